Background: an optimization exercise with open tools, aiming at small area and few clock cycles. Do not read the settings as production practice.
Function was checked by simulation only, so behaviour that the tests miss may differ from the original.
Order is by start time. A run may have started before the one above it ended, and the first run may already hold edits.
Some runs may be left out. An edit can pass the tests and still lose a function that they never use.
No activity file was given, so power comes from the tool's default toggle rates.

$ cat flow/run.sh
#!/bin/bash
# synth_recipe.tcl (not shown) runs the flow's synth.tcl, then flattens the netlist and writes it again
# the make line also repeats each setting of config.mk as NAME=value (left out here)
make -C /OpenROAD-flow-scripts/flow DESIGN_CONFIG=/design/flow/config.mk WORK_HOME=/design/flow/orfs CLKGATE_MAP_FILE= SYNTH_SCRIPT=/design/flow/synth_recipe.tcl finish
$ cat flow/config.mk
export PLATFORM = sky130hd
export DESIGN_NAME = cache
export DESIGN_NICKNAME = cache
export VERILOG_FILES = /design/flow/design.v
export SDC_FILE = /design/flow/constraint.sdc
export NUM_CORES = 4
export LEC_CHECK = 0
export CAP_MARGIN = 20
export CORE_MARGIN = 2
export CORE_UTILIZATION = 40
export PLACE_DENSITY = 0.6
export SETUP_SLACK_MARGIN = 0.2
export SLEW_MARGIN = 20
$ cat flow/constraint.sdc
create_clock -name core_clock -period 10.0 [get_ports {i_clk}]
set_input_delay 2.0000 -clock core_clock [delete_from_list [all_inputs] [get_ports {i_clk}]]
set_output_delay 2.0000 -clock core_clock [all_outputs]
set_load 0.01 [all_outputs]
$ cat flow/design.v
`default_nettype none
module cache (
    input  wire        i_clk,
    input  wire        i_rst,
    input  wire        i_mem_ready,
    output wire [31:0] o_mem_addr,
    output wire        o_mem_ren,
    output wire        o_mem_wen,
    output wire [31:0] o_mem_wdata,
    input  wire [31:0] i_mem_rdata,
    input  wire        i_mem_valid,
    output wire        o_busy,
    input  wire [31:0] i_req_addr,
    input  wire        i_req_ren,
    input  wire        i_req_wen,
    input  wire [ 3:0] i_req_mask,
    input  wire [31:0] i_req_wdata,
    output wire [31:0] o_res_rdata
);
  localparam O = 4;   
  localparam S = 3;   
  localparam DEPTH = 2 ** S;   
  localparam W = 2;   
  localparam T = 32 - O - S;   
  localparam D = 2 ** O / 4;   
  reg busy1;
  assign o_busy = busy1;
  reg [   31:0] datas0[DEPTH - 1:0][D - 1:0];   
  reg [   31:0] datas1[DEPTH - 1:0][D - 1:0];   
  reg [T - 1:0] tags0 [DEPTH - 1:0];   
  reg [T - 1:0] tags1 [DEPTH - 1:0];   
  reg [    1:0] valid [DEPTH - 1:0];   
  reg           lru   [DEPTH - 1:0];   
  wire [T - 1:0] req_tag = i_req_addr[31:O+S];   
  wire [S - 1:0] req_index = i_req_addr[O+S-1:O];   
  wire [1:0] req_wrdOffset = i_req_addr[3:2];   
  wire hit;
  wire Line0_hit = valid[req_index][0] && (tags0[req_index] == req_tag);
  wire Line1_hit = valid[req_index][1] && (tags1[req_index] == req_tag);
  assign hit = Line0_hit || Line1_hit;
  reg cache_Rhit;
  reg ready2write;
  localparam IDLE     = 3'b000;
  localparam MEMREAD  = 3'b001;
  localparam MEMWRITE = 3'b010;
  localparam OUT_DATA = 3'b011;
  reg [2:0] state;
  reg [2:0] next_state;
  always @(posedge i_clk) begin
    if (i_rst) begin
      state <= IDLE;
    end else begin
      state <= next_state;
    end
  end
  reg i_req_wen_ff;
  reg i_req_ren_ff;
  always @(posedge i_clk) begin
    if (i_rst) begin
      i_req_wen_ff <= 1'b0;
      i_req_ren_ff <= 1'b0;
    end else begin
      if (state == IDLE) begin
        i_req_wen_ff <= i_req_wen;
        i_req_ren_ff <= i_req_ren;
      end
    end
  end
  reg [2:0] mem_add_read;
  reg [1:0] block_offset;
  wire [31:0] o_req_addr_offset = {i_req_addr[31:O], mem_add_read[1:0], 2'b00};
  wire [31:0] Data2Write;
  assign o_mem_addr = (state == MEMREAD) ? o_req_addr_offset : {i_req_addr[31:2], 2'b00};
  assign o_mem_ren  = (state == MEMREAD) && ~mem_add_read[2];
  integer i, x;
  always @(posedge i_clk) begin
    if (i_rst) begin
      for (i = 0; i < DEPTH; i = i + 1) begin
        valid[i] <= 2'd0;
        tags0[i] <= {T{1'b0}};
        tags1[i] <= {T{1'b0}};
        lru[i]   <= 1'd0;
        for (x = 0; x < D; x = x + 1) begin
          datas0[i][x] <= 32'b0;
          datas1[i][x] <= 32'b0;
        end
      end
      mem_add_read <= 3'b0;
      block_offset <= 2'b0;
    end else begin
      if (state != MEMREAD) begin
        mem_add_read <= 3'b0;
        block_offset <= 2'b0;
      end else begin
        if (o_mem_ren && i_mem_ready) begin
          mem_add_read <= mem_add_read + 3'd1;
        end
        if (i_mem_valid) begin
          block_offset <= block_offset + 2'd1;
          if (~valid[req_index][0]) begin
            datas0[req_index][block_offset] <= i_mem_rdata;
            tags0[req_index] <= req_tag;
            if (block_offset == 2'd3) begin
              valid[req_index][0] <= 1'b1;
              lru[req_index] <= 1'b1;   
            end
          end else if (~valid[req_index][1]) begin
            datas1[req_index][block_offset] <= i_mem_rdata;
            tags1[req_index] <= req_tag;
            if (block_offset == 2'd3) begin
              valid[req_index][1] <= 1'b1;
              lru[req_index] <= 1'b0;   
            end
          end else begin
            if (lru[req_index] == 1'b0) begin
              datas0[req_index][block_offset] <= i_mem_rdata;
              tags0[req_index] <= req_tag;
              if (block_offset == 2'd3) begin
                lru[req_index] <= 1'b1;   
              end
            end else begin
              datas1[req_index][block_offset] <= i_mem_rdata;
              tags1[req_index] <= req_tag;
              if (block_offset == 2'd3) begin
                lru[req_index] <= 1'b0;   
              end
            end
          end
        end
      end
      if (ready2write) begin
        if (Line0_hit) begin
          datas0[req_index][req_wrdOffset] <= Data2Write;
          lru[req_index] <= 1'b1;   
        end
        if (Line1_hit) begin
          datas1[req_index][req_wrdOffset] <= Data2Write;
          lru[req_index] <= 1'b0;   
        end
      end
    end
  end
  wire [31:0] cache_word =
    Line0_hit ? datas0[req_index][req_wrdOffset] :
    Line1_hit ? datas1[req_index][req_wrdOffset] :
    32'h0;
  wire [31:0] mask32 =
    (i_req_mask == 4'b1111) ? 32'hFFFFFFFF :
    (i_req_mask == 4'b0011) ? 32'h0000FFFF :
    (i_req_mask == 4'b1100) ? 32'hFFFF0000 :
    (i_req_mask == 4'b0001) ? 32'h000000FF :
    (i_req_mask == 4'b0010) ? 32'h0000FF00 :
    (i_req_mask == 4'b0100) ? 32'h00FF0000 :
    (i_req_mask == 4'b1000) ? 32'hFF000000 :
                              32'h00000000;
  wire [31:0] Cache_masked_output_val = cache_word & mask32;
  assign o_res_rdata = (cache_Rhit) ? Cache_masked_output_val : 32'b0;
  assign Data2Write = (cache_word & ~mask32) | (i_req_wdata & mask32);
  assign o_mem_wen   = ready2write;
  assign o_mem_wdata = Data2Write;
  always @(*) begin
    next_state = state;
    busy1 = 1'b0;
    cache_Rhit = 1'b0;
    ready2write = 1'b0;
    case (state)
      IDLE: begin
        cache_Rhit = 1'b1;
        if ((i_req_wen || i_req_ren) && ~hit) begin   
          next_state = MEMREAD;
          busy1 = 1'b1;
          cache_Rhit = 1'b0;
        end
        if (hit && i_req_wen) begin   
          cache_Rhit = 1'b0;
          if (i_mem_ready) begin
            ready2write = 1'b1;
          end else begin
            next_state = MEMWRITE;
            busy1 = 1'b1;
          end
        end
      end
      MEMREAD: begin
        busy1 = 1'b1;   
        if (block_offset == 2'd3 && i_mem_valid) begin   
          if (i_req_ren_ff) begin
            next_state = OUT_DATA;
          end else begin
            next_state = MEMWRITE;
          end
        end
      end
      OUT_DATA: begin
        cache_Rhit = 1'b1;
        next_state = IDLE;
      end
      MEMWRITE: begin
        busy1 = 1'b1;
        if (i_mem_ready) begin
          ready2write = 1'b1;
          busy1 = 1'b0;   
          next_state = IDLE;
        end
      end
      default: begin
        next_state = IDLE;
      end
    endcase
  end
endmodule
`default_nettype wire
==> results of run 1 <==
==> kinds of logic (layout without fill, tap and decap cells) <==
family,count (synthesis),count (layout),synth area share
buffers and inverters,1167,1147,0.0392
muxes,916,916,0.115
xor gates and xnor gates,29,29,0.00216
and+or+nand+nor,2398,2398,0.0923
adders and majority gates,2,2,0.000212
AOI/OAI and AO/OA,1825,1825,0.121
DFF,2481,2481,0.630
other,1,19,0.0000318
==> critical path, stage by stage <==
cell,delay [ns]
buf_4,0.34
nor2b_2,0.71
a221oi_1,0.18
o21ai_0,0.44
xor2_1,0.16
or3_1,0.43
or4_1,0.61
nor3_4,0.60
buf_4,0.42
buf_4,0.20
a21oi_1,0.06
nor3_1,0.82
buf_4,0.24
clkdlybuf4s50_1,0.52
==> power breakdown <==
group	internal (mW)	switching (mW)	leakage, nW	total [mW]
registers	11.7	0.0875	25.5	11.8
logic	0.597	1.47	14.3	2.07
clock network	5.62	4.39	4.21	10.0
total	18.0	5.94	44.1	23.9
==> through the flow <==
step,instance area [um2],total power [mW]
floorplan,118000,13.1
global placement,125000,14.0
detailed placement,125000,14.0
CTS,134000,23.9
global route,134000,24.4
finish,134000,23.9
==> worst paths after layout <==
kind / end / slack, ns / startpoint / cells past startpoint
worst max-delay path: o_res_rdata[28] / 0.23 / i_req_addr[5] / 14
worst min-delay path: valid[6][1] / 0.48 / valid[6][1] / 2
worst max register to register: datas1[3][22] / 4.79 / tags1[6][2] / 11
worst min register to register: valid[6][1] / 0.48 / valid[6][1] / 2
==> state kept, by name, summed over array words and instances, names as in the netlist <==
| register | flops |
|---|---|
| datas0 | 1024 |
| datas1 | 1024 |
| tags0 | 200 |
| tags1 | 200 |
| valid | 16 |
| lru | 8 |
| mem_add_read | 3 |
| state | 3 |
| block_offset | 2 |
| i_req_ren_ff | 1 |
==> synth_stat cells (42+ instances only) <==
library cell     n
mux2_2         255
edfxtp_1      2456
o32ai_1        931
a22o_1          42
nand3_1        137
mux2i_1        331
and2_1         326
a21oi_1        148
clkbuf_1       960
a22oi_1        104
o21ai_0         84
buf_1           77
nand2b_1        42
o22ai_1        141
nor2b_1         46
nand2_1        318
nor2_1        1224
buf_2           58
nor3_1         139
mux4_2         329
a211oi_1        63
or3_1           47
o31ai_1         96
==> cell type report <==
type	count	area share
Multi-Input combinational cell	5173	0.301
Inverter	30	0.000840
Timing Repair Buffer	626	0.0426
Clock inverter	140	0.0102
Sequential cell	2481	0.554
Antenna cell	16	0.000299
Clock buffer	351	0.0546
Tap cell	3919	0.0366
==> per-layer routing <==
metal	vias up	wire, um	GRT usage
met4	10	31900	0.182
met5	-	72	0
li1	34300	-	-
met2	6753	201000	0.445
met1	43200	157000	0.370
met3	1405	58900	0.0770
==> summary.md, run 1 <==
| Metric | Value |
|---|---|
| Placed insts | ~12,000 |
| Sink Count | ~2,500 |
| Gp weighted congestion | 0.905 |
| Worst setup SP type | input port |
| RSZ-0062 raised after global routing | false |
| Final core utilization | 0.457 |
| CP arrival | approximately 7.8 ns |
| Hold Violations, Final | 0 |
| CP endpoint kind | output pin |
| Routed WL per cell | 35.3 um |
| Syn Inst Count | 8,819 |
| Leakage | 44.1 nW |
| Synth warn | 1 |
| GRT Residual Overflow | 0 |
| Most common cell after layout, fill and taps aside | edfxtp_1 |
| Post-Route WL | between 400,000 and 500,000 um |
| Top post-synthesis cells by area | edfxtp_1 63%, o32ai_1 6.9%, mux4_2 6.3% |
| Main synth FF type | edfxtp_1 |
| Post-CTS Repair Setup Buffers | 0 |
| Final Cycle Share | 0.977 |
| Multi-input logic area | ~40,000 um2 |
| Core area | about 290,000 um2 |
| Worst hold slack | ~0.48 ns |
| Peak supply drop | 130 uV |
| Share of post-route cells with drive strength above 1 | 0.191 |
| Area share of the largest cell type after synthesis | 0.626 |
| DRT Pass-1 Iters | 7 |
| Clock transition at path regs | 0.06 ns |
| Worst slack, placed | roughly 0.34 ns |
| Final setup fails | 0 |
| Outcome | complete, no violations |
| Min-delay worst type | flip-flop to flip-flop |
| Setup TNS | 0 ns |
| Fmax | about 0.1 GHz |
| Number of synthesized register bits | 2,481 |
| Clk root buf | clkbuf_16 |
| Post-synth EDFFs | approximately 2,500 |
| Full die area | between 200,000 and 300,000 um2 |
| Vias in the first global route | about 84,000 |
| Crit Path Category | input port to output pin |
| Register area | 74,300 um2 |
| Netlist cell types | 73 |
| Pwr per Cell Area | 178 nW/um2 |
| Most frequent cells in the layout | 2,456 x edfxtp_1, 1,180 x nor2_1, 931 x o32ai_1, 392 x buf_4, 331 x mux2i_1 |
| Initial Utilization | 0.401 |
| Port Buf Inserts | 200 |
| First-pass GRT wire length | approximately 630,000 um |
| Max Slew Vio Count | 0 |
| Resized cells post-CTS | 0 |
| Cell area after synthesis | 118,000 um2 |
| Avg Inst Size Synth | around 13 um2 |
| Detail Placement HPWL | about 270,000 um |
| Area growth syn-to-layout | 13.7% |
| Vias per cell | 6.73 |
| Crit path max fanout | 21 |
| Initial antenna violation count | 23 |
| Row count | approximately 200 |
| Critical Path RT | about 8 ns |
| Chip width | approximately 550 um |
| Clk Latency, worst-skew pair | approximately 0.95 ns |
| Pin count of the biggest net entering global routing | 154 |
| Layout Cells excl Fill | roughly 13,000 |
| GRT Util Overall | 0.292 |
| H-tree depth | 5 |
| Cts hold-fix bufs | 0 |
| Seq/Total Area, Yosys | 0.630 |
| # IOs | just over 200 |
| Post-synthesis async set-or-reset flop share | 0 |
| Worst clock skew | approximately 0.10 ns |
| Slew HR | 0.0976 |
| Setup ws final | between 0.2 and 0.25 ns |
| Vias | between 80,000 and 90,000 |
| Die Y | around 550 um |
| Final #Nets | 8,699 |
| ANT nets after route | 0 |
| 1st-iter DRT viols | roughly 14,000 |
| FILL cells | about 26,000 |
| Cts bufs inserted | around 280 |
| Min Tclk post-route | between 9 and 10 ns |
| Max-Cap Viols | 0 |
| Clk buf depth | 4 |
| CTS tree | done |
| Slew @ Worst Pin | ~1.4 ns |
| Cell taking the most area after synthesis | edfxtp_1 |
| DRC errors left | 0 |
Testbench counts, summed over its fixed seeds: cycles 61,603.
==> inputs of run 2 (changes only) <==
==> flow/design.v (replaced) <==
`default_nettype none
module cache (
    input  wire        i_clk,
    input  wire        i_rst,
    input  wire        i_mem_ready,
    output wire [31:0] o_mem_addr,
    output wire        o_mem_ren,
    output wire        o_mem_wen,
    output wire [31:0] o_mem_wdata,
    input  wire [31:0] i_mem_rdata,
    input  wire        i_mem_valid,
    output wire        o_busy,
    input  wire [31:0] i_req_addr,
    input  wire        i_req_ren,
    input  wire        i_req_wen,
    input  wire [ 3:0] i_req_mask,
    input  wire [31:0] i_req_wdata,
    output wire [31:0] o_res_rdata
);
  localparam S = 3;
  localparam DEPTH = 8;
  localparam T = 25;
  reg [31:0] datas0[0:DEPTH*4-1];
  reg [31:0] datas1[0:DEPTH*4-1];
  reg [T-1:0] tags0[0:DEPTH-1];
  reg [T-1:0] tags1[0:DEPTH-1];
  reg [DEPTH-1:0] valid0;
  reg [DEPTH-1:0] valid1;
  reg [DEPTH-1:0] lru;   
  wire [T-1:0] req_tag = i_req_addr[31:7];
  wire [S-1:0] req_set = i_req_addr[6:4];
  wire [1:0] req_word = i_req_addr[3:2];
  wire hit0 = valid0[req_set] && (tags0[req_set] == req_tag);
  wire hit1 = valid1[req_set] && (tags1[req_set] == req_tag);
  wire hit = hit0 || hit1;
  reg st_fill;   
  reg st_wait;   
  reg wr_r;   
  reg wdone;   
  reg [2:0] ic;   
  reg [2:0] rc;   
  wire idle = ~st_fill & ~st_wait;
  wire req = i_req_ren | i_req_wen;
  wire miss_start = idle & req & ~hit;
  wire whit = idle & i_req_wen & hit;
  wire resp = st_fill & i_mem_valid;
  wire resp_first = resp & (rc[1:0] == 2'd0) & ~rc[2];
  wire resp_last = resp & (rc[1:0] == 2'd3);
  wire rc_done = rc[2] | resp_last;
  assign o_mem_ren = miss_start | (st_fill & ~ic[2]);
  wire rd_acc = o_mem_ren & i_mem_ready;
  wire [1:0] rd_word = req_word + (ic[1:0] & {2{st_fill}});
  assign o_mem_addr = {i_req_addr[31:4], rd_word, 2'b00};
  wire [4:0] widx = {req_set, req_word};
  wire [31:0] cache_word = hit1 ? datas1[widx] : datas0[widx];
  wire [31:0] mask32 = {{8{i_req_mask[3]}}, {8{i_req_mask[2]}}, {8{i_req_mask[1]}}, {8{i_req_mask[0]}}};
  wire merge = ~resp | (wr_r & resp_first);
  wire [31:0] base = resp ? i_mem_rdata : cache_word;
  wire [31:0] din = merge ? ((base & ~mask32) | (i_req_wdata & mask32)) : base;
  wire fill_w = st_fill & wr_r & ~wdone & ic[2] & merge & ((rc != 3'd0) ^ resp);
  assign o_mem_wen = whit | st_wait | fill_w;
  assign o_mem_wdata = din;
  wire w_acc = o_mem_wen & i_mem_ready;
  wire fill_done = st_fill & rc_done & (~wr_r | wdone | w_acc);
  assign o_busy = idle ? (miss_start | (whit & ~i_mem_ready)) :
                  st_wait ? ~i_mem_ready : ~fill_done;
  assign o_res_rdata = cache_word;
  wire fway = ~valid0[req_set] ? 1'b0 : ~valid1[req_set] ? 1'b1 : lru[req_set];
  wire uway = hit ? hit1 : fway;
  wire arr_we = whit | resp;
  wire arr_way = hit1;
  wire [1:0] arr_word = resp ? (req_word + rc[1:0]) : req_word;
  wire [4:0] aidx = {req_set, arr_word};
  always @(posedge i_clk) begin
    if (arr_we) begin
      if (arr_way) datas1[aidx] <= din;
      else datas0[aidx] <= din;
    end
    if (miss_start) begin
      if (fway) tags1[req_set] <= req_tag;
      else tags0[req_set] <= req_tag;
    end
    if (miss_start | whit) lru[req_set] <= ~uway;
  end
  always @(posedge i_clk) begin
    if (i_rst) begin
      valid0 <= {DEPTH{1'b0}};
      valid1 <= {DEPTH{1'b0}};
    end else if (miss_start) begin
      if (fway) valid1[req_set] <= 1'b1;
      else valid0[req_set] <= 1'b1;
    end
  end
  always @(posedge i_clk) begin
    if (i_rst) begin
      st_fill <= 1'b0;
      st_wait <= 1'b0;
    end else begin
      if (miss_start) st_fill <= 1'b1;
      else if (fill_done) st_fill <= 1'b0;
      if (whit & ~i_mem_ready) st_wait <= 1'b1;
      else if (st_wait & i_mem_ready) st_wait <= 1'b0;
    end
  end
  always @(posedge i_clk) begin
    if (miss_start) begin
      wr_r <= i_req_wen;
      wdone <= 1'b0;
      ic <= {2'b00, i_mem_ready};
      rc <= 3'd0;
    end else begin
      if (rd_acc) ic <= ic + 3'd1;
      if (resp) rc <= rc + 3'd1;
      if (w_acc) wdone <= 1'b1;
    end
  end
endmodule
`default_nettype wire
==> summary.md, run 2 <==
| Metric | Value |
|---|---|
| Core area | approximately 240,000 um2 |
| Internal power | between 15 and 20 mW |
| Peak supply drop | slightly below 200 uV |
| Main synth FF type | edfxtp_1 |
| DRT Pass-1 Iters | 6 |
| Post-route cell area | around 110,000 um2 |
| Slew HR | 0.151 |
| Worst setup SP type | input port |
| Post-synthesis async set-or-reset flop share | 0 |
| Full die area | ~250,000 um2 |
| Min Tclk post-route | roughly 9.3 ns |
| Post-CTS Repair Setup Buffers | 0 |
| Sink Count | 2,482 |
| Row count | 180 |
| Most frequent cells in the layout | 2,458 x edfxtp_1, 580 x mux4_2, 240 x buf_4, 233 x clkbuf_16, 210 x mux2i_1 |
| Clk buf depth | 3 |
| Crit. path cell count | 12 |
| Cts bufs inserted | roughly 230 |
| Die Y | ~500 um |
| Netlist cell types | 75 |
| Initial antenna violation count | 18 |
| Post-Route WL | between 200,000 and 300,000 um |
| Routed wl met3 | approximately 19,000 um |
| H-tree depth | 4 |
| Most common cell after layout, fill and taps aside | edfxtp_1 |
| CP endpoint kind | output pin |
| DRC errors left | 0 |
| Clock transition at path regs | approximately 0.060 ns |
| Crit path max fanout | 32 |
| Port Buf Inserts | 200 |
| WL met2 | 131,000 um |
| ANT nets after route | 0 |
| Resized cells post-CTS | 0 |
| Vias per cell | 5.85 |
| Initial Utilization | 0.402 |
| Worst clock skew | 0.0292 ns |
| Crit Path Category | input port to output pin |
| Clk root buf | clkbuf_16 |
| Worst hold slack | 0.468 ns |
| Cell taking the most area after synthesis | edfxtp_1 |
| Area growth syn-to-layout | 15.7% |
| Post-synth EDFFs | around 2,500 |
| Reg2Reg Depth | 11 |
| Area of placed instances | approximately 100,000 um2 |
| Switch Pwr | approximately 5.0 mW |
| WL met1 | 107,000 um |
| Max-Cap Viols | 0 |
| Worst setup path endpoint | o_mem_wdata[18] |
| CP max stage delay | 0.79 ns |
| Critical Path RT | 8.00 ns |
| Worst Setup SP | i_req_addr[6] |
| GRT Util Overall | 0.217 |
| Vias in the first global route | just under 50,000 |
| Top sig layer | met4 |
| Pwr per Cell Area | 197 nW/um2 |
| Synth warn | 1 |
| Cell area after synthesis | between 90,000 and 100,000 um2 |
| Clk Latency, worst-skew pair | ~0.86 ns |
| Pin count of the biggest net entering global routing | 90 |
| Gp weighted congestion | 0.864 |
| Worst path buffer plus inverter count | 4 |
| Setup ws final | just under 0.7 ns |
| RSZ-0062 raised after global routing | false |
| Reg2reg end | datas0[20][0] |
| Flop pwr share | 0.534 |
| Area share of the largest cell type after synthesis | 0.765 |
| 1st-iter DRT viols | 5,370 |
| Sw frac | 0.229 |
| Share of post-route cells with drive strength above 1 | 0.262 |
| Setup TNS | 0 ns |
| Seq/Total Area, Yosys | 0.770 |
| Top post-synthesis cells by area | edfxtp_1 76%, mux4_2 14%, mux2i_1 2.2% |
| CP arrival | about 7.3 ns |
| # IOs | ~210 |
| Worst slack, placed | between 0.7 and 0.8 ns |
| Cell chain of the critical path | clkdlybuf4s50_1 -> buf_4 -> nor2b_2 -> a22oi_1 -> a21oi_1 -> o22ai_1 -> or4_1 -> nor4_4 -> buf_12 -> mux2i_1 -> o21ai_4 -> clkdlybuf4s50_1 |
| Fmax | 0.107 GHz |
| Reg2reg setup slack | between 4 and 5 ns |
| Synth top cells by count | 2,458 x edfxtp_1, 580 x mux4_2, 210 x mux2i_1, 133 x clkbuf_1, 105 x a22oi_1 |
| Biggest regs | datas0 x1024, datas1 x1024 |
| Worst flop-to-flop path startpoint | tags1[7][13] |
| Min-delay worst type | flip-flop to flip-flop |
| Chip width | slightly below 500 um |
| Comb power frac | 0.080 |
| Final setup fails | 0 |
| Number of synthesized register bits | approximately 2,500 |
| Slowest CP cell | nor2b_2 |
| Top-count cell post-synth | edfxtp_1 |
| Hold Violations, Final | 0 |
| Outcome | complete, no violations |
| Final core utilization | 0.465 |
| Max Slew Vio Count | 0 |
| CTS tree | done |
| Slew @ Worst Pin | around 1.3 ns |
| Vias | approximately 48,000 |
| Cts hold-fix bufs | 0 |
| Clock Power Share | 0.386 |
| CP delay by family, top | simple AND/OR/NAND/NOR gates |
| Final #Nets | between 4,000 and 5,000 |
| Syn Inst Count | between 4,000 and 5,000 |
| Final Cycle Share | 0.931 |
| First-pass GRT wire length | between 300,000 and 400,000 um |
| Routed WL per cell | about 32 um |
| Avg Inst Size Synth | roughly 22 um2 |
| Most used cell, CP | clkdlybuf4s50_1 |
| GRT Residual Overflow | 0 |
| Leakage | 35.1 nW |
| Detail Placement HPWL | between 150,000 and 200,000 um |
[run 2: cell count changes after synthesis, moves of 227 or more]
cell | previous run | this run
nor2_1 | 1224 | 55
o32ai_1 | 931 | 0
clkbuf_1 | 960 | 133
and2_1 | 326 | 8
mux4_2 | 329 | 580
mux2_2 | 255 | 25
nand2_1 | 318 | 91
[run 2: tightest hold or removal path, cell delays in order, from the launching register on]
cell	delay, ns
dfxtp_1	0.33
nand2b_1	0.06
o41ai_1	0.05
[run 2: metrics by stage]
stage | power (mW) | std cells
after global placement | 13.7 | 7784
after CTS | 22.2 | 8213
final | 22.0 | 8229
after floorplan | 12.9 | 4414
after detailed placement | 13.8 | 7785
after global routing | 22.7 | 8218
[run 2: power by group through the flow]
stage | Clock [mW] | Combinational [mW] | Sequential [mW]
3_5_place_dp | 0 | 1.79 | 12.0
6_report | 8.50 | 1.77 | 11.8
3_3_place_gp | 0 | 1.76 | 12.0
2_1_floorplan | 0 | 0.834 | 12.0
5_1_grt | 9.04 | 1.86 | 11.8
4_1_cts | 8.64 | 1.80 | 11.8
[run 2: metal layers]
metal  vias to the layer above  GRT usage
met5                         -          0
met4                         0     0.0794
met3                       359     0.0377
met2                      1923      0.357
met1                     26200      0.291
li1                      19600          -
[run 2: logic make-up (layout without fill, tap and decap cells)]
group | after synthesis | in the layout | share of synthesized area
AO/OA/AOI/OAI | 375 | 375 | 0.0289
XOR/XNOR | 41 | 41 | 0.00372
adder cells (fa/ha/maj) | 9 | 9 | 0.00117
buffers and inverters | 313 | 928 | 0.0148
flip-flops | 2482 | 2482 | 0.770
multiplexers | 815 | 815 | 0.160
other | 1 | 17 | 0.0000389
AND/OR/NAND/NOR | 377 | 377 | 0.0214
[run 2: how the worst min path moves through the flow]
| stage | start | endpoint | slack [ns] | depth (start not counted) |
|---|---|---|---|---|
| after floorplan | valid1[6] | valid1[6] | 0.42 | 2 |
| after global placement | valid1[0] | valid1[0] | 0.44 | 2 |
| after detailed placement | valid1[6] | valid1[6] | 0.44 | 2 |
| after CTS | valid1[7] | valid1[7] | 0.46 | 2 |
| after global routing | valid1[7] | valid1[7] | 0.47 | 2 |
| final | valid0[7] | valid0[7] | 0.47 | 2 |
[run 2: layout make-up]
class,instances,area [um2]
fillers,19800,129000
flip-flops and latches,2482,74300
multi-input cells,1619,21800
clock buffers,289,6070
repair buffers,458,4180
well taps,3185,3990
clock inverters,139,1160
inverters,42,165
diodes,15,37.5
Testbench counts for the RTL of run 2, summed over its fixed seeds: cycles 55,009.
==> inputs of run 3 (changes only) <==
--- a/flow/design.v
+++ b/flow/design.v
@@ -22,6 +22,8 @@
   localparam T = 25;
-  reg [31:0] datas0[0:DEPTH*4-1];
-  reg [31:0] datas1[0:DEPTH*4-1];
-  reg [T-1:0] tags0[0:DEPTH-1];
-  reg [T-1:0] tags1[0:DEPTH-1];
+  reg [31:0] dx0[0:15];
+  reg [31:0] dy0[0:15];
+  reg [31:0] dx1[0:15];
+  reg [31:0] dy1[0:15];
+  reg [T-1:0] tx[0:DEPTH-1];
+  reg [T-1:0] ty[0:DEPTH-1];
   reg [DEPTH-1:0] valid0;
@@ -29,2 +31,3 @@
   reg [DEPTH-1:0] lru;   
+  reg ph;
   wire [T-1:0] req_tag = i_req_addr[31:7];
@@ -32,4 +35,26 @@
   wire [1:0] req_word = i_req_addr[3:2];
-  wire hit0 = valid0[req_set] && (tags0[req_set] == req_tag);
-  wire hit1 = valid1[req_set] && (tags1[req_set] == req_tag);
+  wire [DEPTH-1:0] set_dec = 8'd1 << req_set;
+  wire [15:0] pair_dec = 16'd1 << {req_set, req_word[1]};
+  wire rd_y = req_word[0] ^ ph;   
+  reg [T-1:0] tagx_r, tagy_r;
+  reg [31:0] word0_r, word1_r;
+  integer k;
+  always @(*) begin
+    tagx_r = {T{1'b0}};
+    tagy_r = {T{1'b0}};
+    for (k = 0; k < DEPTH; k = k + 1) begin
+      tagx_r = tagx_r | (tx[k] & {T{set_dec[k]}});
+      tagy_r = tagy_r | (ty[k] & {T{set_dec[k]}});
+    end
+    word0_r = 32'd0;
+    word1_r = 32'd0;
+    for (k = 0; k < 16; k = k + 1) begin
+      word0_r = word0_r | (dx0[k] & {32{pair_dec[k] & ~rd_y}}) | (dy0[k] & {32{pair_dec[k] & rd_y}});
+      word1_r = word1_r | (dx1[k] & {32{pair_dec[k] & ~rd_y}}) | (dy1[k] & {32{pair_dec[k] & rd_y}});
+    end
+  end
+  wire eqx = (tagx_r == req_tag);
+  wire eqy = (tagy_r == req_tag);
+  wire hit0 = valid0[req_set] && (ph ? eqy : eqx);
+  wire hit1 = valid1[req_set] && (ph ? eqx : eqy);
   wire hit = hit0 || hit1;
@@ -37,4 +62,7 @@
   reg st_wait;   
+  reg awp;   
   reg wr_r;   
   reg wdone;   
+  reg fw_r;   
+  reg tag_pend;   
   reg [2:0] ic;   
@@ -46,3 +74,3 @@
   wire resp = st_fill & i_mem_valid;
-  wire resp_first = resp & (rc[1:0] == 2'd0) & ~rc[2];
+  wire resp_first = resp & (rc == 3'd0);
   wire resp_last = resp & (rc[1:0] == 2'd3);
@@ -53,4 +81,10 @@
   assign o_mem_addr = {i_req_addr[31:4], rd_word, 2'b00};
-  wire [4:0] widx = {req_set, req_word};
-  wire [31:0] cache_word = hit1 ? datas1[widx] : datas0[widx];
+  reg wb_valid;
+  reg wb_way;
+  reg [S-1:0] wb_set;
+  reg [1:0] wb_word;
+  reg [31:0] wb_data;
+  wire acc_way = st_fill ? fw_r : hit1;
+  wire fwd = wb_valid & (wb_way == acc_way) & (wb_set == req_set) & (wb_word == req_word);
+  wire [31:0] cache_word = fwd ? wb_data : acc_way ? word1_r : word0_r;
   wire [31:0] mask32 = {{8{i_req_mask[3]}}, {8{i_req_mask[2]}}, {8{i_req_mask[1]}}, {8{i_req_mask[0]}}};
@@ -59,2 +93,9 @@
   wire [31:0] din = merge ? ((base & ~mask32) | (i_req_wdata & mask32)) : base;
+  wire [1:0] in_word = st_fill ? (req_word + rc[1:0]) : req_word;
+  wire in_now = in_word[0] ^ ph;   
+  wire aw_ok = ~(in_now & wb_valid);
+  wire aw_req = whit | (st_wait & awp);
+  wire in_we = resp | (aw_req & aw_ok);
+  wire in_direct = in_we & in_now & ~wb_valid;
+  wire in_buf = in_we & ~in_now;
   wire fill_w = st_fill & wr_r & ~wdone & ic[2] & merge & ((rc != 3'd0) ^ resp);
@@ -64,21 +105,29 @@
   wire fill_done = st_fill & rc_done & (~wr_r | wdone | w_acc);
-  assign o_busy = idle ? (miss_start | (whit & ~i_mem_ready)) :
-                  st_wait ? ~i_mem_ready : ~fill_done;
+  wire wait_done = i_mem_ready & (~awp | aw_ok);
+  assign o_busy = idle ? (miss_start | (whit & ~(i_mem_ready & aw_ok))) :
+                  st_wait ? ~wait_done : ~fill_done;
   assign o_res_rdata = cache_word;
   wire fway = ~valid0[req_set] ? 1'b0 : ~valid1[req_set] ? 1'b1 : lru[req_set];
-  wire uway = hit ? hit1 : fway;
-  wire arr_we = whit | resp;
-  wire arr_way = hit1;
-  wire [1:0] arr_word = resp ? (req_word + rc[1:0]) : req_word;
-  wire [4:0] aidx = {req_set, arr_word};
+  wire [31:0] bus = wb_valid ? wb_data : din;
+  wire b_we = wb_valid | in_direct;
+  wire b_way = wb_valid ? wb_way : acc_way;
+  wire [3:0] b_pair = wb_valid ? {wb_set, wb_word[1]} : {req_set, in_word[1]};
+  wire t_we = (miss_start & (fway != ph)) | tag_pend;
+  wire t_way = st_fill ? fw_r : fway;
   always @(posedge i_clk) begin
-    if (arr_we) begin
-      if (arr_way) datas1[aidx] <= din;
-      else datas0[aidx] <= din;
+    for (k = 0; k < 16; k = k + 1) begin
+      dy0[k] <= dx0[k];
+      dy1[k] <= dx1[k];
+      dx0[k] <= (b_we & ~b_way & (b_pair == k)) ? bus : dy0[k];
+      dx1[k] <= (b_we & b_way & (b_pair == k)) ? bus : dy1[k];
     end
-    if (miss_start) begin
-      if (fway) tags1[req_set] <= req_tag;
-      else tags0[req_set] <= req_tag;
+    for (k = 0; k < DEPTH; k = k + 1) begin
+      ty[k] <= tx[k];
+      tx[k] <= (t_we & (req_set == k)) ? req_tag : ty[k];
     end
-    if (miss_start | whit) lru[req_set] <= ~uway;
+    if (miss_start | whit) lru[req_set] <= ~(hit ? hit1 : fway);
+    wb_data <= din;
+    wb_way <= acc_way;
+    wb_set <= req_set;
+    wb_word <= in_word;
   end
@@ -95,2 +144,5 @@
     if (i_rst) begin
+      ph <= 1'b0;
+      wb_valid <= 1'b0;
+      tag_pend <= 1'b0;
       st_fill <= 1'b0;
@@ -98,6 +150,9 @@
     end else begin
+      ph <= ~ph;
+      wb_valid <= in_buf;
+      tag_pend <= miss_start & (fway == ph);
       if (miss_start) st_fill <= 1'b1;
       else if (fill_done) st_fill <= 1'b0;
-      if (whit & ~i_mem_ready) st_wait <= 1'b1;
-      else if (st_wait & i_mem_ready) st_wait <= 1'b0;
+      if (whit & ~(i_mem_ready & aw_ok)) st_wait <= 1'b1;
+      else if (st_wait & wait_done) st_wait <= 1'b0;
     end
@@ -105,2 +160,4 @@
   always @(posedge i_clk) begin
+    if (whit) awp <= ~aw_ok;
+    else if (aw_ok) awp <= 1'b0;
     if (miss_start) begin
@@ -108,2 +165,3 @@
       wdone <= 1'b0;
+      fw_r <= fway;
       ic <= {2'b00, i_mem_ready};
--- a/flow/config.mk
+++ b/flow/config.mk
@@ -7,2 +7,3 @@
 export LEC_CHECK = 0
+export ABC_AREA = 1
 export CAP_MARGIN = 20
==> summary.md, run 3 <==
| Metric | Value |
|---|---|
| Worst clock skew | approximately 0.095 ns |
| Max Slew Vio Count | 0 |
| Full die area | 225,000 um2 |
| Internal power | ~19 mW |
| Post-synthesis async set-or-reset flop share | 0 |
| Post-CTS Repair Setup Buffers | 0 |
| Hold Violations, Final | 0 |
| Gp weighted congestion | roughly 0.91 |
| ANT nets after route | 0 |
| Clk Latency, worst-skew pair | 0.97 ns |
| Compound-Gate Fraction of Synth Area | 0.0897 |
| Pwr per Cell Area | roughly 260 nW/um2 |
| Leakage | about 46 nW |
| Share of post-route cells with drive strength above 1 | 0.0726 |
| Worst hold slack | ~0.30 ns |
| Cts hold-fix bufs | 0 |
| Cell taking the most area after synthesis | dfxtp_1 |
| Slew HR | 0.194 |
| Top post-synthesis cells by area | dfxtp_1 57%, nand2_1 21%, a22o_1 4.2% |
| Post-synthesis xor/xnor area fraction | 0.000779 |
| Routed WL per cell | approximately 24 um |
| # IOs | between 200 and 250 |
| Critical Path RT | approximately 8.0 ns |
| Placed insts | about 14,000 |
| Layout Cells excl Fill | between 10,000 and 15,000 |
| Peak supply drop | between 200 and 250 uV |
| Crit Path Category | input port to output pin |
| Comb power frac | 0.129 |
| Initial antenna violation count | 2 |
| Seq/Total Area, Yosys | 0.573 |
| Setup TNS | 0 ns |
| Clock transition at path regs | 0.06 ns |
| GRT Residual Overflow | 0 |
| GRT Util Overall | 0.286 |
| Synth warn | 7 |
| RSZ-0062 raised after global routing | false |
| Vias in the first global route | approximately 73,000 |
| Most used cell, CP | nand2_1 |
| Final setup fails | 0 |
| Min Tclk post-route | 9.54 ns |
| Slew @ Worst Pin | approximately 1.2 ns |
| Vias | between 70,000 and 80,000 |
| Synth top cells by count | 4,994 x nand2_1, 2,513 x dfxtp_1, 420 x a22o_1, 399 x nor2_1, 373 x inv_1 |
| Final Cycle Share | 0.954 |
| CP max stage delay | 0.96 ns |
| Fmax | about 0.10 GHz |
| Slowest CP cell | nor4_1 |
| Most common cell after layout, fill and taps aside | nand2_1 |
| Worst setup SP type | input port |
| Detail Placement HPWL | around 200,000 um |
| Worst path buffer plus inverter count | 5 |
| Post-synth EDFFs | 12 |
| DRC errors left | 0 |
| Netlist cell types | 60 |
| Port Buf Inserts | 200 |
| Clock Power Share | 0.374 |
| Chip width | about 470 um |
| Clk buf depth | 4 |
| Number of synthesized register bits | 2,525 |
| Cts bufs inserted | roughly 280 |
| DRT Pass-1 Iters | 6 |
| Flop pwr share | 0.498 |
| Core area | 220,000 um2 |
| Top-count cell post-synth | nand2_1 |
| Switch Pwr | roughly 7.6 mW |
| CP delay by family, top | simple AND/OR/NAND/NOR gates |
| Min-delay worst type | flip-flop to flip-flop |
| Sw frac | 0.283 |
| Area growth syn-to-layout | 15.1% |
| Row count | roughly 170 |
| Largest family of logic cells by synthesized area | simple AND/OR/NAND/NOR gates |
| Pwr Total | between 20 and 30 mW |
| Crit path max fanout | 18 |
| Pin count of the biggest net entering global routing | 51 |
| CP arrival | 7.54 ns |
| Max-Cap Viols | 0 |
| Cell area after synthesis | slightly below 90,000 um2 |
| H-tree depth | 5 |
| Resized cells post-CTS | 0 |
| Avg Inst Size Synth | between 8 and 9 um2 |
| Syn Inst Count | between 10,000 and 15,000 |
| Post-Route WL | ~330,000 um |
| Sink Count | 2,525 |
| Cell chain of the critical path | clkdlybuf4s50_1 -> xnor2_4 -> inv_2 -> nand2_1 -> inv_2 -> buf_4 -> a22o_1 -> nor2_1 -> nand4_1 -> nor4_1 -> nand3_1 -> nand2_1 -> nand2_1 -> nand3_1 -> a21boi_0 -> clkdlybuf4s50_1 |
| 1st-iter DRT viols | around 8,000 |
| Clk root buf | clkbuf_16 |
| First-pass GRT wire length | between 400,000 and 500,000 um |
| Mux contribution to synthesized area | 0 |
| Area share of the largest cell type after synthesis | 0.569 |
| Most frequent cells in the layout | 4,983 x nand2_1, 2,512 x dfxtp_1, 420 x a22o_1, 385 x nor2_1, 369 x inv_1 |
| Vias per cell | approximately 5.4 |
| Initial Utilization | 0.402 |
| Die Y | between 400 and 500 um |
| Adder-Cell Fraction of Synth Area | 0.00184 |
| Post-synthesis simple-gate area fraction | 0.276 |
| Main synth FF type | dfxtp_1 |
| Outcome | complete, no violations |
| CP endpoint kind | output pin |
| CTS tree | done |
| Final #Nets | approximately 11,000 |
[run 3: power by group through the flow]
stage	combinational, mW	sequential (mW)	clock, mW
finish	3.44	13.3	9.99
global placement	3.29	13.3	0
floorplan	2.04	13.1	0
CTS	3.38	13.3	10.1
detailed placement	3.35	13.4	0
global route	3.71	13.5	10.5
[run 3: area by class of cell]
class                           count  area [um2]
Inverter                          432        1650
Fill cell                       21100      118000
Timing Repair Buffer              446        4140
Sequential cell                  2525       50700
Tap cell                         2958        3700
Clock buffer                      399        8090
Multi-Input combinational cell   7162       32700
Antenna cell                        8        20.0
Clock inverter                     67         663
[run 3: per-layer routing]
metal	track usage	share of wire
met1	0.371	0.40
met2	0.438	0.43
met3	0.0540	0.10
met4	0.178	0.071
met5	0	0
[run 3: worst paths after layout]
check	start	to	slack, ns	cells past startpoint
worst min register to register	dx1[2][14]	dy1[2][14]	0.30	0
worst max register to register	tx[0][6]	dx0[10][18]	4.22	26
worst min-delay path	dx1[2][14]	dy1[2][14]	0.30	0
worst max-delay path	i_req_addr[2]	o_mem_wdata[22]	0.46	16
[run 3: per-stage QoR]
stage	area [um2]	setup slack (ns)	utilization
2_1_floorplan	88400	2.93	-
3_3_place_gp	92900	0.558	0.423
3_5_place_dp	92900	0.572	0.423
4_1_cts	102000	0.536	0.463
5_1_grt	102000	0.206	0.463
6_report	102000	0.455	0.463
[run 3: kinds of logic (layout without fill, tap and decap cells)]
kind of cell	count (synthesis)	after routing
and+or+nand+nor	6063	6063
buffers and inverters	1092	1344
adders and majority gates	13	13
DFF	2525	2525
AOI/OAI and AO/OA	1077	1077
xor gates and xnor gates	7	7
other	1	10
Testbench counts for the RTL of run 3, summed over its fixed seeds: cycles 55,580.
==> inputs of run 4 (changes only) <==
--- a/flow/config.mk
+++ b/flow/config.mk
@@ -10,4 +10,6 @@
 export CORE_MARGIN = 2
-export CORE_UTILIZATION = 40
-export PLACE_DENSITY = 0.6
+export CORE_UTILIZATION = 60
+export CTS_BUF_LIST = sky130_fd_sc_hd__clkbuf_8
+export CTS_CLUSTER_SIZE = 30
+export PLACE_DENSITY = 0.7
 export SETUP_SLACK_MARGIN = 0.2
==> summary.md, run 4 <==
| Metric | Value |
|---|---|
| Outcome | complete, no violations |
| Hold path cells | 0 |
| Setup TNS | 0 ns |
| Row count | between 100 and 150 |
| CP arrival | about 7.5 ns |
| Post-synth EDFFs | 12 |
| Synth top cells by count | 4,994 x nand2_1, 2,513 x dfxtp_1, 420 x a22o_1, 399 x nor2_1, 373 x inv_1 |
| Final core utilization | 0.682 |
| Vias in the first global route | ~73,000 |
| Full die area | 150,000 um2 |
| Netlist cell types | 60 |
| Max Slew Vio Count | 0 |
| Post-synthesis async set-or-reset flop share | 0 |
| Vias per cell | between 5 and 6 |
| Pin count of the biggest net entering global routing | 64 |
| Synth warn | 7 |
| First-pass GRT wire length | roughly 460,000 um |
| Core area | 146,000 um2 |
| Worst setup SP type | input port |
| Share of post-route cells with drive strength above 1 | 0.0851 |
| Cts bufs inserted | 396 |
| Max-Cap Viols | 0 |
| Clock transition at path regs | roughly 0.06 ns |
| Area share of the largest cell type after synthesis | 0.569 |
| Most common cell after layout, fill and taps aside | nand2_1 |
| Post-Route WL | around 310,000 um |
| # IOs | 205 |
| Cell taking the most area after synthesis | dfxtp_1 |
| Gp weighted congestion | 0.930 |
| Area growth syn-to-layout | 12.6% |
| Worst hold start | dx0[15][11] |
| Clk buf depth | 4 |
| CTS tree | done |
| Die Y | around 390 um |
| Reg2reg end | dx0[15][13] |
| Top post-synthesis cells by area | dfxtp_1 57%, nand2_1 21%, a22o_1 4.2% |
| Slew HR | 0.253 |
| Initial antenna violation count | 9 |
| Met3 Usage GRT | 0.103 |
| Seq/Total Area, Yosys | 0.573 |
| Vias | between 70,000 and 80,000 |
| Slew @ Worst Pin | ~1.1 ns |
| Clk Latency, worst-skew pair | around 1.1 ns |
| Worst clock skew | 0.0857 ns |
| Reg2Reg Depth | 18 |
| Cts hold-fix bufs | 0 |
| Clk root buf | clkbuf_8 |
| Fmax | around 0.11 GHz |
| Hold Violations, Final | 0 |
| Cell area after synthesis | between 80,000 and 90,000 um2 |
| Crit path max fanout | 31 |
| GRT Util Overall | 0.406 |
| M2 GR Usage | 0.595 |
| Hold Path Sink | dy0[15][11] |
| Avg Inst Size Synth | ~8 um2 |
| Initial Utilization | 0.606 |
| Critical Path RT | 8.00 ns |
| Most Crowded Layer GR | met2 |
| Top-count cell post-synth | nand2_1 |
| Pwr per Cell Area | between 200 and 300 nW/um2 |
| GR Util met1 | 0.538 |
| DRT Pass-1 Iters | 8 |
| Leakage | ~46 nW |
| Syn Inst Count | between 10,000 and 15,000 |
| GRT Residual Overflow | 0 |
| Chip width | approximately 390 um |
| RSZ-0062 raised after global routing | false |
| Sink Count | ~2,500 |
| ANT nets after route | 0 |
| Main synth FF type | dfxtp_1 |
| Min Tclk post-route | between 9 and 10 ns |
| Port Buf Inserts | 200 |
| Reg2reg setup slack | 4.21 ns |
| Routed WL per cell | approximately 24 um |
| Final Cycle Share | 0.950 |
| Final #Nets | 11,100 |
| H-tree depth | 5 |
| DRC errors left | 0 |
| Most frequent cells in the layout | 4,983 x nand2_1, 2,512 x dfxtp_1, 502 x clkbuf_8, 498 x inv_1, 420 x a22o_1 |
| Worst Setup SP | i_req_addr[5] |
| 1st-iter DRT viols | roughly 8,700 |
| Crit Path Category | input port to output pin |
| Peak supply drop | 153 uV |
| Min-delay worst type | flip-flop to flip-flop |
| CP endpoint kind | output pin |
| Final setup fails | 0 |
| Number of synthesized register bits | 2,525 |
| Worst flop-to-flop path startpoint | ph |
| Detail Placement HPWL | between 150,000 and 200,000 um |
| Post-CTS Repair Setup Buffers | 0 |
-- run 4: cell counts after synthesis --
Identical to the previous run, type by type.
-- run 4: kinds of logic after synthesis --
logic type | synth area share
compound gates | 0.0897
xor+xnor | 0.000779
fa+ha+maj | 0.00184
buf+inv | 0.0583
flops | 0.573
other cells | 0.0000424
simple gates | 0.276
-- run 4: layer usage --
layer | wire [um] | vias to the layer above | share of wire
met5 | 40 | - | 0.00013
met2 | 131000 | 4772 | 0.42
li1 | - | 34900 | -
met1 | 123000 | 36200 | 0.39
met3 | 39900 | 954 | 0.13
met4 | 20500 | 6 | 0.065
-- run 4: cell type report --
cell class                      count  area, um2
Fill cell                       11900      46400
Antenna cell                        8       20.0
Multi-Input combinational cell   7162      32700
Sequential cell                  2525      50700
Timing Repair Buffer              458       4300
Inverter                          432       1640
Clock inverter                    177        816
Tap cell                         1917       2400
Clock buffer                      502       6910
-- run 4: power breakdown --
group,internal (mW),leakage (nW),switching (mW)
clock,4.55,4.50,4.01
combinational,1.08,21.3,2.35
sequential,12.2,20.7,1.09
-- run 4: worst max path at each step --
stage | slack, ns | endpoint
2_1_floorplan | 2.93 | o_mem_wdata[1]
3_3_place_gp | 0.34 | o_mem_wdata[11]
3_5_place_dp | 0.34 | o_mem_wdata[9]
4_1_cts | 0.30 | o_mem_wdata[9]
5_1_grt | 0.29 | o_mem_wdata[0]
6_report | 0.50 | o_mem_wdata[6]
-- run 4: per-stage QoR --
step / instances / total power [mW] / hold WS, ns / setup slack, ns / area [um2]
final: 13200 / 25.3 / 0.300 / 0.502 / 99500
after global routing: 13200 / 26.2 / 0.314 / 0.292 / 99500
after CTS: 13200 / 25.2 / 0.294 / 0.298 / 99400
after detailed placement: 12500 / 16.7 / 0.336 / 0.336 / 91700
after global placement: 12500 / 16.6 / 0.332 / 0.342 / 91700
after floorplan: 10800 / 15.2 / 0.327 / 2.93 / 88400
-- run 4: timing repair --
item                       4_1_cts  5_1_grt
setup endpoints to repair        0       63
gates resized for setup          0        7
hold endpoints to repair         0        0
-- run 4: worst max-delay path, cell delays in order --
cell,delay [ns]
clkdlybuf4s50_1,0.51
buf_4,0.19
ha_1,0.37
buf_4,0.28
inv_2,0.06
nor2_4,0.26
buf_12,0.26
nand2_1,0.08
nand2_1,0.07
nor2_1,0.06
nand3_1,0.08
nand2_1,0.05
nor2_1,0.10
nand2_1,0.11
nor2_2,0.30
nand3_2,0.24
nand2_1,0.15
nand3_2,0.12
nand2_4,0.14
nand3b_4,0.26
buf_4,0.31
nand3_2,0.10
buf_4,0.29
nand2_1,0.18
nand3_1,0.12
a21boi_0,0.15
clkdlybuf4s50_1,0.60
==> inputs of run 5 (changes only) <==
--- a/flow/design.v
+++ b/flow/design.v
@@ -56,3 +56,3 @@
   wire eqx = (tagx_r == req_tag);
-  wire eqy = (tagy_r == req_tag);
+  wire eqy = (tagy_r == ~req_tag);
   wire hit0 = valid0[req_set] && (ph ? eqy : eqx);
@@ -66,3 +66,3 @@
   reg fw_r;   
-  reg tag_pend;   
+  reg [1:0] tag_st;   
   reg [2:0] ic;   
@@ -81,10 +81,11 @@
   assign o_mem_addr = {i_req_addr[31:4], rd_word, 2'b00};
-  reg wb_valid;
-  reg wb_way;
-  reg [S-1:0] wb_set;
-  reg [1:0] wb_word;
-  reg [31:0] wb_data;
+  reg s1_valid, s1_clr, s1_way, s2_valid, s2_way;
+  reg [S-1:0] s1_set, s2_set;
+  reg [1:0] s1_word, s2_word;
+  reg [31:0] s1_data, s2_data;
   wire acc_way = st_fill ? fw_r : hit1;
-  wire fwd = wb_valid & (wb_way == acc_way) & (wb_set == req_set) & (wb_word == req_word);
-  wire [31:0] cache_word = fwd ? wb_data : acc_way ? word1_r : word0_r;
+  wire fwd1 = s1_valid & (s1_way == acc_way) & (s1_set == req_set) & (s1_word == req_word);
+  wire fwd2 = s2_valid & (s2_way == acc_way) & (s2_set == req_set) & (s2_word == req_word);
+  wire [31:0] arr_word = (acc_way ? word1_r : word0_r) ^ {32{rd_y}};
+  wire [31:0] cache_word = fwd1 ? s1_data : fwd2 ? s2_data : arr_word;
   wire [31:0] mask32 = {{8{i_req_mask[3]}}, {8{i_req_mask[2]}}, {8{i_req_mask[1]}}, {8{i_req_mask[0]}}};
@@ -94,8 +95,6 @@
   wire [1:0] in_word = st_fill ? (req_word + rc[1:0]) : req_word;
-  wire in_now = in_word[0] ^ ph;   
-  wire aw_ok = ~(in_now & wb_valid);
+  wire in_x = ~(in_word[0] ^ ph);   
+  wire aw_ok = ~(in_x & s1_valid & ~s1_clr);
   wire aw_req = whit | (st_wait & awp);
   wire in_we = resp | (aw_req & aw_ok);
-  wire in_direct = in_we & in_now & ~wb_valid;
-  wire in_buf = in_we & ~in_now;
   wire fill_w = st_fill & wr_r & ~wdone & ic[2] & merge & ((rc != 3'd0) ^ resp);
@@ -110,24 +109,37 @@
   wire fway = ~valid0[req_set] ? 1'b0 : ~valid1[req_set] ? 1'b1 : lru[req_set];
-  wire [31:0] bus = wb_valid ? wb_data : din;
-  wire b_we = wb_valid | in_direct;
-  wire b_way = wb_valid ? wb_way : acc_way;
-  wire [3:0] b_pair = wb_valid ? {wb_set, wb_word[1]} : {req_set, in_word[1]};
-  wire t_we = (miss_start & (fway != ph)) | tag_pend;
+  wire c1_we = in_we & in_x;
+  wire [4:0] c1_row = {acc_way, req_set, in_word[1]};
+  wire c2_we = s1_valid & ~s1_clr;
+  wire [4:0] c2_row = {s1_way, s1_set, s1_word[1]};
+  wire set1 = s1_valid & s1_clr;
+  wire b_we = set1 | s2_valid;
+  wire [4:0] b_row = set1 ? {s1_way, s1_set, s1_word[1]} : {s2_way, s2_set, s2_word[1]};
+  wire [31:0] bus = set1 ? s1_data : s2_data;
   wire t_way = st_fill ? fw_r : fway;
+  wire t_clr = (miss_start & (fway == ph)) | tag_st[1];
+  wire t_set = tag_st[0];
   always @(posedge i_clk) begin
-    for (k = 0; k < 16; k = k + 1) begin
-      dy0[k] <= dx0[k];
-      dy1[k] <= dx1[k];
-      dx0[k] <= (b_we & ~b_way & (b_pair == k)) ? bus : dy0[k];
-      dx1[k] <= (b_we & b_way & (b_pair == k)) ? bus : dy1[k];
+    for (k = 0; k < 32; k = k + 1) begin
+      if (k < 16) begin
+        dy0[k] <= ~(dx0[k] | {32{(c1_we & (c1_row == k)) | (c2_we & (c2_row == k))}});
+        dx0[k] <= ~(dy0[k] | ({32{b_we & (b_row == k)}} & ~bus));
+      end else begin
+        dy1[k-16] <= ~(dx1[k-16] | {32{(c1_we & (c1_row == k)) | (c2_we & (c2_row == k))}});
+        dx1[k-16] <= ~(dy1[k-16] | ({32{b_we & (b_row == k)}} & ~bus));
+      end
     end
     for (k = 0; k < DEPTH; k = k + 1) begin
-      ty[k] <= tx[k];
-      tx[k] <= (t_we & (req_set == k)) ? req_tag : ty[k];
+      ty[k] <= ~(tx[k] | {T{t_clr & (req_set == k)}});
+      tx[k] <= ~(ty[k] | ({T{t_set & (req_set == k)}} & ~req_tag));
     end
     if (miss_start | whit) lru[req_set] <= ~(hit ? hit1 : fway);
-    wb_data <= din;
-    wb_way <= acc_way;
-    wb_set <= req_set;
-    wb_word <= in_word;
+    s1_clr <= in_x;
+    s1_way <= acc_way;
+    s1_set <= req_set;
+    s1_word <= in_word;
+    s1_data <= din;
+    s2_way <= s1_way;
+    s2_set <= s1_set;
+    s2_word <= s1_word;
+    s2_data <= s1_data;
   end
@@ -145,4 +157,5 @@
       ph <= 1'b0;
-      wb_valid <= 1'b0;
-      tag_pend <= 1'b0;
+      s1_valid <= 1'b0;
+      s2_valid <= 1'b0;
+      tag_st <= 2'd0;
       st_fill <= 1'b0;
@@ -151,4 +164,5 @@
       ph <= ~ph;
-      wb_valid <= in_buf;
-      tag_pend <= miss_start & (fway == ph);
+      s1_valid <= in_we;
+      s2_valid <= s1_valid & ~s1_clr;
+      tag_st <= {miss_start & (fway != ph), t_clr};
       if (miss_start) st_fill <= 1'b1;
==> flow/config.mk (replaced) <==
export PLATFORM = sky130hd
export DESIGN_NAME = cache
export DESIGN_NICKNAME = cache
export VERILOG_FILES = /design/flow/design.v
export SDC_FILE = /design/flow/constraint.sdc
export NUM_CORES = 4
export LEC_CHECK = 0
export CAP_MARGIN = 20
export CORE_MARGIN = 2
export CORE_UTILIZATION = 40
export CTS_CLUSTER_DIAMETER = 120
export CTS_CLUSTER_SIZE = 25
export PLACE_DENSITY = 0.6
export SETUP_SLACK_MARGIN = 0.2
export SLEW_MARGIN = 20
==> summary.md, run 5 <==
| Metric | Value |
|---|---|
| Synth warn | 7 |
| Cell area after synthesis | 83,700 um2 |
| Reg2reg setup slack | around 4.3 ns |
| Vias per cell | between 6 and 7 |
| Most used cell, CP | clkdlybuf4s50_1 |
| Clk Latency, worst-skew pair | 0.84 ns |
| Min-delay worst type | flip-flop to flip-flop |
| Fmax | 0.103 GHz |
| Top-count cell post-synth | dfxtp_1 |
| Met3 Usage GRT | 0.0710 |
| Final #Nets | approximately 8,500 |
| Vias | 70,500 |
| Worst Setup SP | i_req_addr[4] |
| DRT Pass-1 Iters | 10 |
| Placed insts | between 10,000 and 15,000 |
| Final setup fails | 0 |
| Area of placed instances | between 80,000 and 90,000 um2 |
| H-tree depth | 3 |
| Worst setup SP type | input port |
| Detail Placement HPWL | about 190,000 um |
| Full die area | around 210,000 um2 |
| Worst flop-to-flop path startpoint | tx[4][3] |
| Sink Count | around 2,600 |
| Seq/Total Area, Yosys | 0.615 |
| 1st-iter DRT viols | around 10,000 |
| Clk root buf | clkbuf_16 |
| Reg2Reg Depth | 13 |
| Worst clock skew | about 0.057 ns |
| Post-Route WL | roughly 350,000 um |
| GR Util met1 | 0.403 |
| Top post-synthesis cells by area | dfxtp_1 61%, a22oi_1 7.8%, nor2_1 7.8% |
| Reg2reg end | dy0[14][17] |
| Hold Violations, Final | 0 |
| Min Tclk post-route | between 9 and 10 ns |
| CP arrival | around 7.7 ns |
| Number of synthesized register bits | 2,566 |
| Chip width | ~460 um |
| Most Crowded Layer GR | met2 |
| DRC errors left | 0 |
| Outcome | complete, no violations |
| Initial Utilization | 0.403 |
| RSZ-0062 raised after global routing | false |
| Clk buf depth | 3 |
| Slowest CP cell | clkdlybuf4s50_1 |
| CTS tree | done |
| Worst setup path endpoint | o_mem_wdata[4] |
| Setup ws final | around 0.26 ns |
| Cts hold-fix bufs | 0 |
| Area share of the largest cell type after synthesis | 0.611 |
| Pin count of the biggest net entering global routing | 60 |
| Post-synthesis async set-or-reset flop share | 0 |
| Most frequent cells in the layout | 2,554 x dfxtp_1, 1,705 x nor2_1, 1,062 x a21oi_1, 872 x a22oi_1, 290 x nand2_1 |
| GRT Util Overall | 0.315 |
| Vias in the first global route | 68,300 |
| M2 GR Usage | 0.487 |
| GRT Residual Overflow | 0 |
| Gp weighted congestion | a little over 0.9 |
| Hold path cells | 0 |
| First-pass GRT wire length | around 500,000 um |
| Die Y | between 400 and 500 um |
| Initial antenna violation count | 10 |
| CP max stage delay | 0.63 ns |
| FILL cells | just under 20,000 |
| Post-synth EDFFs | 12 |
| Avg Inst Size Synth | 9.85 um2 |
| Max Slew Vio Count | 0 |
| Row count | 167 |
| # IOs | a little over 200 |
| Syn Inst Count | 8,495 |
| Post-route cell area | roughly 93,000 um2 |
| ANT nets after route | 0 |
| Cts bufs inserted | between 100 and 150 |
| Core area | between 200,000 and 250,000 um2 |
| CP endpoint kind | output pin |
| Clock transition at path regs | roughly 0.10 ns |
| Synth top cells by count | 2,554 x dfxtp_1, 1,738 x nor2_1, 1,065 x a21oi_1, 872 x a22oi_1, 485 x clkbuf_1 |
| Slew HR | 0.179 |
| Max-Cap Viols | 0 |
| Final Cycle Share | 0.974 |
| Most common cell after layout, fill and taps aside | dfxtp_1 |
| Routed WL per cell | between 30 and 40 um |
| Peak supply drop | approximately 140 uV |
| Pwr per Cell Area | roughly 230 nW/um2 |
| Setup TNS | 0 ns |
| Cell chain of the critical path | clkdlybuf4s50_1 -> inv_1 -> ha_1 -> ha_4 -> a22o_1 -> a221o_1 -> o21ai_0 -> nand4_1 -> or4_1 -> nor4b_1 -> o2bb2a_2 -> mux2i_1 -> nand2_1 -> buf_4 -> nor2_4 -> buf_12 -> a211o_1 -> a31o_2 -> clkdlybuf4s50_1 |
| Crit path max fanout | 19 |
| Share of post-route cells with drive strength above 1 | 0.0743 |
| Worst slack, placed | 0.0902 ns |
| Crit Path Category | input port to output pin |
| Critical Path RT | approximately 8 ns |
| Worst hold slack | around 0.37 ns |
| Netlist cell types | between 60 and 70 |
| Slew @ Worst Pin | 1.23 ns |
| Main synth FF type | dfxtp_1 |
| Port Buf Inserts | 200 |
| Leakage | ~38 nW |
| Cell taking the most area after synthesis | dfxtp_1 |
| Layout Cells excl Fill | ~11,000 |
| Area growth syn-to-layout | 11.0% |
| Worst hold start | s1_word[0] |
-- run 5: area by class of cell --
| cell class | count | area, um2 | share of cell area |
|---|---|---|---|
| Antenna cell | 3 | 7.51 | 0.0000808 |
| Clock inverter | 9 | 115 | 0.00124 |
| Sequential cell | 2566 | 51500 | 0.554 |
| Multi-Input combinational cell | 5212 | 30300 | 0.326 |
| Timing Repair Buffer | 474 | 4460 | 0.0480 |
| Clock buffer | 121 | 2900 | 0.0312 |
| Tap cell | 2788 | 3490 | 0.0376 |
| Inverter | 26 | 103 | 0.00110 |
-- run 5: layer usage --
layer / wire, um / share of wire
met4: 24400 / 0.070
met2: 151000 / 0.43
met1: 130000 / 0.37
met3: 42300 / 0.12
met5: 23 / 0.000066
-- run 5: worst min-delay path by stage --
stage,endpoint,slack [ns]
floorplan,s2_data[0],0.34
global placement,s2_word[0],0.36
detailed placement,s2_word[0],0.36
CTS,s2_word[0],0.37
global route,s2_data[1],0.39
finish,s2_word[0],0.37
-- run 5: what timing repair did --
action,CTS,global route
gates resized for setup,8,10
endpoints found under the setup margin,22,32
buffers inserted,0,1
-- run 5: critical path, delay by kind of cell --
family | cells | cell delay [ns]
simple gates | 5 | 1.24
buf+inv | 5 | 1.85
mux | 1 | 0.33
compound gates | 6 | 1.66
fa+ha+maj | 2 | 0.58
-- run 5: cell families (layout without fill, tap and decap cells) --
logic type / count (synthesis) / after routing / share of synthesized area
xor+xnor: 83 / 83 / 0.00869
mux: 94 / 94 / 0.0123
flops: 2566 / 2566 / 0.615
fa+ha+maj: 13 / 13 / 0.00194
compound gates: 2437 / 2437 / 0.194
simple gates: 2583 / 2583 / 0.131
other cells: 1 / 5 / 0.0000448
buf+inv: 718 / 630 / 0.0366
-- run 5: power breakdown --
part,switching [mW],internal [mW]
clock,3.25,2.08
combinational,2.18,1.32
sequential,0.997,11.9
total,6.42,15.3
-- run 5: stage by stage --
| stage | power (mW) | utilization |
|---|---|---|
| floorplan | 14.8 | - |
| global placement | 16.3 | 0.432 |
| CTS | 21.6 | 0.447 |
| detailed placement | 16.5 | 0.433 |
| finish | 21.8 | 0.448 |
| global route | 22.5 | 0.448 |
Testbench counts for the RTL of run 5, summed over its fixed seeds: cycles 55,595.
==> inputs of run 6 (changes only) <==
--- a/flow/config.mk
+++ b/flow/config.mk
@@ -10,4 +10,4 @@
 export CORE_UTILIZATION = 40
-export CTS_CLUSTER_DIAMETER = 120
-export CTS_CLUSTER_SIZE = 25
+export CTS_CLUSTER_DIAMETER = 90
+export CTS_CLUSTER_SIZE = 30
 export PLACE_DENSITY = 0.6
==> summary.md, run 6 <==
| Metric | Value |
|---|---|
| Cell chain of the critical path | clkdlybuf4s50_1 -> inv_1 -> ha_1 -> ha_4 -> a22o_1 -> a221o_1 -> o21ai_0 -> nand4_1 -> or4_1 -> nor4b_1 -> o2bb2a_2 -> o21a_1 -> inv_4 -> mux2i_1 -> buf_4 -> xnor2_1 -> a221o_1 -> a31o_2 -> clkdlybuf4s50_1 |
| Clock transition at path regs | between 0.1 and 0.15 ns |
| Area of placed instances | 89,800 um2 |
| Initial antenna violation count | 9 |
| Post-Route WL | 346,000 um |
| CP max stage delay | roughly 0.62 ns |
| 1st-iter DRT viols | slightly above 10,000 |
| Post-route cell area | between 90,000 and 100,000 um2 |
| Clk Latency, worst-skew pair | just over 0.8 ns |
| Slew @ Worst Pin | between 1 and 1.5 ns |
| Area growth syn-to-layout | 11.2% |
| Top post-synthesis cells by area | dfxtp_1 61%, a22oi_1 7.8%, nor2_1 7.8% |
| Post-synthesis async set-or-reset flop share | 0 |
| DRC errors left | 0 |
| Die Y | between 400 and 500 um |
| Full die area | between 200,000 and 250,000 um2 |
| Final #Nets | 8,503 |
| Post-synth EDFFs | 12 |
| Detail Placement HPWL | between 150,000 and 200,000 um |
| Final Cycle Share | 0.976 |
| Pwr per Cell Area | 235 nW/um2 |
| GRT Util Overall | 0.314 |
| Syn Inst Count | 8,495 |
| Number of synthesized register bits | 2,566 |
| Vias per cell | around 6.3 |
| Vias in the first global route | between 60,000 and 70,000 |
| Clk root buf | clkbuf_16 |
| CP endpoint kind | output pin |
| Clk buf depth | 3 |
| Pin count of the biggest net entering global routing | 60 |
| Share of post-route cells with drive strength above 1 | 0.0767 |
| Routed WL per cell | roughly 31 um |
| FILL cells | 19,500 |
| Outcome | complete, no violations |
| Netlist cell types | between 60 and 70 |
| Synth warn | 7 |
| Most common cell after layout, fill and taps aside | dfxtp_1 |
| Min Tclk post-route | just under 10 ns |
| # IOs | 205 |
| Pwr Total | between 20 and 25 mW |
| CTS tree | done |
| Seq/Total Area, Yosys | 0.615 |
| H-tree depth | 3 |
| Top-count cell post-synth | dfxtp_1 |
| Leakage | approximately 38 nW |
| Row count | around 170 |
| Cell area after synthesis | ~84,000 um2 |
| Peak supply drop | between 150 and 200 uV |
| Most frequent cells in the layout | 2,554 x dfxtp_1, 1,705 x nor2_1, 1,062 x a21oi_1, 872 x a22oi_1, 289 x nand2_1 |
| Port Buf Inserts | 200 |
| DRT Pass-1 Iters | 9 |
| Critical Path RT | 8.00 ns |
| CP delay by family, top | compound AO/OA/AOI/OAI gates |
| Cts bufs inserted | about 100 |
| Initial Utilization | 0.403 |
| Sink Count | roughly 2,600 |
| Worst clock skew | 0.0522 ns |
| Worst setup SP type | input port |
| First-pass GRT wire length | 488,000 um |
| RSZ-0062 raised after global routing | false |
| Cts hold-fix bufs | 0 |
| Synth top cells by count | 2,554 x dfxtp_1, 1,738 x nor2_1, 1,065 x a21oi_1, 872 x a22oi_1, 485 x clkbuf_1 |
| Area share of the largest cell type after synthesis | 0.611 |
| Final setup fails | 0 |
| Crit path max fanout | 15 |
| Main synth FF type | dfxtp_1 |
| Crit Path Category | input port to output pin |
| Slowest CP cell | clkdlybuf4s50_1 |
| Max-Cap Viols | 0 |
| Avg Inst Size Synth | 9.85 um2 |
| Max Slew Vio Count | 0 |
| GRT Residual Overflow | 0 |
| CP arrival | between 7 and 8 ns |
| Hold Violations, Final | 0 |
| Worst path buffer plus inverter count | 5 |
| Vias | 70,400 |
| Cell taking the most area after synthesis | dfxtp_1 |
| Chip width | between 400 and 500 um |
| Core area | 207,000 um2 |
| ANT nets after route | 0 |
| Gp weighted congestion | 0.922 |
| Setup TNS | 0 ns |
| Worst hold slack | ~0.37 ns |
| Min-delay worst type | flip-flop to flip-flop |
| Fmax | around 0.10 GHz |
| Slew HR | 0.199 |
[run 6: cell counts after synthesis]
Identical to the previous run, type by type.
[run 6: area by class of cell]
| cell class | instances | area, um2 | share of cell area |
|---|---|---|---|
| multi-input combinational | 5212 | 30300 | 0.326 |
| inverter | 26 | 100 | 0.00108 |
| tap | 2788 | 3490 | 0.0375 |
| timing repair buffer | 474 | 4460 | 0.0479 |
| clock inverter | 32 | 417 | 0.00448 |
| sequential | 2566 | 51500 | 0.553 |
| antenna | 2 | 5.00 | 0.0000538 |
| clock buffer | 116 | 2770 | 0.0298 |
[run 6: kinds of logic (layout without fill, tap and decap cells)]
kind of cell,count (synthesis),count (layout),share of synthesized area
simple gates,2583,2583,0.131
flops,2566,2566,0.615
compound gates,2437,2437,0.194
buf+inv,718,648,0.0366
mux,94,94,0.0123
xor+xnor,83,83,0.00869
fa+ha+maj,13,13,0.00194
other cells,1,4,0.0000448
[run 6: final timing paths]
kind	startpoint	endpoint	slack, ns	cells past startpoint
setup / recovery	i_req_addr[4]	o_mem_wdata[1]	0.24	19
hold / removal	s1_word[0]	s2_word[0]	0.37	0
setup reg to reg	tx[4][3]	dy0[14][17]	4.41	13
hold reg to reg	s1_word[0]	s2_word[0]	0.37	0
[run 6: stage by stage]
step           setup slack, ns   util  instances
2_1_floorplan             1.43      -       8496
3_3_place_gp             0.164  0.432      11100
3_5_place_dp            0.0902  0.433      11100
4_1_cts                  0.202  0.448      11200
5_1_grt                  0.205  0.448      11200
6_report                 0.237  0.448      11200
[run 6: timing repair]
action,4_1_cts,5_1_grt
gates resized for setup,8,8
setup buffers,0,1
endpoints found under the hold margin,0,0
setup endpoints to repair,22,31
cloned,0,0
[run 6: power by group]
| group | internal, mW | total [mW] | switching, mW | leakage [nW] |
|---|---|---|---|---|
| Combinational | 1.32 | 3.49 | 2.17 | 14.7 |
| Clock | 2.11 | 5.43 | 3.32 | 1.56 |
| Sequential | 11.9 | 12.9 | 0.996 | 21.6 |
| Total | 15.4 | 21.8 | 6.48 | 37.8 |
[run 6: routing by layer]
metal  GRT usage  vias up  part of all wire
met5           0        -           0.00014
met4       0.178        8             0.070
met3      0.0734     1220              0.12
met2       0.488     4731              0.43
met1       0.401    34800              0.37
li1            -    29700                 -
[run 6: worst register-to-register path, stage by stage (launching register included)]
cell and delay [ns]:
dfxtp_1 0.33, a22o_1 0.22, a221o_1 0.29, a211oi_2 0.35, xnor2_1 0.11, nor4_1 0.40
nand4_1 0.37, o32ai_1 0.63, mux2i_1 0.23, o31ai_4 0.70, nand4_4 0.35, o21ai_4 0.88
buf_4 0.55, nor2_1 0.09
==> inputs of run 7 (changes only) <==
--- a/flow/config.mk
+++ b/flow/config.mk
@@ -9,6 +9,6 @@
 export CORE_MARGIN = 2
-export CORE_UTILIZATION = 40
+export CORE_UTILIZATION = 55
 export CTS_CLUSTER_DIAMETER = 90
 export CTS_CLUSTER_SIZE = 30
-export PLACE_DENSITY = 0.6
+export PLACE_DENSITY = 0.7
 export SETUP_SLACK_MARGIN = 0.2
==> summary.md, run 7 <==
| Metric | Value |
|---|---|
| Outcome | complete, no violations |
| Seq/Total Area, Yosys | 0.615 |
| Main synth FF type | dfxtp_1 |
| GRT Residual Overflow | 0 |
| Port Buf Inserts | 200 |
| Syn Inst Count | 8,495 |
| Share of post-route cells with drive strength above 1 | 0.0724 |
| CP arrival | 7.66 ns |
| Crit path max fanout | 19 |
| 1st-iter DRT viols | 11,600 |
| Hold Violations, Final | 0 |
| Cts bufs inserted | between 90 and 100 |
| Final setup fails | 0 |
| Area growth syn-to-layout | 9.86% |
| Synth warn | 7 |
| Pin count of the biggest net entering global routing | between 60 and 70 |
| Vias in the first global route | around 69,000 |
| DRT Pass-1 Iters | 9 |
| Worst clock skew | around 0.04 ns |
| Top-count cell post-synth | dfxtp_1 |
| RSZ-0062 raised after global routing | false |
| Die Y | 394 um |
| FILL cells | between 10,000 and 15,000 |
| Avg Inst Size Synth | 9.85 um2 |
| Post-synthesis async set-or-reset flop share | 0 |
| Clk root buf | clkbuf_16 |
| Cts hold-fix bufs | 0 |
| Clk Latency, worst-skew pair | approximately 0.78 ns |
| ANT nets after route | 0 |
| Vias | 71,800 |
| Top post-synthesis cells by area | dfxtp_1 61%, a22oi_1 7.8%, nor2_1 7.8% |
| Row count | between 100 and 150 |
| Initial antenna violation count | 11 |
| Vias per cell | approximately 6.9 |
| Max Slew Vio Count | 0 |
| Setup TNS | 0 ns |
| Final #Nets | 8,493 |
| Fmax | 0.104 GHz |
| Final core utilization | 0.606 |
| Netlist cell types | about 70 |
| H-tree depth | 3 |
| Worst setup SP type | input port |
| Clk buf depth | 3 |
| Detail Placement HPWL | 186,000 um |
| Leakage | roughly 38 nW |
| Min Tclk post-route | between 9 and 10 ns |
| Slew @ Worst Pin | between 1 and 1.5 ns |
| First-pass GRT wire length | approximately 470,000 um |
| Initial Utilization | 0.552 |
| Area share of the largest cell type after synthesis | 0.611 |
| Cell area after synthesis | roughly 84,000 um2 |
| Post-Route WL | 332,000 um |
| Chip width | approximately 390 um |
| Sink Count | about 2,600 |
| Crit Path Category | input port to output pin |
| Routed WL per cell | between 30 and 40 um |
| CP endpoint kind | output pin |
| Gp weighted congestion | between 0.9 and 1 |
| Max-Cap Viols | 0 |
| # IOs | roughly 210 |
| Min-delay worst type | flip-flop to flip-flop |
| CP max stage delay | ~0.59 ns |
| Cell chain of the critical path | clkdlybuf4s50_1 -> inv_1 -> ha_1 -> ha_2 -> buf_4 -> a22oi_1 -> nand2_1 -> o21ai_0 -> nand4_1 -> or4_1 -> nor4b_1 -> o2bb2a_2 -> mux2i_1 -> nand2b_2 -> nor2_4 -> buf_4 -> a221o_1 -> buf_4 -> clkdlybuf4s50_1 |
| Post-synth EDFFs | 12 |
| Full die area | roughly 160,000 um2 |
| Pwr per Cell Area | between 200 and 250 nW/um2 |
| Clock transition at path regs | ~0.11 ns |
| Peak supply drop | a little under 200 uV |
| DRC errors left | 0 |
| Final Cycle Share | 0.966 |
| Most used cell, CP | buf_4 |
| CTS tree | done |
| Critical Path RT | around 8 ns |
| Most frequent cells in the layout | 2,554 x dfxtp_1, 1,705 x nor2_1, 1,061 x a21oi_1, 872 x a22oi_1, 291 x nand2_1 |
| Most common cell after layout, fill and taps aside | dfxtp_1 |
| Cell taking the most area after synthesis | dfxtp_1 |
| Core area | 152,000 um2 |
| Number of synthesized register bits | approximately 2,600 |
| Slowest CP cell | clkdlybuf4s50_1 |
| GRT Util Overall | 0.411 |
| Synth top cells by count | 2,554 x dfxtp_1, 1,738 x nor2_1, 1,065 x a21oi_1, 872 x a22oi_1, 485 x clkbuf_1 |
| Slew HR | 0.158 |
## run 7: cell counts after synthesis
Identical to the previous run, type by type.
## run 7: layout make-up
cell class | count | area, um2 | area share
Antenna cell | 5 | 12.5 | 0.000136
Multi-Input combinational cell | 5212 | 30300 | 0.329
Tap cell | 2030 | 2540 | 0.0276
Sequential cell | 2566 | 51500 | 0.560
Clock inverter | 10 | 110 | 0.00120
Timing Repair Buffer | 471 | 4820 | 0.0524
Inverter | 26 | 98.8 | 0.00108
Clock buffer | 109 | 2590 | 0.0282
## run 7: report_power, final
part | leakage, nW | switching, mW | internal (mW) | total (mW)
logic | 14.8 | 2.05 | 1.38 | 3.43
clock network | 1.32 | 3.13 | 1.87 | 5.01
registers | 21.6 | 1.02 | 11.9 | 12.9
total | 37.7 | 6.19 | 15.2 | 21.4
## run 7: layer usage
layer,vias to the layer above,part of all wire,global-route usage
met5,-,0.00024,0
met4,12,0.077,0.242
met3,1504,0.16,0.130
met2,5908,0.41,0.598
met1,34700,0.36,0.536
li1,29600,-,-
## run 7: path summary, 6_finish.rpt
path                                    start  slack [ns]  depth (start not counted)             end
worst min-delay path               s1_word[0]        0.38                          0      s2_word[0]
worst max-delay path            i_req_addr[5]        0.34                         19  o_res_rdata[7]
worst max register to register       tx[6][6]        4.35                         13      dy0[6][31]
worst min register to register     s1_word[0]        0.38                          0      s2_word[0]
## run 7: worst max-delay path, delay by kind of cell
family	cells	cell delay (ns)
buffers and inverters	6	2.10
and+or+nand+nor	6	1.73
AOI/OAI and AO/OA	4	1.06
adders and majority gates	2	0.55
muxes	1	0.18
## run 7: metrics by stage
step           std cells  power (mW)  setup slack [ns]  hold slack, ns  area (um2)
6_report           10400        21.4             0.343           0.379       91900
5_1_grt            10400        22.0             0.221           0.390       91900
4_1_cts            10400        21.1             0.312           0.376       91600
3_5_place_dp       10300        16.3             0.106           0.361       88900
3_3_place_gp       10300        16.1             0.141           0.357       88700
2_1_floorplan       8496        14.8              1.43           0.343       83700
## run 7: timing repair
item | in CTS | in global routing
endpoints found under the setup margin | 6 | 38
pin swaps | 0 | 0
resized for setup | 2 | 5
gates cloned | 0 | 0
setup buffers | 0 | 1
endpoints found under the hold margin | 0 | 0
## run 7: kinds of logic (layout without fill, tap and decap cells)
logic type	after synthesis	after routing	share of synthesized area
AO/OA/AOI/OAI	2437	2437	0.194
other	1	7	0.0000448
flip-flops	2566	2566	0.615
AND/OR/NAND/NOR	2583	2583	0.131
adder cells (fa/ha/maj)	13	13	0.00194
multiplexers	94	94	0.0123
buffers and inverters	718	616	0.0366
XOR/XNOR	83	83	0.00869
==> inputs of run 8 (changes only) <==
==> flow/flow/run.sh (new file) <==
#!/bin/bash
# The standard layout (standard.sh: ORFS synth .. finish), except that the
# input and output ports are buffered with the smallest buffer cell instead of
# the one buffer_ports picks by default. Every port still gets its buffer.
set -euo pipefail
export BUFFER_PORTS_ARGS="-buffer_cell sky130_fd_sc_hd__buf_1"
bash standard.sh > standard.log 2>&1
==> flow/standard.sh (new file) <==
#!/bin/bash
# synth_recipe.tcl (not shown) runs the flow's synth.tcl, then flattens the netlist and writes it again
# the make line also repeats each setting of config.mk as NAME=value (left out here)
make -C /OpenROAD-flow-scripts/flow DESIGN_CONFIG=/design/flow/config.mk WORK_HOME=/design/flow/orfs CLKGATE_MAP_FILE= SYNTH_SCRIPT=/design/flow/synth_recipe.tcl "${@:-finish}"
--- a/flow/config.mk
+++ b/flow/config.mk
@@ -9,6 +9,6 @@
 export CORE_MARGIN = 2
-export CORE_UTILIZATION = 55
+export CORE_UTILIZATION = 40
 export CTS_CLUSTER_DIAMETER = 90
 export CTS_CLUSTER_SIZE = 30
-export PLACE_DENSITY = 0.7
+export PLACE_DENSITY = 0.6
 export SETUP_SLACK_MARGIN = 0.2
removed: flow/run.sh
==> summary.md, run 8 <==
| Metric | Value |
|---|---|
| Outcome | complete, no violations |
| Worst flop-to-flop path startpoint | tx[6][15] |
| Sink Count | around 2,600 |
| Pin count of the biggest net entering global routing | 65 |
| Top post-synthesis cells by area | dfxtp_1 61%, a22oi_1 7.8%, nor2_1 7.8% |
| Comb power frac | 0.152 |
| Hold path cells | 1 |
| Port Buf Inserts | 200 |
| Most frequent cells in the layout | 2,554 x dfxtp_1, 1,705 x nor2_1, 1,062 x a21oi_1, 872 x a22oi_1, 290 x nand2_1 |
| Synth warn | 7 |
| Area growth syn-to-layout | 9.58% |
| Main synth FF type | dfxtp_1 |
| Seq/Total Area, Yosys | 0.615 |
| Setup ws final | about 0.25 ns |
| Reg2reg setup slack | between 4 and 5 ns |
| Routed WL per cell | 30.8 um |
| Sw frac | 0.300 |
| Final Cycle Share | 0.975 |
| Initial antenna violation count | 8 |
| Crit Path Category | input port to output pin |
| Reg2reg end | dy1[6][9] |
| Flop pwr share | 0.597 |
| Pwr per Cell Area | about 240 nW/um2 |
| Vias | roughly 71,000 |
| Netlist cell types | 68 |
| CTS tree | done |
| Slew HR | 0.159 |
| Post-Route WL | 346,000 um |
| Worst hold slack | between 0.3 and 0.4 ns |
| Area share of the largest cell type after synthesis | 0.611 |
| # IOs | 205 |
| Worst slack, placed | ~0.48 ns |
| Peak supply drop | 147 uV |
| Final setup fails | 0 |
| Final core utilization | 0.442 |
| RSZ-0062 raised after global routing | false |
| Core area | between 200,000 and 250,000 um2 |
| Layout Cells excl Fill | 11,200 |
| Fmax | between 0.1 and 0.15 GHz |
| Hold Path Sink | dy1[11][25] |
| Reg2Reg Depth | 13 |
| Max Slew Vio Count | 0 |
| GRT Residual Overflow | 0 |
| Setup TNS | 0 ns |
| Slowest CP cell | or4_1 |
| Cts hold-fix bufs | 0 |
| Worst clock skew | 0.0636 ns |
| Min Tclk post-route | 9.75 ns |
| H-tree depth | 3 |
| Placed insts | ~11,000 |
| Max-Cap Viols | 0 |
| Gp weighted congestion | between 0.9 and 1 |
| Cell taking the most area after synthesis | dfxtp_1 |
| DRT Pass-1 Iters | 7 |
| Post-synthesis async set-or-reset flop share | 0 |
| Avg Inst Size Synth | just under 10 um2 |
| Crit. path cell count | 20 |
| DRC errors left | 0 |
| Full die area | approximately 210,000 um2 |
| Cts bufs inserted | between 100 and 150 |
| Clock Power Share | 0.251 |
| 1st-iter DRT viols | between 10,000 and 15,000 |
| Post-synth EDFFs | 12 |
| FILL cells | about 20,000 |
| ANT nets after route | 0 |
| Switch Pwr | 6.51 mW |
| CP max stage delay | between 0.5 and 0.6 ns |
| Clk root buf | clkbuf_16 |
| Synth top cells by count | 2,554 x dfxtp_1, 1,738 x nor2_1, 1,065 x a21oi_1, 872 x a22oi_1, 485 x clkbuf_1 |
| Most common cell after layout, fill and taps aside | dfxtp_1 |
| Clk Latency, worst-skew pair | between 0.8 and 0.9 ns |
| Cell chain of the critical path | buf_1 -> inv_1 -> ha_4 -> buf_4 -> a22oi_1 -> a32oi_1 -> or3_1 -> nand4_1 -> or4_1 -> nor4b_1 -> o2bb2a_1 -> o21a_1 -> buf_4 -> clkinv_2 -> buf_12 -> mux2i_1 -> xnor2_1 -> a221o_1 -> a31o_2 -> buf_1 |
| Detail Placement HPWL | 190,000 um |
| CP arrival | between 7 and 8 ns |
| GRT Util Overall | 0.314 |
| Number of synthesized register bits | 2,566 |
| Hold Violations, Final | 0 |
| CP endpoint kind | output pin |
| Worst setup SP type | input port |
| Leakage | between 30 and 40 nW |
| CP delay by family, top | compound AO/OA/AOI/OAI gates |
| Vias per cell | 6.30 |
| First-pass GRT wire length | 487,000 um |
| Clock transition at path regs | roughly 0.11 ns |
| Final #Nets | about 8,500 |
| Worst path buffer plus inverter count | 7 |
| Slew @ Worst Pin | 1.26 ns |
| Share of post-route cells with drive strength above 1 | 0.0734 |
| Syn Inst Count | between 8,000 and 9,000 |
| Crit path max fanout | 30 |
| Clk buf depth | 3 |
| Internal power | 15.2 mW |
| Vias in the first global route | 68,000 |
| Min-delay worst type | flip-flop to flip-flop |
| Initial Utilization | 0.403 |
| Row count | between 150 and 200 |
| Die Y | approximately 460 um |
| Chip width | about 460 um |
| Worst hold start | dx1[11][25] |
| Cell area after synthesis | between 80,000 and 90,000 um2 |
| Critical Path RT | 8.00 ns |
| Top-count cell post-synth | dfxtp_1 |
==> run 8: logic make-up (layout without fill, tap and decap cells) <==
kind of cell / after synthesis / in the layout / synth area share
and+or+nand+nor: 2583 / 2583 / 0.131
xor gates and xnor gates: 83 / 83 / 0.00869
DFF: 2566 / 2566 / 0.615
AOI/OAI and AO/OA: 2437 / 2437 / 0.194
adders and majority gates: 13 / 13 / 0.00194
muxes: 94 / 94 / 0.0123
other: 1 / 9 / 0.0000448
buffers and inverters: 718 / 629 / 0.0366
==> run 8: routing by layer <==
metal | share of wire | global-route usage | wire length (um)
met1 | 0.38 | 0.401 | 131000
met2 | 0.43 | 0.486 | 150000
met3 | 0.12 | 0.0670 | 40300
met4 | 0.071 | 0.188 | 24700
met5 | 0.000058 | 0 | 20
==> run 8: cell type report <==
| type | instances | area, um2 | share of cell area |
|---|---|---|---|
| sequential | 2566 | 51500 | 0.562 |
| multi-input combinational | 5212 | 30300 | 0.330 |
| tap | 2788 | 3490 | 0.0381 |
| timing repair buffer | 455 | 3130 | 0.0341 |
| clock buffer | 117 | 2710 | 0.0296 |
| clock inverter | 31 | 460 | 0.00502 |
| inverter | 26 | 98.8 | 0.00108 |
| antenna | 7 | 17.5 | 0.000191 |
==> run 8: how the worst max path moves through the flow <==
stage / start / end / slack (ns)
after floorplan: i_req_addr[5] / o_mem_wdata[20] / 1.43
after global placement: i_req_addr[4] / o_mem_wdata[21] / 0.50
after detailed placement: i_req_addr[4] / o_mem_wdata[21] / 0.48
after CTS: i_req_addr[4] / o_mem_wdata[2] / 0.48
after global routing: i_req_addr[4] / o_mem_wdata[2] / 0.27
final: i_req_addr[4] / o_mem_wdata[2] / 0.25
==> run 8: timing repair <==
action / 4_1_cts / 5_1_grt
setup buffers: 0 / 0
gates resized for setup: 0 / 1
endpoints found under the setup margin: 0 / 1
==> run 8: through the flow <==
step	power (mW)	area (um2)
6_report	21.7	91700
5_1_grt	22.4	91700
4_1_cts	21.5	91600
3_5_place_dp	16.3	88400
3_3_place_gp	16.1	88200
2_1_floorplan	14.8	83700
==> run 8: power groups by stage <==
stage / sequential (mW) / combinational [mW] / clock, mW
floorplan: 12.8 / 1.96 / 0
global placement: 13.1 / 3.07 / 0
detailed placement: 13.1 / 3.18 / 0
CTS: 12.9 / 3.19 / 5.44
global route: 13.1 / 3.49 / 5.81
finish: 12.9 / 3.30 / 5.43
==> run 8: worst register-to-register path: stages (launching register included) <==
cell,delay [ns]
dfxtp_1,0.33
a222oi_1,0.39
nand2_1,0.13
a222oi_1,0.39
xnor2_1,0.21
nor4_1,0.36
nand3_1,0.30
o32ai_1,0.39
mux2i_1,0.22
o31ai_4,0.70
nand4_4,0.33
o21ai_4,1.03
buf_4,0.42
nor2_1,0.08
==> inputs of run 9 (changes only) <==
--- a/flow/config.mk
+++ b/flow/config.mk
@@ -7,3 +7,3 @@
 export LEC_CHECK = 0
-export CAP_MARGIN = 20
+export CAP_MARGIN = 0
 export CORE_MARGIN = 2
@@ -14,2 +14,2 @@
 export SETUP_SLACK_MARGIN = 0.2
-export SLEW_MARGIN = 20
+export SLEW_MARGIN = 0
==> summary.md, run 9 <==
| Metric | Value |
|---|---|
| 1st-iter DRT viols | around 10,000 |
| Post-synth EDFFs | 12 |
| Area of placed instances | 88,200 um2 |
| Die Y | roughly 460 um |
| Post-synthesis async set-or-reset flop share | 0 |
| Fmax | between 0.1 and 0.15 GHz |
| Largest family of logic cells by synthesized area | compound AO/OA/AOI/OAI gates |
| Min-delay worst type | flip-flop to flip-flop |
| Mux contribution to synthesized area | 0.0123 |
| Clk Latency, worst-skew pair | 0.83 ns |
| Crit Path Category | input port to output pin |
| Leakage | between 30 and 40 nW |
| H-tree depth | 3 |
| ANT nets after route | 0 |
| Cell taking the most area after synthesis | dfxtp_1 |
| Critical Path RT | around 8 ns |
| Vias | 70,800 |
| Top-count cell post-synth | dfxtp_1 |
| Gp weighted congestion | around 0.93 |
| Row count | 167 |
| Syn Inst Count | roughly 8,500 |
| Adder-Cell Fraction of Synth Area | 0.00194 |
| CP arrival | around 7.6 ns |
| Placed insts | roughly 11,000 |
| Most common cell after layout, fill and taps aside | dfxtp_1 |
| Final setup fails | 0 |
| GRT Util Overall | 0.314 |
| Clk buf depth | 3 |
| Share of post-route cells with drive strength above 1 | 0.0725 |
| Cts bufs inserted | between 100 and 150 |
| Cell area after synthesis | between 80,000 and 90,000 um2 |
| Full die area | about 210,000 um2 |
| CP endpoint kind | output pin |
| RSZ-0062 raised after global routing | false |
| SO Viols | max-capacitance violations, max-slew violations |
| CP delay by family, top | compound AO/OA/AOI/OAI gates |
| Clock transition at path regs | 0.11 ns |
| DRC errors left | 0 |
| Core area | approximately 210,000 um2 |
| CP max stage delay | 0.66 ns |
| Vias per cell | 6.32 |
| First-pass GRT wire length | approximately 490,000 um |
| Compound-Gate Fraction of Synth Area | 0.194 |
| Port Buf Inserts | 200 |
| Final #Nets | between 8,000 and 9,000 |
| Final Cycle Share | 0.964 |
| Slowest CP cell | mux2i_1 |
| Layout Cells excl Fill | 11,200 |
| Avg Inst Size Synth | 9.85 um2 |
| FILL cells | between 15,000 and 20,000 |
| Routed WL per cell | just over 30 um |
| Clk root buf | clkbuf_16 |
| Chip width | ~460 um |
| Cts hold-fix bufs | 0 |
| Post-synthesis simple-gate area fraction | 0.131 |
| Top post-synthesis cells by area | dfxtp_1 61%, a22oi_1 7.8%, nor2_1 7.8% |
| Setup TNS | 0 ns |
| Peak supply drop | around 170 uV |
| Slew HR | -0.0427 |
| Max Slew Vio Count | 19 |
| Initial antenna violation count | 13 |
| Seq/Total Area, Yosys | 0.615 |
| Cell chain of the critical path | buf_1 -> inv_1 -> ha_1 -> ha_2 -> buf_4 -> a22o_1 -> a21o_1 -> o21ai_0 -> nand4_1 -> or4_1 -> nor4b_1 -> o2bb2a_1 -> o21a_1 -> buf_4 -> clkinv_2 -> buf_12 -> mux2i_1 -> xnor2_1 -> a211o_1 -> a31o_2 -> buf_1 |
| GRT Residual Overflow | 0 |
| Most frequent cells in the layout | 2,554 x dfxtp_1, 1,705 x nor2_1, 1,062 x a21oi_1, 872 x a22oi_1, 292 x nand2_1 |
| DRT Pass-1 Iters | 7 |
| Pwr per Cell Area | between 200 and 250 nW/um2 |
| Initial Utilization | 0.403 |
| Synth top cells by count | 2,554 x dfxtp_1, 1,738 x nor2_1, 1,065 x a21oi_1, 872 x a22oi_1, 485 x clkbuf_1 |
| Area growth syn-to-layout | 9.33% |
| Max-Cap Viols | 1 |
| Main synth FF type | dfxtp_1 |
| # IOs | between 200 and 250 |
| Sink Count | 2,566 |
| Outcome | failed layout checks |
| Pin count of the biggest net entering global routing | 65 |
| CTS tree | done |
| Min Tclk post-route | between 9 and 10 ns |
| Synth warn | 7 |
| Area share of the largest cell type after synthesis | 0.611 |
| Worst clock skew | between 0.05 and 0.06 ns |
| Slew @ Worst Pin | approximately 1.6 ns |
| Crit path max fanout | 25 |
| Number of synthesized register bits | ~2,600 |
| Worst slack, placed | between 0.4 and 0.5 ns |
| Post-Route WL | between 300,000 and 400,000 um |
| Post-synthesis xor/xnor area fraction | 0.00869 |
| Worst path buffer plus inverter count | 7 |
| Setup ws final | between 0.3 and 0.4 ns |
| Vias in the first global route | slightly below 70,000 |
| Worst setup SP type | input port |
| Hold Violations, Final | 0 |
| Post-route cell area | between 90,000 and 100,000 um2 |
| Detail Placement HPWL | around 190,000 um |
| Netlist cell types | 68 |
[run 9: cell counts after synthesis]
Identical to the previous run, type by type.
[run 9: logic make-up after synthesis]
logic type               count (synthesis)
multiplexers                            94
XOR/XNOR                                83
adder cells (fa/ha/maj)                 13
AND/OR/NAND/NOR                       2583
other                                    1
AO/OA/AOI/OAI                         2437
buffers and inverters                  718
flip-flops                            2566
[run 9: through the flow]
stage / total power [mW] / hold slack, ns / util
CTS: 21.5 / 0.374 / 0.441
global route: 22.4 / 0.379 / 0.441
floorplan: 14.8 / 0.343 / -
global placement: 16.1 / 0.354 / 0.425
detailed placement: 16.3 / 0.358 / 0.425
finish: 21.6 / 0.379 / 0.441
[run 9: area by class of cell]
cell class / instances / area (um2) / share of cell area
Sequential cell: 2566 / 51500 / 0.563
Inverter: 26 / 98.8 / 0.00108
Timing Repair Buffer: 448 / 2940 / 0.0321
Antenna cell: 3 / 7.51 / 0.0000821
Clock inverter: 33 / 487 / 0.00532
Multi-Input combinational cell: 5212 / 30300 / 0.331
Clock buffer: 113 / 2690 / 0.0294
Tap cell: 2788 / 3490 / 0.0381
[run 9: path summary, 6_finish.rpt]
kind	startpoint	endpoint	slack, ns	depth (start not counted)
worst max-delay path	i_req_addr[4]	o_mem_wdata[21]	0.36	21
worst min register to register	s1_word[0]	s2_word[0]	0.38	0
worst max register to register	tx[6][15]	dy0[0][6]	4.27	13
worst min-delay path	s1_word[0]	s2_word[0]	0.38	0
[run 9: where the power goes]
part	switching, mW	internal (mW)
logic	2.15	1.11
clock network	3.35	2.09
registers	1.01	11.9
total	6.51	15.1
[run 9: what timing repair did]
| item | CTS | global route |
|---|---|---|
| gates resized for setup | 0 | 2 |
| endpoints found under the setup margin | 0 | 2 |
| buffers inserted | 0 | 1 |
[run 9: metal layers]
metal / wire, um / GRT usage / share of wire
met1: 130000 / 0.402 / 0.38
met4: 25000 / 0.186 / 0.072
met3: 41500 / 0.0705 / 0.12
met2: 149000 / 0.485 / 0.43
met5: 69 / 0 / 0.00020
[run 9: worst reg2reg max path, stage by stage, from the launching register on]
cell and delay, ns:
dfxtp_1 0.33, a222oi_1 0.34, nand2_1 0.12, a222oi_1 0.40, xnor2_1 0.21, nor4_1 0.45
nand3_1 0.32, o32ai_1 0.41, mux2i_1 0.22, o31ai_4 0.71, nand4_4 0.34, o21ai_4 1.24
buf_4 0.47, nor2_1 0.07
==> inputs of run 10 (changes only) <==
--- a/flow/design.v
+++ b/flow/design.v
@@ -74,3 +74,3 @@
   wire resp = st_fill & i_mem_valid;
-  wire resp_first = resp & (rc == 3'd0);
+  wire resp_req = resp & (rc == 3'd1);   
   wire resp_last = resp & (rc[1:0] == 2'd3);
@@ -79,3 +79,3 @@
   wire rd_acc = o_mem_ren & i_mem_ready;
-  wire [1:0] rd_word = req_word + (ic[1:0] & {2{st_fill}});
+  wire [1:0] rd_word = req_word + (st_fill ? {ic[1], ~ic[0] & ~ic[2]} : {1'b0, ~hit});
   assign o_mem_addr = {i_req_addr[31:4], rd_word, 2'b00};
@@ -91,6 +91,6 @@
   wire [31:0] mask32 = {{8{i_req_mask[3]}}, {8{i_req_mask[2]}}, {8{i_req_mask[1]}}, {8{i_req_mask[0]}}};
-  wire merge = ~resp | (wr_r & resp_first);
+  wire merge = ~resp | (wr_r & resp_req);
   wire [31:0] base = resp ? i_mem_rdata : cache_word;
   wire [31:0] din = merge ? ((base & ~mask32) | (i_req_wdata & mask32)) : base;
-  wire [1:0] in_word = st_fill ? (req_word + rc[1:0]) : req_word;
+  wire [1:0] in_word = st_fill ? (req_word + {rc[1], ~rc[0]}) : req_word;
   wire in_x = ~(in_word[0] ^ ph);   
@@ -99,3 +99,4 @@
   wire in_we = resp | (aw_req & aw_ok);
-  wire fill_w = st_fill & wr_r & ~wdone & ic[2] & merge & ((rc != 3'd0) ^ resp);
+  wire fill_w = st_fill & wr_r & ~wdone & ic[2] & merge &
+                ((rc[2:1] != 2'd0) | resp_req | (&i_req_mask));
   assign o_mem_wen = whit | st_wait | fill_w;
--- a/flow/config.mk
+++ b/flow/config.mk
@@ -7,3 +7,3 @@
 export LEC_CHECK = 0
-export CAP_MARGIN = 0
+export CAP_MARGIN = 20
 export CORE_MARGIN = 2
@@ -14,2 +14,2 @@
 export SETUP_SLACK_MARGIN = 0.2
-export SLEW_MARGIN = 0
+export SLEW_MARGIN = 20
==> summary.md, run 10 <==
| Metric | Value |
|---|---|
| Pwr per Cell Area | between 200 and 250 nW/um2 |
| CP endpoint kind | output pin |
| Share of post-route cells with drive strength above 1 | 0.0788 |
| Outcome | complete, no violations |
| Netlist cell types | 72 |
| Final setup fails | 0 |
| Area growth syn-to-layout | 9.92% |
| Resized cells post-CTS | 0 |
| Routed WL per cell | between 30 and 40 um |
| FILL cells | between 15,000 and 20,000 |
| Post-synth EDFFs | 12 |
| Main synth FF type | dfxtp_1 |
| Final Cycle Share | 0.970 |
| Row count | about 170 |
| Cell taking the most area after synthesis | dfxtp_1 |
| Core area | ~210,000 um2 |
| Vias per cell | between 6 and 7 |
| Leakage | around 37 nW |
| Max Slew Vio Count | 0 |
| DRC errors left | 0 |
| Post-Route WL | ~350,000 um |
| ANT nets after route | 0 |
| Pin count of the biggest net entering global routing | between 60 and 70 |
| Most frequent cells in the layout | 2,554 x dfxtp_1, 1,650 x nor2_1, 1,069 x a21oi_1, 563 x a22oi_1, 289 x a22o_1 |
| GRT Util Overall | 0.317 |
| Die Y | ~460 um |
| Max-Cap Viols | 0 |
| Clk root buf | clkbuf_16 |
| Gp weighted congestion | 0.888 |
| Full die area | approximately 210,000 um2 |
| Top post-synthesis cells by area | dfxtp_1 61%, nor2_1 7.7%, a21oi_1 6.4% |
| Fmax | 0.103 GHz |
| Worst setup SP type | input port |
| Clock transition at path regs | 0.11 ns |
| RSZ-0062 raised after global routing | false |
| Worst slack, placed | between 0.4 and 0.5 ns |
| Clk buf depth | 3 |
| CP arrival | approximately 7.7 ns |
| Cts hold-fix bufs | 0 |
| Area of placed instances | between 80,000 and 90,000 um2 |
| Seq/Total Area, Yosys | 0.614 |
| Initial antenna violation count | 7 |
| DRT Pass-1 Iters | 7 |
| Final #Nets | ~8,500 |
| Slew HR | 0.155 |
| Avg Inst Size Synth | around 10 um2 |
| Pwr Total | 21.8 mW |
| Crit Path Category | input port to output pin |
| Hold Violations, Final | 0 |
| Post-synthesis async set-or-reset flop share | 0 |
| Syn Inst Count | 8,405 |
| Post-CTS Repair Setup Buffers | 0 |
| Synth warn | 7 |
| Crit path max fanout | 27 |
| Vias | 71,300 |
| Peak supply drop | approximately 140 uV |
| Post-route cell area | approximately 90,000 um2 |
| Min-delay worst type | flip-flop to flip-flop |
| Min Tclk post-route | 9.70 ns |
| Clk Latency, worst-skew pair | 0.82 ns |
| # IOs | 205 |
| Sink Count | 2,566 |
| GRT Residual Overflow | 0 |
| Setup TNS | 0 ns |
| H-tree depth | 3 |
| Setup ws final | 0.301 ns |
| Chip width | between 400 and 500 um |
| Worst clock skew | 0.0994 ns |
| Slew @ Worst Pin | ~1.3 ns |
| Cts bufs inserted | 100 |
| Reg2reg setup slack | approximately 4.0 ns |
| First-pass GRT wire length | between 400,000 and 500,000 um |
| Detail Placement HPWL | ~200,000 um |
| Top-count cell post-synth | dfxtp_1 |
| Number of synthesized register bits | approximately 2,600 |
| Area share of the largest cell type after synthesis | 0.610 |
| Cell area after synthesis | 83,900 um2 |
| 1st-iter DRT viols | 9,526 |
| Synth top cells by count | 2,554 x dfxtp_1, 1,710 x nor2_1, 1,069 x a21oi_1, 563 x a22oi_1, 395 x clkbuf_1 |
| Most common cell after layout, fill and taps aside | dfxtp_1 |
| Critical Path RT | ~8 ns |
| Initial Utilization | 0.401 |
| Final core utilization | 0.441 |
| Vias in the first global route | approximately 70,000 |
| CTS tree | done |
| Port Buf Inserts | 200 |
-- run 10: cell types whose count changed in the layout (fill, tap and decap cells not counted), moves of 30 or more --
cell | before | now
a221oi_1 | 116 | 283
nor2_1 | 1705 | 1650
nand4_1 | 151 | 248
nor2_4 | 33 | 65
nand2_1 | 292 | 174
a22oi_1 | 872 | 563
buf_4 | 223 | 268
nand2_2 | 3 | 38
nand3_1 | 127 | 43
o21ai_1 | 0 | 42
nor3_2 | 38 | 8
o211ai_1 | 1 | 31
a22o_1 | 118 | 289
a31o_1 | 1 | 32
-- run 10: per-stage QoR --
| step | hold WS (ns) | instances |
|---|---|---|
| final | 0.367 | 11200 |
| after global routing | 0.379 | 11200 |
| after CTS | 0.349 | 11200 |
| after detailed placement | 0.378 | 11000 |
| after global placement | 0.373 | 11000 |
| after floorplan | 0.349 | 8406 |
-- run 10: metal layers --
layer | GRT usage | vias up | wire length [um]
met4 | 0.180 | 6 | 24400
met5 | 0 | - | 41
met1 | 0.411 | 35200 | 132000
met2 | 0.484 | 5150 | 149000
met3 | 0.0713 | 1226 | 43300
li1 | - | 29700 | -
-- run 10: final timing paths --
kind / start / endpoint / depth (start not counted)
hold / removal: dy1[8][29] / dx1[8][29] / 1
hold reg to reg: dy1[8][29] / dx1[8][29] / 1
setup / recovery: i_req_addr[4] / o_mem_wdata[6] / 17
setup reg to reg: ty[4][19] / dy1[0][1] / 13
-- run 10: worst max-delay path, cell delays in order --
cell and delay, ns:
buf_1 0.28, buf_4 0.41, ha_4 0.48, and2_1 0.69
a221oi_1 0.19, and3_1 0.24, nor4_1 0.65, and4b_1 0.32
and4_1 0.29, o21a_1 0.30, nor2_4 0.20, buf_12 0.26
mux2i_1 0.48, xnor2_1 0.16, o21ai_1 0.28, a31o_1 0.22
buf_1 0.16
-- run 10: final cells by class --
class | instances | area [um2] | share of cell area
well taps | 2805 | 3510 | 0.0381
clock inverters | 28 | 445 | 0.00483
multi-input cells | 5093 | 30100 | 0.327
diodes | 5 | 12.5 | 0.000136
flip-flops and latches | 2566 | 51500 | 0.558
repair buffers | 521 | 3850 | 0.0418
inverters | 52 | 195 | 0.00212
clock buffers | 108 | 2570 | 0.0279
-- run 10: cells by family (layout without fill, tap and decap cells) --
family	count (synthesis)	after routing	share of synthesized area
xor+xnor	58	58	0.00606
simple gates	2413	2413	0.122
other cells	1	7	0.0000447
mux	136	136	0.0177
fa+ha+maj	12	12	0.00179
buf+inv	747	709	0.0409
compound gates	2472	2472	0.198
flops	2566	2566	0.614
-- run 10: power by group --
| part | switching [mW] | internal (mW) |
|---|---|---|
| Clock | 3.29 | 2.02 |
| Sequential | 1.08 | 12.0 |
| Combinational | 2.14 | 1.19 |
| Total | 6.52 | 15.2 |
Testbench counts for the RTL of run 10, summed over its fixed seeds: cycles 55,262.
==> inputs of run 11 (changes only) <==
--- a/flow/config.mk
+++ b/flow/config.mk
@@ -12,3 +12,3 @@
 export CTS_CLUSTER_SIZE = 30
-export PLACE_DENSITY = 0.6
+export PLACE_DENSITY = 0.8
 export SETUP_SLACK_MARGIN = 0.2
==> summary.md, run 11 <==
| Metric | Value |
|---|---|
| Row count | 168 |
| Cell taking the most area after synthesis | dfxtp_1 |
| Post-synth EDFFs | 12 |
| Most frequent cells in the layout | 2,554 x dfxtp_1, 1,650 x nor2_1, 1,069 x a21oi_1, 563 x a22oi_1, 289 x a22o_1 |
| Placed insts | ~11,000 |
| Most used cell, CP | buf_4 |
| First-pass GRT wire length | 480,000 um |
| DRC errors left | 0 |
| CP max stage delay | 0.72 ns |
| Avg Inst Size Synth | ~10 um2 |
| Peak supply drop | ~180 uV |
| Register area | ~50,000 um2 |
| Switch Pwr | roughly 6.5 mW |
| GRT Util Overall | 0.303 |
| Clk Latency, worst-skew pair | 0.84 ns |
| Clk buf depth | 3 |
| Chip width | 462 um |
| Detail Placement HPWL | approximately 200,000 um |
| Core area | roughly 210,000 um2 |
| Post-synthesis async set-or-reset flop share | 0 |
| Cts bufs inserted | slightly below 100 |
| Synth warn | 7 |
| 1st-iter DRT viols | roughly 14,000 |
| Main synth FF type | dfxtp_1 |
| GRT Residual Overflow | 0 |
| Sink Count | approximately 2,600 |
| Initial antenna violation count | 22 |
| Comb power frac | 0.158 |
| Slew @ Worst Pin | 1.29 ns |
| Clk root buf | clkbuf_16 |
| Netlist cell types | 72 |
| Critical Path RT | roughly 8.0 ns |
| Final setup fails | 0 |
| Min Tclk post-route | approximately 9.7 ns |
| Worst clock skew | 0.112 ns |
| Leakage | roughly 37 nW |
| Max Slew Vio Count | 0 |
| CP arrival | a little under 8 ns |
| DRT Pass-1 Iters | 10 |
| Top post-synthesis cells by area | dfxtp_1 61%, nor2_1 7.7%, a21oi_1 6.4% |
| Port Buf Inserts | 200 |
| Share of post-route cells with drive strength above 1 | 0.0751 |
| Cts hold-fix bufs | 0 |
| FILL cells | between 15,000 and 20,000 |
| Multi-input logic area | 30,100 um2 |
| CTS tree | done |
| Vias | 74,300 |
| Outcome | complete, no violations |
| Full die area | 213,000 um2 |
| Worst slack, placed | roughly 0.22 ns |
| Vias per cell | between 6 and 7 |
| Post-Route WL | roughly 340,000 um |
| Min-delay worst type | flip-flop to flip-flop |
| Crit path max fanout | 19 |
| Area growth syn-to-layout | 9.74% |
| Synth top cells by count | 2,554 x dfxtp_1, 1,710 x nor2_1, 1,069 x a21oi_1, 563 x a22oi_1, 395 x clkbuf_1 |
| Vias in the first global route | roughly 72,000 |
| Flop pwr share | 0.610 |
| Layout Cells excl Fill | roughly 11,000 |
| CP endpoint kind | output pin |
| Syn Inst Count | 8,405 |
| Crit Path Category | input port to output pin |
| Cell chain of the critical path | buf_1 -> buf_4 -> ha_2 -> inv_1 -> o21ai_1 -> nor3_1 -> nand4b_1 -> or4_1 -> nor4_1 -> buf_4 -> o21a_1 -> buf_4 -> nor2_4 -> mux2i_1 -> xnor2_1 -> o21ai_1 -> a31o_1 -> buf_1 |
| Setup ws final | between 0.2 and 0.3 ns |
| Initial Utilization | 0.401 |
| Seq/Total Area, Yosys | 0.614 |
| Slowest CP cell | mux2i_1 |
| Max-Cap Viols | 0 |
| Most common cell after layout, fill and taps aside | dfxtp_1 |
| Gp weighted congestion | ~0.97 |
| Clock transition at path regs | about 0.12 ns |
| Cell area after synthesis | roughly 84,000 um2 |
| RSZ-0062 raised after global routing | false |
| Top-count cell post-synth | dfxtp_1 |
| Routed WL per cell | between 30 and 40 um |
| Internal power | 15.1 mW |
| ANT nets after route | 0 |
| Hold Violations, Final | 0 |
| Setup TNS | 0 ns |
| Final #Nets | 8,444 |
| H-tree depth | 3 |
| Final Cycle Share | 0.974 |
| Area share of the largest cell type after synthesis | 0.610 |
| Pwr per Cell Area | 234 nW/um2 |
| Clock Power Share | 0.232 |
| Die Y | between 400 and 500 um |
| Slew HR | 0.135 |
| Sw frac | 0.300 |
| Number of synthesized register bits | roughly 2,600 |
| Worst setup SP type | input port |
| Pin count of the biggest net entering global routing | slightly below 80 |
| # IOs | 205 |
| Fmax | roughly 0.10 GHz |
==> run 11: kinds of logic after synthesis <==
logic type,after synthesis,share of synthesized area
DFF,2566,0.614
AOI/OAI and AO/OA,2472,0.198
and+or+nand+nor,2413,0.122
buffers and inverters,747,0.0409
muxes,136,0.0177
xor gates and xnor gates,58,0.00606
adders and majority gates,12,0.00179
other,1,0.0000447
==> run 11: path summary, 6_finish.rpt <==
check / startpoint / endpoint / slack [ns] / depth (start not counted)
max: i_req_addr[5] / o_mem_wdata[6] / 0.26 / 18
min: s1_word[0] / s2_word[0] / 0.37 / 0
max reg2reg: tx[0][14] / dy1[10][21] / 4.07 / 14
min reg2reg: s1_word[0] / s2_word[0] / 0.37 / 0
==> run 11: final cells by class <==
| class | instances | share of cell area |
|---|---|---|
| flip-flops and latches | 2566 | 0.559 |
| multi-input cells | 5094 | 0.327 |
| repair buffers | 515 | 0.0437 |
| well taps | 2805 | 0.0381 |
| clock buffers | 102 | 0.0270 |
| clock inverters | 10 | 0.00217 |
| inverters | 52 | 0.00212 |
| diodes | 18 | 0.000489 |
==> run 11: power groups by stage <==
| stage | Sequential, mW | Combinational, mW | Clock [mW] |
|---|---|---|---|
| final | 13.1 | 3.40 | 5.00 |
| after CTS | 13.1 | 3.16 | 4.92 |
| after global placement | 13.2 | 2.96 | 0 |
| after floorplan | 12.9 | 1.98 | 0 |
| after detailed placement | 13.3 | 3.14 | 0 |
| after global routing | 13.3 | 3.56 | 5.27 |
==> run 11: layer usage <==
metal	GRT usage	wire length [um]
met1	0.362	110000
met2	0.429	131000
met3	0.133	61400
met4	0.227	34500
met5	0.00452	262
==> run 11: per-stage QoR <==
stage	utilization	instance area [um2]	total power [mW]	hold WS, ns
final	0.441	92100	21.5	0.372
after detailed placement	0.426	88900	16.4	0.361
after global placement	0.424	88700	16.2	0.356
after floorplan	-	83900	14.9	0.349
after CTS	0.438	91600	21.2	0.359
after global routing	0.440	92000	22.1	0.378
==> run 11: worst max-delay path: cells and delay by family <==
family	cells	cell delay [ns]
compound gates	4	0.86
xor+xnor	1	0.16
fa+ha+maj	1	0.52
buf+inv	6	1.51
mux	1	0.72
simple gates	5	1.90
==> run 11: what timing repair did <==
action                                  4_1_cts  5_1_grt
resized for setup                             0        2
endpoints found under the setup margin        0       33
hold endpoints to repair                      0        0
buffers inserted                              0        2
==> inputs of run 12 (changes only) <==
--- a/flow/config.mk
+++ b/flow/config.mk
@@ -12,3 +12,4 @@
 export CTS_CLUSTER_SIZE = 30
-export PLACE_DENSITY = 0.8
+export GPL_ROUTABILITY_DRIVEN = 0
+export PLACE_DENSITY = 0.6
 export SETUP_SLACK_MARGIN = 0.2
==> summary.md, run 12 <==
| Metric | Value |
|---|---|
| Outcome | complete, no violations |
| Clock transition at path regs | 0.11 ns |
| Avg Inst Size Synth | 9.98 um2 |
| Vias | 71,300 |
| Initial Utilization | 0.401 |
| Most frequent cells in the layout | 2,554 x dfxtp_1, 1,650 x nor2_1, 1,069 x a21oi_1, 563 x a22oi_1, 289 x a22o_1 |
| Post-CTS Repair Setup Buffers | 0 |
| Flop pwr share | 0.603 |
| Worst clock skew | roughly 0.1 ns |
| Core area | 209,000 um2 |
| Area growth syn-to-layout | 9.92% |
| DRT Pass-1 Iters | 7 |
| FILL cells | ~20,000 |
| GRT Residual Overflow | 0 |
| Initial antenna violation count | 7 |
| Sink Count | between 2,000 and 3,000 |
| Slew @ Worst Pin | 1.26 ns |
| Area share of the largest cell type after synthesis | 0.610 |
| Most used cell, CP | buf_1 |
| Pwr per Cell Area | 236 nW/um2 |
| Crit Path Category | input port to output pin |
| Final #Nets | around 8,500 |
| Netlist cell types | 72 |
| Die Y | 462 um |
| Post-synthesis async set-or-reset flop share | 0 |
| Clk Latency, worst-skew pair | 0.82 ns |
| Worst setup SP type | input port |
| Worst setup path endpoint | o_mem_wdata[6] |
| Full die area | 213,000 um2 |
| CP max stage delay | a little under 0.7 ns |
| Number of synthesized register bits | 2,566 |
| First-pass GRT wire length | 493,000 um |
| Most common cell after layout, fill and taps aside | dfxtp_1 |
| Post-synth EDFFs | 12 |
| Resized cells post-CTS | 0 |
| Row count | 168 |
| Leakage | between 30 and 40 nW |
| Clock Power Share | 0.244 |
| H-tree depth | 3 |
| Synth top cells by count | 2,554 x dfxtp_1, 1,710 x nor2_1, 1,069 x a21oi_1, 563 x a22oi_1, 395 x clkbuf_1 |
| # IOs | 205 |
| Crit. path cell count | 17 |
| CP arrival | roughly 7.7 ns |
| Cell area after synthesis | between 80,000 and 90,000 um2 |
| Worst Setup SP | i_req_addr[4] |
| Chip width | ~460 um |
| Main synth FF type | dfxtp_1 |
| Port Buf Inserts | 200 |
| Detail Placement HPWL | 203,000 um |
| Final Cycle Share | 0.970 |
| Share of post-route cells with drive strength above 1 | 0.0788 |
| Reg2reg setup slack | 3.99 ns |
| Top-count cell post-synth | dfxtp_1 |
| Hold path cells | 1 |
| Syn Inst Count | between 8,000 and 9,000 |
| RSZ-0062 raised after global routing | false |
| Cell chain of the critical path | buf_1 -> buf_4 -> ha_4 -> and2_1 -> a221oi_1 -> and3_1 -> nor4_1 -> and4b_1 -> and4_1 -> o21a_1 -> nor2_4 -> buf_12 -> mux2i_1 -> xnor2_1 -> o21ai_1 -> a31o_1 -> buf_1 |
| Hold Violations, Final | 0 |
| Critical Path RT | 8.00 ns |
| 1st-iter DRT viols | 9,526 |
| Fmax | ~0.10 GHz |
| Routed WL per cell | ~31 um |
| Synth warn | 7 |
| Setup TNS | 0 ns |
| GRT Util Overall | 0.317 |
| Cell taking the most area after synthesis | dfxtp_1 |
| Worst path buffer plus inverter count | 4 |
| Clk root buf | clkbuf_16 |
| CP delay by family, top | simple AND/OR/NAND/NOR gates |
| Peak supply drop | ~140 uV |
| Switch Pwr | about 6.5 mW |
| Crit path max fanout | 27 |
| Seq/Total Area, Yosys | 0.614 |
| Slowest CP cell | and2_1 |
| Min-delay worst type | flip-flop to flip-flop |
| CP endpoint kind | output pin |
| Sw frac | 0.300 |
| Worst hold slack | 0.367 ns |
| Reg2reg end | dy1[0][1] |
| ANT nets after route | 0 |
| Comb power frac | 0.153 |
| Slew HR | 0.155 |
| Cts hold-fix bufs | 0 |
| Max-Cap Viols | 0 |
| Cts bufs inserted | 100 |
| Final setup fails | 0 |
| Worst flop-to-flop path startpoint | ty[4][19] |
| Post-Route WL | between 300,000 and 400,000 um |
| Min Tclk post-route | ~9.7 ns |
| Vias per cell | ~6.4 |
| Top post-synthesis cells by area | dfxtp_1 61%, nor2_1 7.7%, a21oi_1 6.4% |
| Reg2Reg Depth | 13 |
| Vias in the first global route | slightly below 70,000 |
| DRC errors left | 0 |
| Clk buf depth | 3 |
| Internal power | roughly 15 mW |
| CTS tree | done |
| Pin count of the biggest net entering global routing | slightly below 70 |
| Max Slew Vio Count | 0 |
-- run 12: cell counts after synthesis --
Identical to the previous run, type by type.
-- run 12: worst min-delay path by stage --
| stage | from | endpoint |
|---|---|---|
| finish | dy1[8][29] | dx1[8][29] |
| global route | dy1[8][29] | dx1[8][29] |
| CTS | dy0[15][31] | dx0[15][31] |
| detailed placement | s1_word[0] | s2_word[0] |
| global placement | s1_word[0] | s2_word[0] |
| floorplan | s1_word[0] | s2_word[0] |
-- run 12: worst register-to-register path, cell delays in order (launching register included) --
cell and delay [ns]:
dfxtp_1 0.33, a22o_1 0.23, a221o_1 0.27, o21ai_0 0.42, nand4_1 0.26, nor4_1 0.61, nand4_1 0.44, o221ai_1 0.37
o2111ai_1 0.34, nand2_1 0.90, nand4_1 0.27, nand2_2 0.77, buf_4 0.56, nor2_1 0.10
-- run 12: through the flow --
step           total power [mW]  worst slack (ns)  cells  cell area (um2)   util
3_3_place_gp               16.4             0.472  11000            88900  0.425
2_1_floorplan              14.9              1.89   8406            83900      -
4_1_cts                    21.7             0.450  11200            92100  0.441
6_report                   21.8             0.301  11200            92200  0.441
5_1_grt                    22.5             0.249  11200            92200  0.441
3_5_place_dp               16.5             0.472  11000            89100  0.426
-- run 12: kinds of logic (layout without fill, tap and decap cells) --
kind of cell,after synthesis,after routing,synth area share
muxes,136,136,0.0177
DFF,2566,2566,0.614
AOI/OAI and AO/OA,2472,2472,0.198
adders and majority gates,12,12,0.00179
buffers and inverters,747,709,0.0409
other,1,7,0.0000447
and+or+nand+nor,2413,2413,0.122
xor gates and xnor gates,58,58,0.00606
-- run 12: layout make-up --
class	count	area (um2)	share of cell area
Clock buffer	108	2570	0.0279
Tap cell	2805	3510	0.0381
Inverter	52	195	0.00212
Sequential cell	2566	51500	0.558
Timing Repair Buffer	521	3850	0.0418
Antenna cell	5	12.5	0.000136
Clock inverter	28	445	0.00483
Multi-Input combinational cell	5093	30100	0.327
-- run 12: metal layers --
metal,share of wire,vias to the layer above,track usage
met5,0.00012,-,0
met3,0.12,1226,0.0713
met4,0.070,6,0.180
met1,0.38,35200,0.411
li1,-,29700,-
met2,0.43,5150,0.484
-- run 12: power by group through the flow --
stage / registers (mW) / clock network, mW / logic (mW)
floorplan: 12.9 / 0 / 1.98
global placement: 13.2 / 0 / 3.12
detailed placement: 13.3 / 0 / 3.24
CTS: 13.1 / 5.33 / 3.26
global route: 13.3 / 5.67 / 3.55
finish: 13.1 / 5.31 / 3.33
==> inputs of run 13 (changes only) <==
--- a/flow/config.mk
+++ b/flow/config.mk
@@ -9,7 +9,6 @@
 export CORE_MARGIN = 2
-export CORE_UTILIZATION = 40
+export CORE_UTILIZATION = 50
 export CTS_CLUSTER_DIAMETER = 90
 export CTS_CLUSTER_SIZE = 30
-export GPL_ROUTABILITY_DRIVEN = 0
-export PLACE_DENSITY = 0.6
+export PLACE_DENSITY = 0.65
 export SETUP_SLACK_MARGIN = 0.2
==> summary.md, run 13 <==
| Metric | Value |
|---|---|
| Clk root buf | clkbuf_16 |
| CP max stage delay | 0.71 ns |
| Slew @ Worst Pin | approximately 1.3 ns |
| Worst flop-to-flop path startpoint | tx[6][15] |
| Clk Latency, worst-skew pair | about 0.80 ns |
| Initial antenna violation count | 2 |
| Cell area after synthesis | around 84,000 um2 |
| Pwr per Cell Area | around 240 nW/um2 |
| Post-Route WL | around 340,000 um |
| CP arrival | 7.54 ns |
| Peak supply drop | roughly 170 uV |
| Routed WL per cell | around 32 um |
| Top-count cell post-synth | dfxtp_1 |
| Detail Placement HPWL | 198,000 um |
| Post-synth EDFFs | 12 |
| GRT Util Overall | 0.382 |
| Gp weighted congestion | around 0.9 |
| Avg Inst Size Synth | 9.98 um2 |
| Area share of the largest cell type after synthesis | 0.610 |
| Main synth FF type | dfxtp_1 |
| Reg2reg setup slack | approximately 4 ns |
| GRT Residual Overflow | 0 |
| FILL cells | 14,700 |
| Cts bufs inserted | 100 |
| Slew HR | 0.160 |
| Max-Cap Viols | 0 |
| Fmax | 0.105 GHz |
| Full die area | between 150,000 and 200,000 um2 |
| Synth warn | 7 |
| Vias in the first global route | 69,000 |
| Number of synthesized register bits | between 2,000 and 3,000 |
| Vias | between 70,000 and 80,000 |
| Worst clock skew | 0.0954 ns |
| Worst slack, placed | approximately 0.59 ns |
| Min Tclk post-route | 9.54 ns |
| Slowest CP cell | ha_2 |
| Max Slew Vio Count | 0 |
| Outcome | complete, no violations |
| Sink Count | about 2,600 |
| Final core utilization | 0.548 |
| Clk buf depth | 3 |
| Netlist cell types | slightly above 70 |
| Setup ws final | about 0.46 ns |
| Die Y | 414 um |
| Worst setup SP type | input port |
| CTS tree | done |
| Min-delay worst type | flip-flop to flip-flop |
| DRT Pass-1 Iters | 9 |
| Row count | 150 |
| Worst Setup SP | i_req_addr[5] |
| Pwr Total | between 20 and 25 mW |
| Hold Violations, Final | 0 |
| Final #Nets | between 8,000 and 9,000 |
| Reg2reg end | dy1[8][8] |
| Most used cell, CP | buf_1 |
| Clock transition at path regs | ~0.10 ns |
| DRC errors left | 0 |
| Reg2Reg Depth | 13 |
| Cell taking the most area after synthesis | dfxtp_1 |
| Initial Utilization | 0.503 |
| Port Buf Inserts | 200 |
| Crit path max fanout | 22 |
| RSZ-0062 raised after global routing | false |
| Core area | ~170,000 um2 |
| Leakage | approximately 37 nW |
| Critical Path RT | approximately 8.0 ns |
| Worst hold slack | between 0.3 and 0.4 ns |
| Cell chain of the critical path | buf_1 -> ha_2 -> inv_1 -> o22a_1 -> and3_1 -> or4_1 -> nor4_1 -> and4_1 -> o21a_1 -> nor2_4 -> buf_12 -> mux2i_1 -> xnor2_1 -> o21ai_1 -> a31o_1 -> buf_1 |
| Setup TNS | 0 ns |
| Syn Inst Count | roughly 8,400 |
| Most frequent cells in the layout | 2,554 x dfxtp_1, 1,650 x nor2_1, 1,069 x a21oi_1, 563 x a22oi_1, 289 x a22o_1 |
| Worst setup path endpoint | o_mem_wdata[11] |
| Crit Path Category | input port to output pin |
| Resized cells post-CTS | 0 |
| Synth top cells by count | 2,554 x dfxtp_1, 1,710 x nor2_1, 1,069 x a21oi_1, 563 x a22oi_1, 395 x clkbuf_1 |
| Chip width | between 400 and 500 um |
| Seq/Total Area, Yosys | 0.614 |
| Final setup fails | 0 |
| Share of post-route cells with drive strength above 1 | 0.0785 |
| Cts hold-fix bufs | 0 |
| Pin count of the biggest net entering global routing | between 40 and 50 |
| Top post-synthesis cells by area | dfxtp_1 61%, nor2_1 7.7%, a21oi_1 6.4% |
| 1st-iter DRT viols | between 10,000 and 15,000 |
| Post-CTS Repair Setup Buffers | 0 |
| # IOs | just over 200 |
| First-pass GRT wire length | between 400,000 and 500,000 um |
| ANT nets after route | 0 |
| Post-synthesis async set-or-reset flop share | 0 |
| Final Cycle Share | 0.954 |
| Vias per cell | slightly below 7 |
| CP endpoint kind | output pin |
| H-tree depth | 3 |
| Most common cell after layout, fill and taps aside | dfxtp_1 |
| Area growth syn-to-layout | 8.96% |
-- run 13: cell counts after synthesis --
Identical to the previous run, type by type.
-- run 13: worst min path at each step --
stage / start / endpoint / depth (start not counted)
3_3_place_gp: s1_word[0] / s2_word[0] / 0
6_report: dx1[15][25] / dy1[15][25] / 1
3_5_place_dp: s1_word[0] / s2_word[0] / 0
5_1_grt: dx1[15][25] / dy1[15][25] / 1
2_1_floorplan: s1_word[0] / s2_word[0] / 0
4_1_cts: dx1[15][25] / dy1[15][25] / 1
-- run 13: per-stage QoR --
step | cells | instance area (um2)
after floorplan | 8406 | 83900
after CTS | 10600 | 91300
after global routing | 10600 | 91400
after detailed placement | 10400 | 88400
final | 10600 | 91400
after global placement | 10400 | 88200
-- run 13: layer usage --
layer / track usage / share of wire / vias to the layer above
met5: 0 / 0.000077 / -
met2: 0.589 / 0.43 / 5299
met4: 0.245 / 0.083 / 4
met1: 0.483 / 0.36 / 34900
li1: - / - / 29700
met3: 0.0854 / 0.13 / 1503
-- run 13: worst max-delay path, delay by kind of cell --
kind | cells | cell delay (ns)
AND/OR/NAND/NOR | 5 | 1.98
AO/OA/AOI/OAI | 4 | 1.11
buffers and inverters | 4 | 0.98
adder cells (fa/ha/maj) | 1 | 0.71
XOR/XNOR | 1 | 0.57
multiplexers | 1 | 0.13
-- run 13: logic make-up after synthesis --
kind of cell | count (synthesis) | synth area share
flops | 2566 | 0.614
compound gates | 2472 | 0.198
simple gates | 2413 | 0.122
buf+inv | 747 | 0.0409
mux | 136 | 0.0177
xor+xnor | 58 | 0.00606
fa+ha+maj | 12 | 0.00179
other cells | 1 | 0.0000447
-- run 13: final cells by class --
type	count	area, um2	share of cell area
Sequential cell	2566	51500	0.563
Multi-Input combinational cell	5093	30100	0.329
Timing Repair Buffer	532	3920	0.0429
Tap cell	2204	2760	0.0302
Clock buffer	108	2570	0.0281
Clock inverter	23	365	0.00400
Inverter	52	195	0.00214
Antenna cell	3	7.51	0.0000821
-- run 13: power breakdown --
| group | leakage [nW] | internal, mW | total [mW] | switching [mW] |
|---|---|---|---|---|
| clock | 1.42 | 1.98 | 5.24 | 3.26 |
| combinational | 14.3 | 1.20 | 3.34 | 2.14 |
| sequential | 21.6 | 12.0 | 13.1 | 1.08 |

==> port drivers added, routing unchanged <==
Ports are ideal in the flow. The routed layouts listed here were re-timed in OpenROAD.
Step 1: set_driving_cell puts a clkbuf_16 on i_clk and a buf_2 on each other input, an assumption about the parent block.
Step 2 also shifts input and output timing later by t, the mid clock arrival at the registers, as if the neighbouring blocks saw the same clock.
a / b / c = ideal ports / drivers / drivers and shift; a / b = the first two.
run	t, ns	setup slack, ns	worst hold slack (ns)	worst setup path after step 2
run 1	1.001	0.227 / 0.191 / 0.191	0.475 / 0.475 / 0.475	input to output
run 2	0.952	0.694 / 0.668 / 0.668	0.468 / 0.468 / 0.468	input to output
run 3	1.015	0.455 / 0.393 / 0.393	0.303 / 0.303 / 0.303	input to output
run 4	1.114	0.502 / 0.478 / 0.478	0.300 / 0.300 / 0.300	input to output
run 5	0.891	0.263 / 0.239 / 0.239	0.370 / 0.370 / 0.370	input to output
run 6	0.882	0.237 / 0.213 / 0.213	0.372 / 0.372 / 0.372	input to output
run 7	0.844	0.343 / 0.316 / 0.316	0.379 / 0.379 / 0.379	input to output
run 8	0.893	0.246 / 0.225 / 0.225	0.391 / 0.391 / 0.391	input to output
run 9	0.897	0.364 / 0.342 / 0.342	0.379 / 0.379 / 0.379	input to output
run 10	0.854	0.301 / 0.277 / 0.277	0.367 / 0.367 / 0.367	input to output
run 11	0.886	0.257 / 0.170 / 0.170	0.372 / 0.372 / 0.372	input to output
run 12	0.854	0.301 / 0.277 / 0.277	0.367 / 0.367 / 0.367	input to output
run 13	0.841	0.463 / 0.417 / 0.417	0.335 / 0.335 / 0.335	input to output
For run 11, which loses most, drivers alone change the setup slack by -0.087 ns; drivers and shift together by -0.087 ns.
